Source: an optimization exercise on an open RTL-to-GDS flow (aim: small area, a short achievable clock period and few clock cycles). Production flows keep margins and buffers that such runs may drop.
At most, simulation tests tie the RTL to the original design; equivalence was not proved.
Runs are listed by start time; runs that overlapped did not see each other's results, and the first one shown may already differ from the original design.
Some runs may be left out. An edit can pass the tests and still lose a function that they never use.
Function not checked in runs 2 to 6: the RTL went through the layout flow alone.
No activity file was given, so power comes from the tool's default toggle rates.

**flow/config.mk**
```make
export PLATFORM = sky130hd
export DESIGN_NAME = cascaded_alu
export DESIGN_NICKNAME = cascaded_alu
export VERILOG_FILES = /design/flow/design.v
export SDC_FILE = /design/flow/constraint.sdc
export NUM_CORES = 4
export LEC_CHECK = 0
export CAP_MARGIN = 20
export CORE_MARGIN = 2
export CORE_UTILIZATION = 40
export SLEW_MARGIN = 20
```
**flow/constraint.sdc**
```tcl
create_clock -name core_clock -period 7.5 [get_ports {clk}]
set_input_delay 1.5000 -clock core_clock [delete_from_list [all_inputs] [get_ports {clk}]]
set_output_delay 1.5000 -clock core_clock [all_outputs]
set_load 0.01 [all_outputs]
```
**flow/design.v**
```verilog
module cascaded_alu (A1, B1, op_sel, clk, rst, start_op, end_op, result);
    parameter DATA_WIDTH = 16;
    parameter RESULT_WIDTH = 32;
    input [DATA_WIDTH-1:0] A1;
    input [DATA_WIDTH-1:0] B1;
    input [2:0] op_sel;
    input clk;
    input rst;
    input start_op;
    output end_op;
    output [RESULT_WIDTH-1:0] result;
    wire end_op_alu1;  
    wire [RESULT_WIDTH-1:0] result_alu1;  
    alu1 #(.DATA_WIDTH(DATA_WIDTH), .RESULT_WIDTH(RESULT_WIDTH)) alu1
    (
        .A(A1),
        .B(B1),
        .op_sel(op_sel),
        .clk(clk),
        .rst(rst),
        .start_op(start_op),
        .end_op(end_op_alu1),
        .result(result_alu1)
    );
    alu2 #(.DATA_WIDTH(DATA_WIDTH), .RESULT_WIDTH(RESULT_WIDTH)) alu2
    (
        .A(result_alu1[RESULT_WIDTH-1:DATA_WIDTH]),
        .B(result_alu1[DATA_WIDTH-1:0]),
        .op_sel(op_sel),
        .clk(clk),
        .rst(rst),
        .start_op(end_op_alu1),
        .end_op(end_op),
        .result(result)
    );
endmodule
module alu1 (A, B, op_sel, clk, rst, start_op, end_op, result);
    parameter DATA_WIDTH = 16;
    parameter RESULT_WIDTH = 32;
    input [DATA_WIDTH-1:0] A;
    input [DATA_WIDTH-1:0] B;
    input [2:0] op_sel;
    input clk;
    input rst;
    input start_op;
    output end_op;
    output [RESULT_WIDTH-1:0] result;
    wire [RESULT_WIDTH-1:0] result_zero, result_single, result_mult;
    wire start_op_zero, start_op_single, start_op_mult, end_op_zero, end_op_single, end_op_mult;
    assign start_op_zero = start_op & op_sel[2];
    assign start_op_single = start_op & (op_sel != 3'b000) & ~op_sel[2];
    assign start_op_mult   = start_op & (op_sel == 3'b000);
    zero_cycle #(.DATA_WIDTH(DATA_WIDTH), .RESULT_WIDTH(RESULT_WIDTH)) pass_through
    (
        .A(A),
        .B(B),
        .op_sel(op_sel),
        .clk(clk),
        .rst(rst),
        .start_op(start_op_zero),
        .end_op(end_op_zero),
        .result(result_zero)
    );
    single_cycle1 #(.DATA_WIDTH(DATA_WIDTH), .RESULT_WIDTH(RESULT_WIDTH)) single
    (
        .A(A),
        .B(B),
        .op_sel(op_sel),
        .clk(clk),
        .rst(rst),
        .start_op(start_op_single),
        .end_op(end_op_single),
        .result(result_single)
    );
    three_cycle #(.DATA_WIDTH(DATA_WIDTH), .RESULT_WIDTH(RESULT_WIDTH)) mult
    (
        .A(A),
        .B(B),
        .clk(clk),
        .rst(rst),
        .start_op(start_op_mult),
        .end_op(end_op_mult),
        .result(result_mult)
    );
    assign result = op_sel[2] ? result_zero : (op_sel == 3'b000) ? result_mult : result_single;
    assign end_op = op_sel[2] ? end_op_zero : (op_sel == 3'b000) ? end_op_mult : end_op_single;
endmodule
module alu2 (A, B, op_sel, clk, rst, start_op, end_op, result);
    parameter DATA_WIDTH = 16;
    parameter RESULT_WIDTH = 32;
    input [DATA_WIDTH-1:0] A;
    input [DATA_WIDTH-1:0] B;
    input [2:0] op_sel;
    input clk;
    input rst;
    input start_op;
    output end_op;
    output [RESULT_WIDTH-1:0] result;
    wire [RESULT_WIDTH-1:0] result_zero, result_single;
    wire start_op_zero, start_op_single, end_op_zero, end_op_single;
    assign start_op_zero = start_op & ~op_sel[2];
    assign start_op_single = start_op & op_sel[2];
    zero_cycle #(.DATA_WIDTH(DATA_WIDTH), .RESULT_WIDTH(RESULT_WIDTH)) pass_through
    (
        .A(A),
        .B(B),
        .op_sel(op_sel),
        .clk(clk),
        .rst(rst),
        .start_op(start_op_zero),
        .end_op(end_op_zero),
        .result(result_zero)
    );
    single_cycle2 #(.DATA_WIDTH(DATA_WIDTH), .RESULT_WIDTH(RESULT_WIDTH)) single
    (
        .A(A),
        .B(B),
        .op_sel(op_sel),
        .clk(clk),
        .rst(rst),
        .start_op(start_op_single),
        .end_op(end_op_single),
        .result(result_single)
    );
    assign result = ~op_sel[2] ? result_zero : result_single;
    assign end_op = ~op_sel[2] ? end_op_zero : end_op_single;
endmodule
module zero_cycle (A, B, op_sel, clk, rst, start_op, end_op, result);
    parameter DATA_WIDTH = 16;
    parameter RESULT_WIDTH = 32;
    input [DATA_WIDTH-1:0] A;
    input [DATA_WIDTH-1:0] B;
    input [2:0] op_sel;
    input clk;
    input rst;
    input start_op;
    output logic end_op;
    output logic [RESULT_WIDTH-1:0] result;
    assign result = {A, B};
    assign end_op = start_op;  
endmodule
module single_cycle1 (A, B, op_sel, clk, rst, start_op, end_op, result);
    parameter DATA_WIDTH = 16;
    parameter RESULT_WIDTH = 32;
    input [DATA_WIDTH-1:0] A;
    input [DATA_WIDTH-1:0] B;
    input [2:0] op_sel;
    input clk;
    input rst;
    input start_op;
    output logic end_op;
    output logic [RESULT_WIDTH-1:0] result;
    always_ff @(posedge clk)
        if (rst)
            result <= '0;
        else
            case(op_sel)
                3'b001 : result <= A + B;
                3'b010 : result <= A - B;
                3'b011 : result <= A + B + 1;
            endcase
    always_ff @(posedge clk)
        if (rst)
            end_op <= '0;
        else
            end_op = (start_op == '1);
endmodule
module single_cycle2 (A, B, op_sel, clk, rst, start_op, end_op, result);
    parameter DATA_WIDTH = 16;
    parameter RESULT_WIDTH = 32;
    input [DATA_WIDTH-1:0] A;
    input [DATA_WIDTH-1:0] B;
    input [2:0] op_sel;
    input clk;
    input rst;
    input start_op;
    output logic end_op;
    output logic [RESULT_WIDTH-1:0] result;
    always_ff @(posedge clk)
        if (rst)
            result <= '0;
        else
            case(op_sel)
                3'b100 : result <= A | B;
                3'b101 : result <= A & B;
                3'b110 : result <= A ^ B;
                3'b111 : result <= {~A, ~B};
            endcase
    always_ff @(posedge clk)
        if (rst)
            end_op <= '0;
        else
            end_op = (start_op == '1);
endmodule
module three_cycle (A, B, clk, rst, start_op, end_op, result);
    parameter DATA_WIDTH = 16;
    parameter RESULT_WIDTH = 32;
    input [DATA_WIDTH-1:0] A;
    input [DATA_WIDTH-1:0] B;
    input clk;
    input rst;
    input start_op;
    output logic end_op;
    output logic [RESULT_WIDTH-1:0] result;
    typedef enum logic [1:0] {
        MUL_IDLE,
        MUL_START,
        MUL_WAIT
    } mul_state_t;
    mul_state_t mul_state;
    always_ff @(posedge clk) begin
        if (rst) begin
            mul_state <= MUL_IDLE;
            end_op <= '0;
            result <= '0;
        end else begin
            unique case (mul_state)
                MUL_IDLE: begin
                    if (start_op) begin
                        mul_state <= MUL_START;
                    end
                    end_op <= '0;
                end
                MUL_START: begin
                    mul_state <= MUL_WAIT;
                end             
                MUL_WAIT: begin
                    result <= A * B;
                    end_op <= '1;
                    mul_state <= MUL_IDLE;
                end
            endcase
        end
    end
endmodule
```
**flow/run.sh**
```bash
#!/bin/bash
# synth_recipe.tcl (not shown) runs the flow's synth.tcl, then flattens the netlist and writes it again
# the make line also repeats each setting of config.mk as NAME=value (left out here)
make -C /OpenROAD-flow-scripts/flow DESIGN_CONFIG=/design/flow/config.mk WORK_HOME=/design/flow/orfs CLKGATE_MAP_FILE= SYNTH_SCRIPT=/design/flow/synth_recipe.tcl finish
```
==> flow_metrics.tcl, run 1 <==
set metrics [dict create \
    run_status "finished clean" \
    tightest_slew_ns 1.04 \
    place_hpwl_um 43600 \
    rrSetupSlack_ns 4.93 \
    drc_errors 0 \
    antenna_left 0 \
    synth-simple-area-share_pct 15.8 \
    h-tree-depth 3 \
    async_reset_ff_share_pct 0 \
    post-route-period-util_pct 98.5 \
    synth_compound_area_share_pct 15.2 \
    peakVddDrop_v 0.000558 \
    yosys.area_share.xor_xnor_pct 3.02 \
    cts_hold_buf 0 \
    path_clk_slew_ns 0.07 \
    overflow 0 \
    drt_wl_total_um 53800 \
    end_kind "flop" \
    gp_congestion 0.922 \
    insertion_delay_ns 0.36 \
    grt.total_usage_pct 26.8 \
    regArea_um2 1760 \
    yosysUniqueCellTypes 84 \
    initial_core_util_pct 40.8 \
    final_common_cell "inv_1" \
    finalHoldViolations 0 \
    arrival_ns 7.64 \
    r2r_end "alu2.single.result[6]$_SDFFE_PP0P_" \
    yosys.area.top_type "fa_1" \
    avgSynthCellArea_um2 7.93 \
    synth_edf_count 0 \
    ys_ff_latch 88 \
    reg2reg_from "alu1.single.result[30]$_SDFFE_PP0P_" \
    grt_pass1_wl_um 82400 \
    synthAdderAreaFrac_pct 39.5 \
    dp.cells 2624 \
    synth.top_cells.by_area "fa_1 (25%), ha_1 (14%), dfxtp_1 (11%)" \
    min_path_cells 2 \
    finalSetupTns_ns 0 \
    synth_top_family_by_area "adder cells" \
    synthMuxAreaShare_pct 3.37 \
    die_width_um 200 \
    multi_input_area_um2 12100 \
    start_kind "input port" \
    syn2layout_area_growth_pct 21.5 \
    synth_nets 2346 \
    cts_tree "built" \
    insertedDiodeCount 0 \
    drv_slew 0 \
    finalSetupViolCount 0 \
    power_density_nw_per_um2 456 \
    drt_iter0_drc 1149 \
    synth_flop_cell "dfxtp_1" \
    critPathCapture "alu1.mult.result[29]$_SDFFE_PP0P_" \
    hold_path.class "reg2reg" \
    grt_max_degree 92 \
    via_per_inst 5.35 \
    critPathMaxFanout 7 \
    wl_per_cell_um 20.2 \
    rows 71 \
    cp.required_ns 7.75 \
    grt_pass1_vias 14500 \
    crit_type "in2reg" \
    crit_path_start "A1[8]" \
    drive_above_1_share_pct 14.7 \
    core_region_area_um2 37800 \
    syn_area_um2 15400 \
    period_needed_ns 7.39 \
    nets 2548 \
    leakagePower_nw 9.11 \
    synth.top_cell.area_share_pct 25.5 \
    utilization_pct 49.5 \
    dieArea_um2 40100 \
    drv_cap 0 \
    cts_made_buffers 9 \
    ys_warn_count 3 \
    layout_common_cells "inv_1 (350), nor2_1 (234), nand2_1 (202)" \
    antenna_found_initial 0 \
    slew_headroom_pct 30.4 \
    clock.fmax_ghz 0.135 \
    cts_num_sinks 88 \
    final_cells 2658 \
    dieHeight_um 200 \
    clk_path_buf_depth 2 \
    ios 71 \
    yosysSeqAreaShare_pct 11.4 \
    r2r_cells 9 \
    netlist_instances 1940 \
    io_buffers 70 \
    cts_root_buf "clkbuf_16" \
    rsz0062_at_grt "yes" \
    clock_skew_ns 0.00831 \
    fill_cells 3600 \
    firstDrtPassIters 6 \
    vias 14200 \
]
-- stage by stage --
step	setup slack [ns]	instance area [µm²]	total power, mW	hold WS, ns
6_report	0.111	18700	8.53	0.451
3_3_place_gp	-0.391	17900	7.37	0.438
5_1_grt	-0.102	18700	9.28	0.461
4_1_cts	0.0103	18300	8.00	0.452
2_1_floorplan	0.377	15400	4.32	0.427
3_5_place_dp	-0.548	17900	7.41	0.442
-- sequential cells by signal, indices dropped and copies added (netlist names) --
signal / cells
alu1.mult.result: 32
alu1.mult.mul_state: 2
alu1.single.result: 19
alu1.mult.end_op: 1
alu2.single.end_op: 1
alu1.single.end_op: 1
alu2.single.result: 32
-- critical path, stage by stage --
cell             delay [ns]
clkdlybuf4s50_1        0.50
buf_12                 0.15
clkinvlp_4             0.21
nor2_4                 0.15
fa_1                   0.39
inv_1                  0.08
fa_1                   0.43
fa_1                   0.52
inv_1                  0.06
fa_1                   0.50
fa_1                   0.50
inv_1                  0.06
fa_1                   0.47
inv_1                  0.04
ha_1                   0.33
nand3_4                0.12
nor2_4                 0.11
a31oi_4                0.12
a31oi_4                0.23
o211ai_1               0.21
a21oi_2                0.27
a31oi_1                0.14
or4_1                  0.41
o311ai_0               0.10
-- cells by family (layout without fill, tap and decap cells) --
logic type | Yosys count | in the layout
compound gates | 360 | 360
simple gates | 561 | 561
buf+inv | 466 | 673
xor+xnor | 53 | 53
fa+ha+maj | 368 | 368
flops | 88 | 88
mux | 44 | 44
-- layout make-up --
class	instances	share of cell area [%]
multi-input combinational	1386	64.5
sequential	88	9.42
tap	511	3.42
inverter	367	7.45
timing repair buffer	290	13.5
clock inverter	7	0.549
clock buffer	9	1.20
-- what timing repair did --
item / in CTS / in global routing
pin swaps: 0 / 22
buffers inserted: 2 / 16
setup endpoints to repair: 3 / 16
gates cloned: 0 / 0
resized for setup: 5 / 73
-- layer usage --
metal  wire length (µm)  part of all wire [%]  up-vias  global-route usage [%]
met5                  0                     0        -                       0
met4               2310                   4.3        0                    10.0
met3               3390                   6.3      119                    4.41
met2              25700                    48      501                    45.6
met1              22400                    42     6988                    34.1
li1                   -                     -     6621                       -
-- cell usage after synthesis (5+ instances only) --
library cell,instances
xor2_1,17
a31oi_1,9
mux2i_1,36
o22ai_1,13
buf_1,17
nand3_1,14
dfxtp_1,88
o21a_1,6
o21ai_0,41
clkinv_1,6
o311ai_0,5
inv_1,359
nand2_1,203
nand4b_1,5
a21oi_1,145
a21o_1,36
xnor2_1,36
nor2_1,241
nor4_1,5
nand3b_1,5
ha_1,172
a211oi_1,50
fa_1,196
nor2b_1,24
mux4_2,6
clkbuf_1,73
nand2b_1,14
and3_1,7
nor3_1,11
o211ai_1,6
-- power by group --
group | switching [mW] | leakage (nW) | internal [mW]
Sequential | 0.0112 | 0.717 | 0.490
Combinational | 3.88 | 8.23 | 3.64
Clock | 0.217 | 0.157 | 0.296
Total | 4.10 | 9.11 | 4.43
-- worst min path at each step --
stage                                              from  slack, ns                                  end
floorplan           alu1.single.result[12]$_SDFFE_PP0P_       0.43  alu1.single.result[12]$_SDFFE_PP0P_
global placement     alu1.single.result[4]$_SDFFE_PP0P_       0.44   alu1.single.result[4]$_SDFFE_PP0P_
detailed placement  alu1.single.result[12]$_SDFFE_PP0P_       0.44  alu1.single.result[12]$_SDFFE_PP0P_
CTS                  alu1.single.result[6]$_SDFFE_PP0P_       0.45   alu1.single.result[6]$_SDFFE_PP0P_
global route         alu1.single.result[6]$_SDFFE_PP0P_       0.46   alu1.single.result[6]$_SDFFE_PP0P_
finish              alu1.single.result[12]$_SDFFE_PP0P_       0.45  alu1.single.result[12]$_SDFFE_PP0P_
Testbench counts, summed over its fixed seeds: cycles 53,994.
==> run 2, diff against run 1 <==
==> flow/design.v (replaced) <==
module cascaded_alu (A1, B1, op_sel, clk, rst, start_op, end_op, result);
    input  [15:0] A1;
    input  [15:0] B1;
    input  [2:0]  op_sel;
    input         clk;
    input         rst;
    input         start_op;
    output        end_op;
    output [31:0] result;
    localparam W = 4;
    localparam K = 16 / W;
    reg  [K:1]  s;       
    reg  [31:0] r;       
    wire mstart = start_op & (op_sel == 3'd0);
    always @(posedge clk)
        if (rst) s <= '0;
        else     s <= {s[K-1:1], mstart};
    reg [W-1:0] dig;
    integer i;
    always @* begin
        dig = {W{start_op}} & B1[W-1:0];
        for (i = 1; i < K; i = i + 1)
            dig = dig | ({W{s[i]}} & B1[i*W +: W]);
    end
    wire [15:0]   acc = start_op ? 16'd0 : r[31:16];
    wire [15+W:0] t   = acc + A1 * dig;
    always @(posedge clk)
        r <= {t, r[15:W]};
    wire        sub  = op_sel[1] & ~op_sel[0];
    wire [16:0] sum  = {1'b0, A1} + {1'b0, B1 ^ {16{sub}}} + op_sel[1];
    wire [15:0] ahi  = {{15{sub & ~sum[16]}}, sum[16] ^ sub};
    reg [31:0] res;
    always @* begin
        case (op_sel)
            3'd0:    res = r;
            3'd1, 3'd2, 3'd3: res = {ahi, sum[15:0]};
            3'd4:    res = {16'd0, A1 | B1};
            3'd5:    res = {16'd0, A1 & B1};
            3'd6:    res = {16'd0, A1 ^ B1};
            default: res = {~A1, ~B1};
        endcase
    end
    assign result = res;
    assign end_op = (start_op & (op_sel != 3'd0)) | s[K];
endmodule
==> flow_metrics.tcl, run 2 <==
set metrics [dict create \
    cts_hold_buf 0 \
    clock.fmax_ghz 0.139 \
    finalSetupTns_ns 0 \
    nets 959 \
    yosysSeqAreaShare_pct 12.2 \
    grt_max_degree 34 \
    gp_congestion 0.915 \
    final_area_um2 6990 \
    dp.cells 977 \
    critPathBufInv 4 \
    crit_type "in2out" \
    p_comb_share_pct 58.3 \
    power_density_nw_per_um2 185 \
    avgSynthCellArea_um2 7.97 \
    core_region_area_um2 14500 \
    drt_iter0_drc 450 \
    rows 44 \
    cts_setup_buffers 0 \
    slew_headroom_pct 42.2 \
    yosysMostFrequentCell "a21oi_1" \
    synth.top_cell.area_share_pct 16.0 \
    leakagePower_nw 3.32 \
    rsz0062_at_grt "no" \
    grt.total_usage_pct 22.4 \
    synth_nets 903 \
    yosys-top-cells-count "a21oi_1 (119), inv_1 (111), ha_1 (76)" \
    synth_edf_count 0 \
    drv_cap 0 \
    finalSetupViolCount 0 \
    firstDrtPassIters 6 \
    arrival_ns 5.69 \
    final_cells 985 \
    holdWs_ns 0.351 \
    tightest_slew_ns 0.866 \
    h-tree-depth 2 \
    antenna_left 0 \
    overflow 0 \
    swShare_pct 42.3 \
    io_buffers 70 \
    drive_above_1_share_pct 5.74 \
    drt_wl_total_um 17600 \
    regMostFlops "r" \
    run_status "finished clean" \
    dpl_cell_area_um2 6840 \
    async_reset_ff_share_pct 0 \
    p_int_mw 0.746 \
    cts_tree "built" \
    pwr-share-clk_pct 16.7 \
    path_delay_family "compound AO/OA/AOI/OAI gates" \
    via_per_inst 5.66 \
    end_kind "primary output" \
    vias 5571 \
    yosysUniqueCellTypes 58 \
    crit_chain "clkdlybuf4s50_1 -> nand2b_1 -> xnor2_1 -> fa_1 -> inv_1 -> fa_1 -> a21o_1 -> a2111o_1 -> nand4_1 -> a31oi_1 -> a21o_1 -> a21oi_1 -> ha_1 -> and2_1 -> buf_4 -> a21oi_1 -> o22ai_1 -> clkdlybuf4s50_1" \
    dieHeight_um 126 \
    top_regs "r x32, s x4" \
    wl_per_cell_um 17.9 \
    ios 71 \
    insertedDiodeCount 0 \
    peakVddDrop_v 0.0000931 \
    cts_num_sinks 36 \
    drv_slew 0 \
    synth.top_cells.by_area "ha_1 (16%), fa_1 (15%), dfxtp_1 (12%)" \
    finalHoldViolations 0 \
    syn_area_um2 5930 \
    insertion_delay_ns 0.29 \
    final_common_cell "a21oi_1" \
    synth_flop_cell "dfxtp_1" \
    post-route-period-util_pct 95.8 \
    die_width_um 126 \
    cp.required_ns 6.00 \
    start_kind "input port" \
    slowest_delay_ns 0.56 \
    cts_root_buf "clkbuf_16" \
    layout_common_cells "a21oi_1 (119), inv_1 (111), ha_1 (76)" \
    largest_reg_flops 32 \
    grt_pass1_vias 5580 \
    cp_slowest_cell "clkdlybuf4s50_1" \
    netSwitchingPower_mw 0.547 \
    ys_ff_latch 36 \
    critPathMaxFanout 15 \
    p_seq_share_pct 25.0 \
    grt_pass1_wl_um 28700 \
    drc_errors 0 \
    place_hpwl_um 14200 \
    cts_made_buffers 5 \
    syn2layout_area_growth_pct 17.9 \
    dieArea_um2 15800 \
    hold_path.class "reg2reg" \
    yosys.area.top_type "ha_1" \
    period_needed_ns 7.19 \
    antenna_found_initial 0 \
    clk_path_buf_depth 2 \
    utilization_pct 48.1 \
    clock_skew_ns 0.00907 \
    netlist_instances 744 \
    ys_warn_count 1 \
    initial_core_util_pct 40.8 \
    post_cts_resized 0 \
    path_clk_slew_ns 0.05 \
]
==> run 2: cell types whose count changed in the layout (fill, tap and decap cells not counted), sizes merged, moves of 13 or more <==
cell           change
a211oi            -43
a21o              -20
a21oi             -22
buf              -204
clkdlybuf4s50     +13
dfxtp             -52
fa               -151
ha                -96
inv              -248
mux2i             -32
nand2            -166
nor2             -215
nor2b             -13
o21ai             -21
==> run 2: layer usage <==
metal	global-route usage [%]	part of all wire (%)	vias to the layer above
met5	0	0	-
met4	5.17	1.6	0
met3	3.19	6.7	23
met2	38.3	47	217
met1	30.1	44	2643
li1	-	-	2688
==> run 2: cell type report <==
type                            count  area (µm²)
Timing Repair Buffer               88         835
Sequential cell                    36         721
Tap cell                          184         230
Inverter                          112         420
Multi-Input combinational cell    557        4630
Fill cell                        1466        7540
Clock inverter                      2        10.0
Clock buffer                        6         139
==> run 2: metrics by stage <==
stage / worst slack, ns / power [mW]
finish: 0.314 / 1.29
floorplan: 0.784 / 0.826
detailed placement: 0.334 / 1.07
global route: 0.0227 / 1.40
global placement: 0.457 / 1.06
CTS: 0.303 / 1.29
==> run 2: worst register-to-register path: stages, from the launching register on <==
cell	delay, ns
dfxtp_1	0.35
a22oi_1	0.53
nand2_1	0.25
nand2_1	0.16
fa_1	0.43
fa_1	0.55
fa_1	0.56
inv_1	0.04
ha_1	0.34
o211ai_1	0.09
nor2_1	0.28
nor3_1	0.13
o311ai_0	0.67
a31oi_1	0.24
xnor2_1	0.17
==> run 2: logic make-up after synthesis <==
kind of cell	count (synthesis)	synth area share [%]
buf+inv	151	9.71
mux	10	2.95
compound gates	254	26.7
flops	36	12.2
fa+ha+maj	121	31.2
xor+xnor	41	6.06
simple gates	131	11.2
==> run 2: path summary, 6_finish.rpt <==
check / startpoint / to / slack [ns] / depth (start not counted)
max: op_sel[0] / result[27] / 0.31 / 18
min: r[5]$_DFF_P_ / r[1]$_DFF_P_ / 0.35 / 0
min reg2reg: r[5]$_DFF_P_ / r[1]$_DFF_P_ / 0.35 / 0
max reg2reg: s[2]$_SDFF_PP0_ / r[28]$_DFF_P_ / 2.61 / 14
==> run 2: power by group through the flow <==
stage	Sequential [mW]	Combinational [mW]	Clock, mW
after floorplan	0.301	0.525	0
after global placement	0.328	0.734	0
after detailed placement	0.324	0.747	0
after CTS	0.321	0.754	0.217
after global routing	0.329	0.843	0.225
final	0.324	0.753	0.216
==> run 3, diff against run 2 <==
--- a/flow/config.mk
+++ b/flow/config.mk
@@ -9,3 +9,4 @@
 export CORE_MARGIN = 2
 export CORE_UTILIZATION = 40
+export SETUP_SLACK_MARGIN = 2.0
 export SLEW_MARGIN = 20
==> flow_metrics.tcl, run 3 <==
set metrics [dict create \
    run_status "finished clean" \
    layout_common_cells "inv_1 (99), a21oi_1 (94), ha_1 (70)" \
    final_area_um2 7820 \
    drv_slew 0 \
    end_kind "primary output" \
    netlist_instances 744 \
    dpl_cell_area_um2 6990 \
    p_int_mw 0.819 \
    largest_reg_flops 32 \
    yosysSeqAreaShare_pct 12.2 \
    peakVddDrop_v 0.000134 \
    crit_path_start "op_sel[0]" \
    via_per_inst 5.77 \
    hold_path.class "reg2reg" \
    critPathMaxFanout 8 \
    syn_area_um2 5930 \
    p_comb_share_pct 60.3 \
    h-tree-depth 2 \
    total_power_mw 1.44 \
    netSwitchingPower_mw 0.623 \
    arrival_ns 4.61 \
    dieHeight_um 126 \
    top_regs "r x32, s x4" \
    tightest_slew_ns 0.766 \
    grt.total_usage_pct 24.5 \
    crit_chain "buf_6 -> nand2b_4 -> xnor2_2 -> fa_2 -> inv_2 -> fa_2 -> a21o_1 -> a2111o_1 -> nand4_1 -> a31oi_2 -> a21o_1 -> a21oi_2 -> ha_4 -> nor2b_4 -> buf_8 -> a21oi_1 -> o22ai_2 -> buf_2" \
    final_cells 1037 \
    wl_per_cell_um 19.3 \
    cp.required_ns 6.00 \
    grt_pass1_wl_um 31200 \
    reg2reg_from "s[2]$_SDFF_PP0_" \
    synth_compound_area_share_pct 26.7 \
    avgSynthCellArea_um2 7.97 \
    leakagePower_nw 3.77 \
    cts_num_sinks 36 \
    drive_above_1_share_pct 28.1 \
    finalSetupTns_ns 0 \
    yosysUniqueCellTypes 58 \
    regArea_um2 721 \
    swShare_pct 43.2 \
    dp.cells 978 \
    clock.fmax_ghz 0.164 \
    slew_headroom_pct 48.8 \
    antenna_found_initial 0 \
    yosys-top-cells-count "a21oi_1 (119), inv_1 (111), ha_1 (76)" \
    vias 5983 \
    overflow 0 \
    crit_type "in2out" \
    drv_cap 0 \
    slowest_delay_ns 0.40 \
    drt_iter0_drc 538 \
    async_reset_ff_share_pct 0 \
    antenna_left 0 \
    period_needed_ns 6.11 \
    synth_top_family_by_area "adder cells" \
    core_region_area_um2 14500 \
    cts_made_buffers 5 \
    initial_core_util_pct 40.8 \
    ys_ff_latch 36 \
    synth.top_cell.area_share_pct 16.0 \
    critPathBufInv 4 \
    pwr-share-clk_pct 17.0 \
    synth_nets 903 \
    path_clk_slew_ns 0.05 \
    finalSetupViolCount 0 \
    post-route-period-util_pct 81.5 \
    multi_input_area_um2 5160 \
    finalHoldViolations 0 \
    grt_max_degree 48 \
    synth_edf_count 0 \
    die_width_um 126 \
    place_hpwl_um 14900 \
    dieArea_um2 15800 \
    fill_cells 1368 \
    cp_slowest_cell "a2111o_1" \
    rsz0062_at_grt "yes" \
    yosys.area.top_type "ha_1" \
    start_kind "input port" \
    io_buffers 70 \
    synth_flop_cell "dfxtp_1" \
    yosysMostFrequentCell "a21oi_1" \
    synth-simple-area-share_pct 11.2 \
    regMostFlops "r" \
    ys_warn_count 1 \
    final_common_cell "inv_1" \
    syn2layout_area_growth_pct 31.9 \
    power_density_nw_per_um2 184 \
    drt_wl_total_um 20000 \
    drc_errors 0 \
    insertion_delay_ns 0.29 \
    synthAdderAreaFrac_pct 31.2 \
    insertedDiodeCount 0 \
    synth.top_cells.by_area "ha_1 (16%), fa_1 (15%), dfxtp_1 (12%)" \
    nets 1011 \
    cts_root_buf "clkbuf_16" \
    min_from "r[15]$_DFF_P_" \
    clk_path_buf_depth 2 \
    cts_tree "built" \
    gp_congestion 0.980 \
    synthMuxAreaShare_pct 2.95 \
    path_delay_family "compound AO/OA/AOI/OAI gates" \
    firstDrtPassIters 5 \
    rows 44 \
    ios 71 \
    clock_skew_ns 0.00736 \
    yosys.area_share.xor_xnor_pct 6.06 \
    p_seq_share_pct 22.7 \
    grt_pass1_vias 6018 \
]
run 3: cell counts after synthesis:
No cell type changed its count.
run 3: cell type report:
class	count	area share [%]
clock buffer	5	1.60
clock inverter	3	0.544
inverter	112	5.44
multi-input combinational	557	65.9
sequential	36	9.21
tap	184	2.94
timing repair buffer	140	14.3
run 3: path summary, 6_finish.rpt:
kind                   end  slack (ns)  cells after the start
max reg2reg  r[29]$_DFF_P_        3.12                     16
min          r[11]$_DFF_P_        0.35                      0
max             result[26]        1.39                     18
min reg2reg  r[11]$_DFF_P_        0.35                      0
run 3: through the flow:
stage / utilization [%] / hold WS [ns] / setup WS (ns)
after CTS: 51.6 / 0.351 / 1.30
final: 53.8 / 0.349 / 1.39
after detailed placement: 48.1 / 0.338 / 0.314
after global placement: 48.1 / 0.338 / 0.367
after floorplan: - / 0.324 / 1.48
after global routing: 53.8 / 0.361 / 1.30
run 3: cell families (layout without fill, tap and decap cells):
family                   Yosys count  after routing
AO/OA/AOI/OAI                    254            254
buffers and inverters            151            260
AND/OR/NAND/NOR                  131            131
adder cells (fa/ha/maj)          121            121
XOR/XNOR                          41             41
flip-flops                        36             36
multiplexers                      10             10
run 3: worst register-to-register path: cells and delay by family, from the launching register on:
kind	cells	cell delay, ns
xor+xnor	1	0.14
fa+ha+maj	4	1.77
buf+inv	3	0.38
flops	1	0.44
compound gates	6	1.33
simple gates	2	0.19
run 3: power groups by stage:
stage | Clock, mW | Combinational [mW] | Sequential [mW]
CTS | 0.250 | 0.805 | 0.324
global route | 0.256 | 0.950 | 0.334
floorplan | 0 | 0.550 | 0.301
finish | 0.246 | 0.869 | 0.327
global placement | 0 | 0.760 | 0.328
detailed placement | 0 | 0.772 | 0.327
run 3: what timing repair did:
item,in CTS,in global routing
pin swaps,42,40
endpoints found under the setup margin,43,36
hold buffers,0,0
gates resized for setup,202,81
cloned,2,0
buffers inserted,27,22
run 3: metal layers:
| metal | vias to the layer above | GRT usage [%] | routed length (µm) |
|---|---|---|---|
| li1 | 2793 | - | - |
| met1 | 2906 | 31.9 | 8480 |
| met2 | 240 | 41.8 | 9600 |
| met3 | 44 | 2.85 | 1270 |
| met4 | 0 | 9.24 | 646 |
| met5 | - | 0 | 0 |
==> run 4, diff against run 3 <==
--- a/flow/design.v
+++ b/flow/design.v
@@ -10,4 +10,28 @@
     localparam W = 4;
     localparam K = 16 / W;
+    localparam N = 16 + W;
+    function automatic [32:0] padd(input [31:0] x, input [31:0] y, input ci, input integer n);
+        reg [31:0] g, p, h;
+        reg [32:0] c;
+        integer i, l, j;
+        begin
+            h = x ^ y;
+            g = x & y;
+            p = h;
+            g[0] = g[0] | (p[0] & ci);
+            for (l = 0; (1 << l) < n; l = l + 1)
+                for (i = 0; i < n; i = i + 1)
+                    if ((i >> l) & 1) begin
+                        j = ((i >> l) << l) - 1;
+                        g[i] = g[i] | (p[i] & g[j]);
+                        p[i] = p[i] & p[j];
+                    end
+            c = {g, ci};
+            padd = 33'd0;
+            for (i = 0; i < n; i = i + 1)
+                padd[i] = h[i] ^ c[i];
+            padd[n] = c[n];
+        end
+    endfunction
     reg  [K:1]  s;       
     reg  [31:0] r;       
@@ -23,10 +47,22 @@
             dig = dig | ({W{s[i]}} & B1[i*W +: W]);
     end
-    wire [15:0]   acc = start_op ? 16'd0 : r[31:16];
-    wire [15+W:0] t   = acc + A1 * dig;
+    reg [N-1:0] cs_s, cs_c, row;
+    reg [32:0]  tsum;
+    integer j;
+    always @* begin
+        cs_s = {{W{1'b0}}, start_op ? 16'd0 : r[31:16]};
+        cs_c = {N{1'b0}};
+        for (j = 0; j < W; j = j + 1) begin
+            row  = {{W{1'b0}}, A1 & {16{dig[j]}}} << j;
+            {cs_s, cs_c} = {cs_s ^ cs_c ^ row,
+                            ((cs_s & cs_c) | (cs_s & row) | (cs_c & row)) << 1};
+        end
+        tsum = padd(cs_s, cs_c, 1'b0, N);
+    end
     always @(posedge clk)
-        r <= {t, r[15:W]};
+        r <= {tsum[N-1:0], r[15:W]};
     wire        sub  = op_sel[1] & ~op_sel[0];
-    wire [16:0] sum  = {1'b0, A1} + {1'b0, B1 ^ {16{sub}}} + op_sel[1];
+    wire [32:0] asum = padd({16'd0, A1}, {16'd0, B1 ^ {16{sub}}}, op_sel[1], 16);
+    wire [16:0] sum  = asum[16:0];
     wire [15:0] ahi  = {{15{sub & ~sum[16]}}, sum[16] ^ sub};
     reg [31:0] res;
==> flow_metrics.tcl, run 4 <==
set metrics [dict create \
    run_status "finished clean" \
    antenna_found_initial 0 \
    clock_skew_ns 0.00542 \
    p_int_mw 0.789 \
    period_needed_ns 5.84 \
    initial_core_util_pct 41.3 \
    gp_congestion 0.910 \
    final_common_cell "inv_1" \
    netlist_instances 737 \
    antenna_left 0 \
    swShare_pct 43.2 \
    insertion_delay_ns 0.30 \
    leakagePower_nw 3.59 \
    tightest_slew_ns 1.08 \
    cts_tree "built" \
    peakVddDrop_v 0.0000928 \
    layout_common_cells "inv_1 (125), ha_1 (72), a21oi_1 (70)" \
    pwr-share-clk_pct 16.6 \
    arrival_ns 4.34 \
    synth_flop_cell "dfxtp_1" \
    top_regs "r x32, s x4" \
    grt_max_degree 45 \
    via_per_inst 5.55 \
    synth_edf_count 0 \
    yosysUniqueCellTypes 50 \
    synthMuxAreaShare_pct 1.04 \
    critPathBufInv 4 \
    start_kind "input port" \
    io_buffers 70 \
    ys_ff_latch 36 \
    drv_slew 0 \
    avgSynthCellArea_um2 7.83 \
    finalSetupViolCount 0 \
    ys_warn_count 1 \
    synth-simple-area-share_pct 12.8 \
    dieHeight_um 124 \
    netSwitchingPower_mw 0.600 \
    grt_pass1_wl_um 30000 \
    cp.required_ns 6.00 \
    multi_input_area_um2 4870 \
    insertedDiodeCount 0 \
    cts_made_buffers 5 \
    grt.total_usage_pct 25.8 \
    synth.top_cell.area_share_pct 18.7 \
    power_density_nw_per_um2 185 \
    yosys-top-cells-count "inv_1 (137), a21oi_1 (91), ha_1 (80)" \
    core_region_area_um2 14000 \
    yosysSeqAreaShare_pct 12.5 \
    h-tree-depth 2 \
    place_hpwl_um 14300 \
    ios 71 \
    cp_slowest_cell "a311oi_2" \
    regArea_um2 721 \
    wl_per_cell_um 18.8 \
    syn_area_um2 5770 \
    crit_chain "buf_6 -> nand2b_4 -> buf_8 -> xnor2_1 -> ha_1 -> and2_4 -> o21a_1 -> a311oi_2 -> a21boi_2 -> o21a_1 -> nor2_4 -> ha_4 -> and2_4 -> buf_12 -> a21oi_2 -> o22ai_2 -> buf_2" \
    total_power_mw 1.39 \
    drt_wl_total_um 19100 \
    yosys.area_share.xor_xnor_pct 5.01 \
    cts_root_buf "clkbuf_16" \
    post-route-period-util_pct 77.9 \
    finalSetupTns_ns 0 \
    yosysMostFrequentCell "inv_1" \
    path_clk_slew_ns 0.06 \
    rows 43 \
    slowest_delay_ns 0.33 \
    largest_reg_flops 32 \
    overflow 0 \
    crit_type "in2out" \
    synthAdderAreaFrac_pct 36.1 \
    vias 5641 \
    rsz0062_at_grt "yes" \
    cts_num_sinks 36 \
    critPathMaxFanout 8 \
    regMostFlops "r" \
    hold_path.class "reg2reg" \
    drt_iter0_drc 496 \
    nets 1008 \
    yosys.area.top_type "fa_1" \
    drc_errors 0 \
    p_comb_share_pct 59.9 \
    p_seq_share_pct 23.5 \
    drv_cap 0 \
    async_reset_ff_share_pct 0 \
    synth_top_family_by_area "adder cells" \
    die_width_um 124 \
    fill_cells 1323 \
    end_kind "primary output" \
    grt_pass1_vias 5683 \
    synth_nets 909 \
    slew_headroom_pct 28.1 \
    clock.fmax_ghz 0.171 \
    dieArea_um2 15400 \
    finalHoldViolations 0 \
    clk_path_buf_depth 2 \
    firstDrtPassIters 5 \
    path_delay_family "compound AO/OA/AOI/OAI gates" \
    synth.top_cells.by_area "fa_1 (19%), ha_1 (17%), dfxtp_1 (12%)" \
    drive_above_1_share_pct 25.0 \
    syn2layout_area_growth_pct 29.9 \
    synth_compound_area_share_pct 21.3 \
]
-- run 4: power groups by stage --
stage          clock, mW  sequential [mW]  combinational, mW
2_1_floorplan          0            0.301              0.546
3_3_place_gp           0            0.322              0.757
3_5_place_dp           0            0.323              0.771
4_1_cts            0.232            0.323              0.801
5_1_grt            0.241            0.333              0.924
6_report           0.230            0.326              0.832
-- run 4: layout make-up --
| class | count | area share [%] |
|---|---|---|
| multi-input cells | 530 | 65.0 |
| flip-flops and latches | 36 | 9.62 |
| clock buffers | 6 | 1.85 |
| well taps | 180 | 3.01 |
| repair buffers | 125 | 13.5 |
| clock inverters | 2 | 0.134 |
| inverters | 138 | 6.96 |
-- run 4: routing by layer --
metal | vias up | GRT usage, % | routed length, µm
met4 | 0 | 8.57 | 486
met1 | 2733 | 34.0 | 8320
li1 | 2641 | - | -
met5 | - | 0 | 0
met2 | 227 | 42.8 | 8980
met3 | 40 | 4.62 | 1340
-- run 4: metrics by stage --
| stage | hold slack [ns] | worst slack, ns | util (%) | area [µm²] | instances |
|---|---|---|---|---|---|
| detailed placement | 0.348 | 0.464 | 49.1 | 6870 | 967 |
| global route | 0.362 | 1.56 | 53.6 | 7490 | 1017 |
| CTS | 0.359 | 1.68 | 52.5 | 7340 | 1007 |
| global placement | 0.352 | 0.566 | 49.1 | 6870 | 967 |
| floorplan | 0.323 | 1.63 | - | 6060 | 737 |
| finish | 0.360 | 1.66 | 53.6 | 7490 | 1017 |
-- run 4: path summary, 6_finish.rpt --
path	to	cells after the start	from	slack, ns
hold / removal	r[3]$_DFF_P_	0	r[7]$_DFF_P_	0.36
setup / recovery	result[21]	17	op_sel[0]	1.66
hold reg to reg	r[3]$_DFF_P_	0	r[7]$_DFF_P_	0.36
setup reg to reg	r[28]$_DFF_P_	21	s[1]$_SDFF_PP0_	2.72
-- run 4: timing repair --
action | CTS | global route
hold buffers | 0 | 0
setup endpoints to repair | 46 | 36
pin swaps | 36 | 24
gates resized for setup | 203 | 60
gates cloned | 1 | 0
buffers inserted | 31 | 10
-- run 4: cell families after synthesis --
family	count (synthesis)
buffers and inverters	171
AO/OA/AOI/OAI	203
XOR/XNOR	33
adder cells (fa/ha/maj)	134
multiplexers	4
AND/OR/NAND/NOR	156
flip-flops	36
==> run 5, diff against run 4 <==
--- a/flow/config.mk
+++ b/flow/config.mk
@@ -9,4 +9,4 @@
 export CORE_MARGIN = 2
 export CORE_UTILIZATION = 40
-export SETUP_SLACK_MARGIN = 2.0
+export SETUP_SLACK_MARGIN = 3.0
 export SLEW_MARGIN = 20
==> flow_metrics.tcl, run 5 <==
set metrics [dict create \
    run_status "finished clean" \
    dieArea_um2 15400 \
    cts_tree "built" \
    cp.required_ns 6.00 \
    period_needed_ns 5.87 \
    final_area_um2 8140 \
    wl_per_cell_um 19.3 \
    pwr-share-clk_pct 17.0 \
    pre_cts_ws_ns 0.473 \
    firstDrtPassIters 5 \
    drc_errors 0 \
    crit_type "in2out" \
    cts_hold_buf 0 \
    async_reset_ff_share_pct 0 \
    dp.cells 968 \
    finalSetupViolCount 0 \
    cts_num_sinks 36 \
    clock_skew_ns 0.00497 \
    rsz0062_at_grt "yes" \
    gp_congestion 0.880 \
    p_int_mw 0.884 \
    antenna_found_initial 0 \
    largest_reg_flops 32 \
    top_regs "r x32, s x4" \
    grt_pass1_vias 6011 \
    drive_above_1_share_pct 32.3 \
    drv_cap 0 \
    avgSynthCellArea_um2 7.83 \
    die_width_um 124 \
    critPathMaxFanout 7 \
    insertion_delay_ns 0.30 \
    synth_edf_count 0 \
    rrSetupSlack_ns 2.60 \
    crit_chain "buf_6 -> nand2b_4 -> buf_6 -> buf_6 -> xnor2_2 -> ha_1 -> a21o_1 -> a311oi_2 -> a21boi_2 -> o21a_1 -> nor2_4 -> ha_4 -> and2_4 -> buf_12 -> buf_16 -> a21oi_4 -> o22ai_2 -> buf_2" \
    rows 43 \
    p_seq_share_pct 21.3 \
    drt_wl_total_um 20400 \
    clock.fmax_ghz 0.170 \
    finalHoldViolations 0 \
    yosysSeqAreaShare_pct 12.5 \
    utilization_pct 58.2 \
    grt_max_degree 45 \
    finalSetupTns_ns 0 \
    grt.total_usage_pct 27.2 \
    yosysMostFrequentCell "inv_1" \
    peakVddDrop_v 0.000105 \
    ys_warn_count 1 \
    initial_core_util_pct 41.3 \
    synth_flop_cell "dfxtp_1" \
    synth.top_cell.area_share_pct 18.7 \
    p_comb_share_pct 61.7 \
    yosys-top-cells-count "inv_1 (137), a21oi_1 (91), ha_1 (80)" \
    cp_common_cell "buf_6" \
    end_kind "primary output" \
    regMostFlops "r" \
    syn2layout_area_growth_pct 41.1 \
    synth.top_cells.by_area "fa_1 (19%), ha_1 (17%), dfxtp_1 (12%)" \
    final_common_cell "inv_1" \
    ios 71 \
    total_power_mw 1.54 \
    ys_ff_latch 36 \
    dieHeight_um 124 \
    tightest_slew_ns 0.705 \
    antenna_left 0 \
    post-route-period-util_pct 78.3 \
    netSwitchingPower_mw 0.657 \
    h-tree-depth 2 \
    path_delay_family "compound AO/OA/AOI/OAI gates" \
    drv_slew 0 \
    start_kind "input port" \
    drt_iter0_drc 518 \
    place_hpwl_um 14200 \
    dpl_cell_area_um2 6940 \
    nets 1048 \
    syn_area_um2 5770 \
    netlist_instances 737 \
    power_density_nw_per_um2 189 \
    cts_made_buffers 5 \
    cts_root_buf "clkbuf_16" \
    leakagePower_nw 3.89 \
    swShare_pct 42.6 \
    slowest_delay_ns 0.32 \
    grt_pass1_wl_um 31600 \
    io_buffers 70 \
    path_clk_slew_ns 0.07 \
    arrival_ns 4.37 \
    layout_common_cells "inv_1 (120), a21oi_1 (71), ha_1 (68)" \
    fin_ws_ns 1.63 \
    cp_slowest_cell "ha_1" \
    core_region_area_um2 14000 \
    yosys.area.top_type "fa_1" \
    yosysUniqueCellTypes 50 \
    overflow 0 \
    critPathBufInv 6 \
    final_cells 1057 \
    clk_path_buf_depth 2 \
    hold_path.class "reg2reg" \
    slew_headroom_pct 53.0 \
    insertedDiodeCount 0 \
    vias 5901 \
    via_per_inst 5.58 \
    holdWs_ns 0.355 \
    synth_nets 909 \
]
[run 5: cell counts after synthesis]
No cell type changed its count.
[run 5: worst paths after layout]
kind                                 startpoint       endpoint  depth (start not counted)
worst max-delay path                  op_sel[0]     result[25]                         18
worst min-delay path               r[5]$_DFF_P_   r[1]$_DFF_P_                          0
worst max register to register  s[2]$_SDFF_PP0_  r[29]$_DFF_P_                         21
worst min register to register     r[5]$_DFF_P_   r[1]$_DFF_P_                          0
[run 5: area by class of cell]
type / count / area (µm²)
fillers: 1251 / 5850
multi-input cells: 531 / 5090
repair buffers: 164 / 1420
flip-flops and latches: 36 / 721
inverters: 138 / 522
well taps: 180 / 225
clock buffers: 5 / 125
clock inverters: 3 / 42.5
[run 5: kinds of logic after synthesis]
family | count (synthesis) | share of synthesized area (%)
mux | 4 | 1.04
xor+xnor | 33 | 5.01
simple gates | 156 | 12.8
fa+ha+maj | 134 | 36.1
compound gates | 203 | 21.3
buf+inv | 171 | 11.3
flops | 36 | 12.5
[run 5: routing by layer]
metal	share of wire [%]	wire (µm)	up-vias	track usage (%)
li1	-	-	2724	-
met1	42	8520	2893	35.6
met2	48	9720	230	43.8
met3	6.7	1360	54	4.58
met4	4.0	810	0	12.8
met5	0	0	-	0
[run 5: repair_timing]
item / CTS / global route
cloned: 2 / 0
setup endpoints to repair: 50 / 48
buffers inserted: 60 / 19
gates resized for setup: 277 / 52
pin swaps: 63 / 54
[run 5: power by group through the flow]
stage | Combinational, mW | Clock, mW | Sequential [mW]
after CTS | 0.863 | 0.264 | 0.322
after global routing | 1.06 | 0.271 | 0.332
after detailed placement | 0.787 | 0 | 0.325
after floorplan | 0.561 | 0 | 0.301
final | 0.950 | 0.262 | 0.328
after global placement | 0.773 | 0 | 0.325
==> run 6, diff against run 5 <==
--- a/flow/config.mk
+++ b/flow/config.mk
@@ -6,4 +6,5 @@
 export NUM_CORES = 4
 export LEC_CHECK = 0
+export ABC_AREA = 1
 export CAP_MARGIN = 20
 export CORE_MARGIN = 2
==> flow_metrics.tcl, run 6 <==
set metrics [dict create \
    peakVddDrop_v 0.000139 \
    cts_made_buffers 5 \
    cts_tree "built" \
    cp.required_ns 7.67 \
    rows 42 \
    path_clk_slew_ns 0.07 \
    grt.total_usage_pct 24.6 \
    finalSetupTns_ns 0 \
    insertion_delay_ns 0.30 \
    cp_slowest_cell "fa_1" \
    clk_path_buf_depth 2 \
    finalHoldViolations 0 \
    power_density_nw_per_um2 185 \
    nets 1072 \
    final_cells 1077 \
    grt_max_degree 21 \
    layout_common_cells "inv_1 (172), nand2_1 (101), nor2_1 (85)" \
    rrSetupSlack_ns 2.81 \
    critPathBufInv 8 \
    yosysUniqueCellTypes 35 \
    ys_warn_count 1 \
    syn2layout_area_growth_pct 44.2 \
    ys_ff_latch 36 \
    crit_chain "buf_8 -> inv_6 -> o22ai_4 -> a221oi_4 -> nor2_1 -> ha_1 -> inv_1 -> fa_1 -> inv_2 -> fa_1 -> inv_1 -> fa_1 -> inv_1 -> ha_2 -> inv_2 -> fa_2 -> inv_2 -> nand3_4 -> nand3_4 -> nand3_2 -> nand4_1 -> fa_2" \
    firstDrtPassIters 4 \
    slew_headroom_pct 57.3 \
    dieHeight_um 121 \
    finalSetupViolCount 0 \
    h-tree-depth 2 \
    yosys.area.top_type "fa_1" \
    tightest_slew_ns 0.639 \
    drt_iter0_drc 330 \
    cts_root_buf "clkbuf_16" \
    synth_flop_cell "dfxtp_1" \
    top_regs "r x32, s x4" \
    drt_wl_total_um 17800 \
    largest_reg_flops 32 \
    arrival_ns 5.70 \
    ios 71 \
    avgSynthCellArea_um2 7.18 \
    post-route-period-util_pct 73.8 \
    start_kind "input port" \
    core_region_area_um2 13300 \
    slowest_delay_ns 0.49 \
    drv_cap 0 \
    path_delay_family "adder cells" \
    insertedDiodeCount 0 \
    wl_per_cell_um 16.5 \
    gp_congestion 0.940 \
    cts_hold_buf 0 \
    die_width_um 121 \
    netlist_instances 768 \
    io_buffers 70 \
    synth_nets 940 \
    syn_area_um2 5520 \
    critPathMaxFanout 8 \
    synth.top_cells.by_area "fa_1 (20%), ha_1 (18%), dfxtp_1 (13%)" \
    grt_pass1_wl_um 27700 \
    drive_above_1_share_pct 32.1 \
    end_kind "flop" \
    antenna_left 0 \
    yosysMostFrequentCell "inv_1" \
    yosysSeqAreaShare_pct 13.1 \
    synth.top_cell.area_share_pct 19.6 \
    dieArea_um2 14800 \
    final_common_cell "inv_1" \
    holdWs_ns 0.356 \
    initial_core_util_pct 41.3 \
    regMostFlops "r" \
    dp.cells 1002 \
    period_needed_ns 5.54 \
    drc_errors 0 \
    leakagePower_nw 4.12 \
    clock_skew_ns 0.0111 \
    yosys-top-cells-count "inv_1 (189), nand2_1 (128), nor2_1 (94)" \
    pre_cts_ws_ns 0.557 \
    synth_edf_count 0 \
    run_status "finished clean" \
    clock.fmax_ghz 0.181 \
    hold_path.class "reg2reg" \
    total_power_mw 1.47 \
    crit_type "in2reg" \
    via_per_inst 5.02 \
    overflow 0 \
    vias 5410 \
    cts_num_sinks 36 \
    drv_slew 0 \
    async_reset_ff_share_pct 0 \
    antenna_found_initial 0 \
    grt_pass1_vias 5448 \
    fin_ws_ns 1.96 \
    place_hpwl_um 13100 \
    rsz0062_at_grt "yes" \
    fill_cells 1216 \
]
==> run 6: cell count changes after synthesis, sizes merged, moves of 7 or more <==
cell and delta:
nand2 +72, nor2b -21, xnor2 -19, xor2 +13
o21ai -15, nand3 +21, a22oi -14, a21oi -38
a21o -9, o22ai -11, inv +55, clkbuf -15
nor2 +54, o21a -7
==> run 6: per-layer routing <==
metal	share of wire (%)	track usage, %	wire length [µm]	vias up
li1	-	-	-	2611
met3	5.8	4.23	1030	18
met2	49	41.9	8790	143
met4	1.9	7.26	346	0
met1	43	32.0	7640	2638
met5	0	0	0	-
==> run 6: power by group <==
group	switching, mW	total, mW	internal [mW]
clock network	0.0946	0.251	0.157
logic	0.495	0.888	0.392
registers	0.0579	0.333	0.276
==> run 6: cell families after synthesis <==
kind of cell	Yosys count	synth area share (%)
compound gates	102	11.1
simple gates	259	19.0
xor+xnor	27	4.29
fa+ha+maj	134	37.7
flops	36	13.1
buf+inv	210	14.8
==> run 6: metrics by stage <==
| step | utilization, % | cell area, µm² |
|---|---|---|
| after floorplan | - | 5780 |
| after global placement | 49.7 | 6640 |
| after detailed placement | 49.7 | 6640 |
| after CTS | 55.1 | 7350 |
| after global routing | 59.6 | 7960 |
| final | 59.6 | 7960 |
==> run 6: layout make-up <==
cell class,instances,area [µm²],area share [%]
clock buffer,5,125,1.57
clock inverter,3,42.5,0.535
inverter,192,759,9.55
multi-input combinational,523,4870,61.2
sequential,36,721,9.06
tap,176,220,2.77
timing repair buffer,142,1220,15.3
==> run 6: worst paths after layout <==
path | to | start | cells past startpoint
worst max-delay path | r[28]$_DFF_P_ | start_op | 22
worst max register to register | r[28]$_DFF_P_ | s[1]$_SDFF_PP0_ | 21
worst min register to register | r[6]$_DFF_P_ | r[10]$_DFF_P_ | 0
worst min-delay path | r[6]$_DFF_P_ | r[10]$_DFF_P_ | 0
==> run 6: repair_timing <==
action,4_1_cts,5_1_grt
cloned,2,0
endpoints found under the hold margin,0,0
setup endpoints to repair,50,48
gates resized for setup,290,88
setup buffers,39,26
pin swaps,57,44
==> run 7, diff against run 6 <==
--- a/flow/design.v
+++ b/flow/design.v
@@ -62,20 +62,23 @@
     always @(posedge clk)
         r <= {tsum[N-1:0], r[15:W]};
-    wire        sub  = op_sel[1] & ~op_sel[0];
+    wire d0  = (op_sel == 3'd0);
+    wire dar = ~op_sel[2] & (op_sel[1] | op_sel[0]);
+    wire sub = (op_sel == 3'd2);
+    wire d4  = (op_sel == 3'd4);
+    wire d5  = (op_sel == 3'd5);
+    wire d6  = (op_sel == 3'd6);
+    wire d7  = (op_sel == 3'd7);
     wire [32:0] asum = padd({16'd0, A1}, {16'd0, B1 ^ {16{sub}}}, op_sel[1], 16);
-    wire [16:0] sum  = asum[16:0];
-    wire [15:0] ahi  = {{15{sub & ~sum[16]}}, sum[16] ^ sub};
-    reg [31:0] res;
-    always @* begin
-        case (op_sel)
-            3'd0:    res = r;
-            3'd1, 3'd2, 3'd3: res = {ahi, sum[15:0]};
-            3'd4:    res = {16'd0, A1 | B1};
-            3'd5:    res = {16'd0, A1 & B1};
-            3'd6:    res = {16'd0, A1 ^ B1};
-            default: res = {~A1, ~B1};
-        endcase
-    end
-    assign result = res;
-    assign end_op = (start_op & (op_sel != 3'd0)) | s[K];
+    wire        c16  = asum[16];
+    wire [15:0] lo = ({16{d0}}  & r[15:0])
+                   | ({16{dar}} & asum[15:0])
+                   | ({16{d4}}  & (A1 | B1))
+                   | ({16{d5}}  & (A1 & B1))
+                   | ({16{d6}}  & (A1 ^ B1))
+                   | ({16{d7}}  & ~B1);
+    wire [15:0] hi = ({16{d0}}  & r[31:16])
+                   | ({16{d7}}  & ~A1)
+                   | {{15{sub & ~c16}}, dar & (c16 ^ sub)};
+    assign result = {hi, lo};
+    assign end_op = (start_op & ~d0) | s[K];
 endmodule
--- a/flow/config.mk
+++ b/flow/config.mk
@@ -6,8 +6,7 @@
 export NUM_CORES = 4
 export LEC_CHECK = 0
-export ABC_AREA = 1
 export CAP_MARGIN = 20
 export CORE_MARGIN = 2
 export CORE_UTILIZATION = 40
-export SETUP_SLACK_MARGIN = 3.0
+export SETUP_SLACK_MARGIN = 2.0
 export SLEW_MARGIN = 20
==> flow_metrics.tcl, run 7 <==
set metrics [dict create \
    run_status "finished clean" \
    cp_slowest_cell "fa_2" \
    clk_path_buf_depth 2 \
    path_delay_family "compound AO/OA/AOI/OAI gates" \
    grt.total_usage_pct 24.4 \
    drv_slew 0 \
    ys_ff_latch 36 \
    cts_num_sinks 36 \
    tightest_slew_ns 0.700 \
    insertedDiodeCount 0 \
    pre_cts_ws_ns 0.493 \
    power_density_nw_per_um2 184 \
    syn_area_um2 5580 \
    synth_flop_cell "dfxtp_1" \
    die_width_um 122 \
    synth_nets 880 \
    synth.top_cells.by_area "fa_1 (19%), ha_1 (18%), dfxtp_1 (13%)" \
    drv_cap 0 \
    core_region_area_um2 13800 \
    firstDrtPassIters 5 \
    drive_above_1_share_pct 22.3 \
    grt_pass1_wl_um 27900 \
    slowest_delay_ns 0.35 \
    yosys-top-cells-count "inv_1 (135), ha_1 (80), a21oi_1 (78)" \
    place_hpwl_um 13400 \
    synth_edf_count 0 \
    start_kind "input port" \
    via_per_inst 5.33 \
    hold_path.class "reg2reg" \
    nets 982 \
    synth.top_cell.area_share_pct 19.4 \
    drc_errors 0 \
    rsz0062_at_grt "yes" \
    cts_root_buf "clkbuf_16" \
    crit_chain "buf_6 -> nor3_4 -> xnor2_2 -> fa_2 -> inv_2 -> fa_2 -> a211oi_2 -> buf_4 -> o21ai_4 -> a21oi_2 -> nor2b_1 -> nor2_1 -> fa_2 -> xor2_1 -> a21oi_1 -> o21ai_1 -> o21ai_1 -> buf_2" \
    insertion_delay_ns 0.29 \
    cts_made_buffers 5 \
    cp_common_cell "fa_2" \
    grt_max_degree 52 \
    min_path_cells 0 \
    post-route-period-util_pct 78.6 \
    cp.required_ns 6.00 \
    period_needed_ns 5.90 \
    peakVddDrop_v 0.000108 \
    h-tree-depth 2 \
    crit_type "in2out" \
    avgSynthCellArea_um2 7.88 \
    ios 71 \
    drt_wl_total_um 17800 \
    async_reset_ff_share_pct 0 \
    arrival_ns 4.40 \
    finalSetupTns_ns 0 \
    wl_per_cell_um 17.9 \
    yosysMostFrequentCell "inv_1" \
    fin_ws_ns 1.60 \
    finalHoldViolations 0 \
    top_regs "r x32, s x4" \
    largest_reg_flops 32 \
    critPathBufInv 4 \
    vias 5280 \
    gp_congestion 0.951 \
    clock_skew_ns 0.0114 \
    io_buffers 70 \
    leakagePower_nw 3.52 \
    cp.depth 18 \
    end_kind "primary output" \
    grt_pass1_vias 5554 \
    drt_iter0_drc 329 \
    ys_warn_count 1 \
    rows 43 \
    finalSetupViolCount 0 \
    final_common_cell "inv_1" \
    layout_common_cells "inv_1 (126), ha_1 (72), a21oi_1 (63)" \
    rrSetupSlack_ns 2.90 \
    regMostFlops "r" \
    antenna_found_initial 0 \
    syn2layout_area_growth_pct 31.0 \
    slew_headroom_pct 53.3 \
    dieHeight_um 122 \
    netlist_instances 708 \
    r2r_cells 20 \
    initial_core_util_pct 40.5 \
    dieArea_um2 14900 \
    path_clk_slew_ns 0.07 \
    critPathMaxFanout 3 \
    yosysSeqAreaShare_pct 12.9 \
    yosysUniqueCellTypes 47 \
    clock.fmax_ghz 0.170 \
    yosys.area.top_type "fa_1" \
    antenna_left 0 \
    cts_tree "built" \
    overflow 0 \
]
==> run 7: changes by cell type after synthesis, sizes merged, moves of 15 or more <==
| cell | previous run | this run |
|---|---|---|
| nand2 | 130 | 65 |
| nor2 | 96 | 36 |
| inv | 192 | 136 |
| o21ai | 12 | 44 |
| a21oi | 53 | 79 |
| nand3 | 25 | 1 |
| nor2b | 0 | 24 |
| xnor2 | 6 | 23 |
| clkbuf | 6 | 21 |
==> run 7: layout make-up <==
cell class	instances	area, µm²
fill	1324	6460
multi-input combinational	507	4650
timing repair buffer	124	1060
sequential	36	721
inverter	136	510
tap	180	225
clock buffer	5	125
clock inverter	3	18.8
==> run 7: path summary, 6_finish.rpt <==
path,endpoint,start
max,result[9],op_sel[0]
min,r[9]$_DFF_P_,r[13]$_DFF_P_
max reg2reg,r[28]$_DFF_P_,s[1]$_SDFF_PP0_
min reg2reg,r[9]$_DFF_P_,r[13]$_DFF_P_
==> run 7: stage by stage <==
| step | area, µm² | power, mW | hold slack [ns] | utilization [%] | instances |
|---|---|---|---|---|---|
| 2_1_floorplan | 5770 | 0.796 | 0.326 | - | 708 |
| 3_3_place_gp | 6610 | 1.02 | 0.342 | 48.0 | 941 |
| 3_5_place_dp | 6610 | 1.04 | 0.339 | 48.0 | 941 |
| 4_1_cts | 7010 | 1.29 | 0.353 | 50.9 | 975 |
| 5_1_grt | 7310 | 1.45 | 0.364 | 53.1 | 991 |
| 6_report | 7310 | 1.34 | 0.355 | 53.1 | 991 |
==> run 7: cell families after synthesis <==
logic type | count (synthesis) | share of synthesized area [%]
xor+xnor | 35 | 5.49
fa+ha+maj | 134 | 37.3
simple gates | 144 | 11.9
buf+inv | 165 | 11.1
flops | 36 | 12.9
mux | 5 | 0.897
compound gates | 189 | 20.3
==> run 7: report_power, final <==
group	switching, mW	total (mW)	internal, mW
Combinational	0.432	0.802	0.370
Sequential	0.0516	0.326	0.274
Clock	0.0938	0.217	0.123
==> run 7: worst register-to-register path, stage by stage, from the launching register on <==
cell and delay, ns:
dfxtp_1 0.45, a22oi_2 0.10, buf_4 0.17, buf_4 0.13, buf_6 0.12, buf_4 0.13, a21oi_1 0.12, ha_1 0.16
inv_1 0.06, fa_1 0.51, inv_1 0.06, fa_1 0.48, inv_1 0.05, fa_1 0.50, inv_1 0.05, ha_1 0.27
o211ai_1 0.12, a21oi_4 0.20, o21ai_4 0.08, o31ai_4 0.25, fa_2 0.48
==> run 7: timing repair <==
action,4_1_cts,5_1_grt
pin swaps,39,29
hold endpoints to repair,0,0
gates resized for setup,202,59
setup buffers,26,16
endpoints found under the setup margin,48,36
hold buffers,0,0
==> run 7: per-layer routing <==
| metal | vias up | GRT usage, % | routed length [µm] |
|---|---|---|---|
| met2 | 146 | 41.7 | 8870 |
| met1 | 2577 | 30.6 | 7570 |
| li1 | 2523 | - | - |
| met5 | - | 0 | 0 |
| met4 | 0 | 10.8 | 497 |
| met3 | 34 | 3.09 | 849 |
Testbench counts for the RTL of run 7, summed over its fixed seeds: cycles 35,988.
==> run 8, diff against run 7 <==
==> flow/flow/run.sh (new file) <==
#!/bin/bash
# Standard layout, unchanged; full tool output goes to standard.log.
bash standard.sh > standard.log 2>&1
==> flow/standard.sh (new file) <==
#!/bin/bash
# synth_recipe.tcl (not shown) runs the flow's synth.tcl, then flattens the netlist and writes it again
# the make line also repeats each setting of config.mk as NAME=value (left out here)
make -C /OpenROAD-flow-scripts/flow DESIGN_CONFIG=/design/flow/config.mk WORK_HOME=/design/flow/orfs CLKGATE_MAP_FILE= SYNTH_SCRIPT=/design/flow/synth_recipe.tcl "${@:-finish}"
removed: flow/run.sh
==> flow_metrics.tcl, run 8 <==
set metrics [dict create \
    run_status "finished clean" \
    cts_num_sinks 36 \
    nets 982 \
    vias 5280 \
    synth_nets 880 \
    netSwitchingPower_mw 0.577 \
    largest_reg_flops 32 \
    cts_made_buffers 5 \
    yosysSeqAreaShare_pct 12.9 \
    critPathMaxFanout 3 \
    dp.cells 941 \
    cp.required_ns 6.00 \
    swShare_pct 42.9 \
    final_common_cell "inv_1" \
    final_cells 991 \
    io_buffers 70 \
    rsz0062_at_grt "yes" \
    netlist_instances 708 \
    ys_ff_latch 36 \
    p_int_mw 0.767 \
    syn2layout_area_growth_pct 31.0 \
    synth.top_cells.by_area "fa_1 (19%), ha_1 (18%), dfxtp_1 (13%)" \
    die_width_um 122 \
    cp_common_cell "fa_2" \
    antenna_found_initial 0 \
    yosysUniqueCellTypes 47 \
    grt_max_degree 52 \
    wl_per_cell_um 17.9 \
    fill_cells 1324 \
    avgSynthCellArea_um2 7.88 \
    cp_slowest_cell "fa_2" \
    crit_chain "buf_6 -> nor3_4 -> xnor2_2 -> fa_2 -> inv_2 -> fa_2 -> a211oi_2 -> buf_4 -> o21ai_4 -> a21oi_2 -> nor2b_1 -> nor2_1 -> fa_2 -> xor2_1 -> a21oi_1 -> o21ai_1 -> o21ai_1 -> buf_2" \
    start_kind "input port" \
    slowest_delay_ns 0.35 \
    async_reset_ff_share_pct 0 \
    final_area_um2 7310 \
    drv_cap 0 \
    yosys-top-cells-count "inv_1 (135), ha_1 (80), a21oi_1 (78)" \
    insertedDiodeCount 0 \
    place_hpwl_um 13400 \
    firstDrtPassIters 5 \
    p_comb_share_pct 59.6 \
    clock_skew_ns 0.0114 \
    grt_pass1_vias 5554 \
    utilization_pct 53.1 \
    via_per_inst 5.33 \
    crit_type "in2out" \
    clk_path_buf_depth 2 \
    core_region_area_um2 13800 \
    h-tree-depth 2 \
    insertion_delay_ns 0.29 \
    regMostFlops "r" \
    r2r_cells 20 \
    drive_above_1_share_pct 22.3 \
    drc_errors 0 \
    p_seq_share_pct 24.2 \
    yosys.area.top_type "fa_1" \
    cts_hold_buf 0 \
    cts_tree "built" \
    synth.top_cell.area_share_pct 19.4 \
    finalSetupViolCount 0 \
    initial_core_util_pct 40.5 \
    drt_iter0_drc 329 \
    slew_headroom_pct 53.3 \
    regArea_um2 721 \
    synth_flop_cell "dfxtp_1" \
    dieArea_um2 14900 \
    dieHeight_um 122 \
    dpl_cell_area_um2 6610 \
    grt_pass1_wl_um 27900 \
    period_needed_ns 5.90 \
    post-route-period-util_pct 78.6 \
    power_density_nw_per_um2 184 \
    end_kind "primary output" \
    synth_edf_count 0 \
    hold_path.class "reg2reg" \
    ys_warn_count 1 \
    pre_cts_ws_ns 0.493 \
    fin_ws_ns 1.60 \
    arrival_ns 4.40 \
    finalHoldViolations 0 \
    multi_input_area_um2 4650 \
    overflow 0 \
    finalSetupTns_ns 0 \
    cts_root_buf "clkbuf_16" \
    syn_area_um2 5580 \
    grt.total_usage_pct 24.4 \
    ios 71 \
    leakagePower_nw 3.52 \
    yosysMostFrequentCell "inv_1" \
    gp_congestion 0.951 \
    pwr-share-clk_pct 16.1 \
    min_path_cells 0 \
    layout_common_cells "inv_1 (126), ha_1 (72), a21oi_1 (63)" \
    path_clk_slew_ns 0.07 \
    top_regs "r x32, s x4" \
    drv_slew 0 \
    peakVddDrop_v 0.000108 \
    antenna_left 0 \
    clock.fmax_ghz 0.170 \
    tightest_slew_ns 0.700 \
    drt_wl_total_um 17800 \
    rows 43 \
]
-- run 8: power by group through the flow --
| stage | combinational (mW) | sequential [mW] | clock, mW |
|---|---|---|---|
| after floorplan | 0.494 | 0.302 | 0 |
| after global placement | 0.697 | 0.321 | 0 |
| after detailed placement | 0.712 | 0.323 | 0 |
| after CTS | 0.752 | 0.323 | 0.217 |
| after global routing | 0.900 | 0.330 | 0.225 |
| final | 0.802 | 0.326 | 0.217 |
-- run 8: routing by layer --
metal  vias up  wire length, µm  global-route usage [%]
met1      2577             7570                    30.6
met2       146             8870                    41.7
met4         0              497                    10.8
met5         -                0                       0
met3        34              849                    3.09
li1       2523                -                       -
-- run 8: worst max-delay path: cells and delay by family --
family | cells | cell delay (ns)
xor+xnor | 2 | 0.32
fa+ha+maj | 3 | 0.78
buf+inv | 4 | 0.45
compound gates | 6 | 0.88
simple gates | 3 | 0.44
-- run 8: kinds of logic (layout without fill, tap and decap cells) --
kind of cell               Yosys count  in the layout  share of synthesized area (%)
AOI/OAI and AO/OA                  189            189                           20.3
xor gates and xnor gates            35             35                           5.49
adders and majority gates          134            134                           37.3
buffers and inverters              165            268                           11.1
DFF                                 36             36                           12.9
muxes                                5              5                          0.897
and+or+nand+nor                    144            144                           11.9
-- run 8: through the flow --
stage / hold slack [ns] / total power, mW
floorplan: 0.326 / 0.796
global placement: 0.342 / 1.02
detailed placement: 0.339 / 1.04
CTS: 0.353 / 1.29
global route: 0.364 / 1.45
finish: 0.355 / 1.34
-- run 8: final timing paths --
check | startpoint | end | slack, ns
min reg2reg | r[13]$_DFF_P_ | r[9]$_DFF_P_ | 0.36
min | r[13]$_DFF_P_ | r[9]$_DFF_P_ | 0.36
max reg2reg | s[1]$_SDFF_PP0_ | r[28]$_DFF_P_ | 2.90
max | op_sel[0] | result[9] | 1.60
-- run 8: layout make-up --
class | instances | share of cell area (%)
Multi-Input combinational cell | 507 | 63.7
Clock inverter | 3 | 0.257
Clock buffer | 5 | 1.71
Tap cell | 180 | 3.08
Sequential cell | 36 | 9.86
Timing Repair Buffer | 124 | 14.4
Inverter | 136 | 6.99
-- run 8: what timing repair did --
item,in CTS,in global routing
gates resized for setup,202,59
endpoints found under the setup margin,48,36
pin swaps,39,29
gates cloned,0,0
buffers inserted,26,16
==> run 9, diff against run 8 <==
==> flow/run.sh (new file) <==
#!/bin/bash
# synth_recipe.tcl (not shown) runs the flow's synth.tcl, then flattens the netlist and writes it again
# the make line also repeats each setting of config.mk as NAME=value (left out here)
make -C /OpenROAD-flow-scripts/flow DESIGN_CONFIG=/design/flow/config.mk WORK_HOME=/design/flow/orfs CLKGATE_MAP_FILE= SYNTH_SCRIPT=/design/flow/synth_recipe.tcl finish
--- a/flow/config.mk
+++ b/flow/config.mk
@@ -6,4 +6,5 @@
 export NUM_CORES = 4
 export LEC_CHECK = 0
+export ABC_AREA = 1
 export CAP_MARGIN = 20
 export CORE_MARGIN = 2
removed: flow/flow/run.sh
removed: flow/standard.sh
==> flow_metrics.tcl, run 9 <==
set metrics [dict create \
    run_status "finished clean" \
    ys_warn_count 1 \
    grt_pass1_vias 5435 \
    dieHeight_um 122 \
    cts_made_buffers 5 \
    largest_reg_flops 32 \
    fin_ws_ns 2.05 \
    rsz0062_at_grt "yes" \
    initial_core_util_pct 40.5 \
    gr-usage-met1_pct 31.7 \
    clock.fmax_ghz 0.183 \
    grt_pass1_wl_um 27900 \
    firstDrtPassIters 7 \
    cts_tree "built" \
    rows 43 \
    gp_congestion 0.896 \
    wl_per_cell_um 16.8 \
    tightest_slew_ns 0.861 \
    finalSetupViolCount 0 \
    leakagePower_nw 3.94 \
    netSwitchingPower_mw 0.609 \
    insertedDiodeCount 0 \
    antenna_left 0 \
    io_buffers 70 \
    overflow 0 \
    start_kind "input port" \
    swShare_pct 44.0 \
    p_int_mw 0.775 \
    core_region_area_um2 13700 \
    cts_num_sinks 36 \
    yosysUniqueCellTypes 42 \
    fill_cells 1315 \
    drc_errors 0 \
    synth_flop_cell "dfxtp_1" \
    arrival_ns 5.62 \
    die_width_um 122 \
    final_common_cell "inv_1" \
    place_hpwl_um 12900 \
    antenna_found_initial 0 \
    regMostFlops "r" \
    p_seq_share_pct 22.4 \
    final_cells 1038 \
    slew_headroom_pct 42.6 \
    period_needed_ns 5.45 \
    p_comb_share_pct 61.1 \
    yosysSeqAreaShare_pct 13.0 \
    synth.top_cell.area_share_pct 19.4 \
    cp.required_ns 7.66 \
    end_kind "flop" \
    insertion_delay_ns 0.29 \
    min_from "r[5]$_DFF_P_" \
    layout_common_cells "inv_1 (173), nand2_1 (111), nor2_1 (72), ha_1 (72), fa_1 (47)" \
    grt_max_degree 29 \
    synth_nets 926 \
    yosysMostFrequentCell "inv_1" \
    via_per_inst 5.05 \
    drt_iter0_drc 331 \
    drv_slew 0 \
    drt_wl_total_um 17400 \
    crit_path_start "B1[0]" \
    ios 71 \
    syn_area_um2 5560 \
    ys_ff_latch 36 \
    clk_path_buf_depth 2 \
    synth_edf_count 0 \
    netlist_instances 754 \
    pwr-share-clk_pct 16.5 \
    avgSynthCellArea_um2 7.37 \
    cts_root_buf "clkbuf_16" \
    path_clk_slew_ns 0.06 \
    h-tree-depth 2 \
    grt_use_met3_pct 3.56 \
    dp.cells 993 \
    crit_type "in2reg" \
    synth.top_cells.by_area "fa_1 (19%), ha_1 (18%), inv_1 (13%)" \
    finalSetupTns_ns 0 \
    power_density_nw_per_um2 189 \
    finalHoldViolations 0 \
    hold_path.class "reg2reg" \
    utilization_pct 53.3 \
    grt.total_usage_pct 24.5 \
    cts_hold_buf 0 \
    pre_cts_ws_ns 0.514 \
    yosys-top-cells-count "inv_1 (197), nand2_1 (128), ha_1 (80)" \
    yosys.area.top_type "fa_1" \
    clock_skew_ns 0.00636 \
    top_usage_layer "met2" \
    total_power_mw 1.38 \
    async_reset_ff_share_pct 0 \
    peakVddDrop_v 0.000115 \
    dieArea_um2 14900 \
    top_regs "r x32, s x4" \
    post-route-period-util_pct 72.7 \
    vias 5237 \
    critPathMaxFanout 4 \
    nets 1030 \
    drv_cap 0 \
    reg2reg_from "s[1]$_SDFF_PP0_" \
    grt_use_met2_pct 41.0 \
    syn2layout_area_growth_pct 31.4 \
    drive_above_1_share_pct 21.7 \
]
==> run 9: changes by cell type after synthesis, sizes merged, moves of 8 or more <==
cell	delta
inv	+68
nand2	+67
a21oi	-58
nor2	+45
o21ai	-31
nand3	+25
nor2b	-24
clkbuf	-19
xnor2	-19
o221ai	+16
xor2	+10
a211oi	-8
a22oi	-8
o22ai	+8
==> run 9: cell families after synthesis <==
family / Yosys count / share of synthesized area [%]
and+or+nand+nor: 252 / 18.8
AOI/OAI and AO/OA: 87 / 11.2
buffers and inverters: 219 / 15.5
DFF: 36 / 13.0
xor gates and xnor gates: 26 / 4.10
adders and majority gates: 134 / 37.4
==> run 9: worst max-delay path, stage by stage <==
cell,delay (ns)
buf_6,0.11
inv_4,0.07
o22ai_4,0.08
a221oi_4,0.23
buf_6,0.16
buf_6,0.10
buf_12,0.10
nor2_2,0.03
ha_1,0.28
inv_1,0.07
fa_1,0.44
fa_1,0.41
fa_1,0.47
inv_1,0.08
ha_2,0.17
inv_2,0.03
fa_2,0.34
nand3b_1,0.18
nand2_2,0.12
nand3_2,0.10
nand3_4,0.11
fa_2,0.41
==> run 9: cell type report <==
type                            count  area (µm²)  share of cell area (%)
Multi-Input combinational cell    499        4370                    59.8
Timing Repair Buffer              112        1040                    14.3
Inverter                          204         791                    10.8
Sequential cell                    36         721                    9.86
Tap cell                          180         225                    3.08
Clock buffer                        7         153                    2.09
==> run 9: power groups by stage <==
stage | clock network [mW] | registers (mW) | logic [mW]
6_report | 0.229 | 0.310 | 0.845
5_1_grt | 0.240 | 0.316 | 0.954
2_1_floorplan | 0 | 0.297 | 0.500
3_3_place_gp | 0 | 0.312 | 0.720
4_1_cts | 0.233 | 0.309 | 0.774
3_5_place_dp | 0 | 0.314 | 0.735
==> run 9: path summary, 6_finish.rpt <==
check	endpoint	slack, ns	cells past startpoint
worst max-delay path	r[28]$_DFF_P_	2.05	22
worst min-delay path	r[1]$_DFF_P_	0.35	0
worst max register to register	r[28]$_DFF_P_	2.88	21
worst min register to register	r[1]$_DFF_P_	0.35	0
==> run 9: what timing repair did <==
action,4_1_cts,5_1_grt
endpoints found under the hold margin,0,0
pin swaps,26,38
endpoints found under the setup margin,47,38
resized for setup,203,69
cloned,2,0
buffers inserted,21,15
==> run 9: metal layers <==
layer | share of wire [%] | vias up
li1 | - | 2523
met1 | 43 | 2494
met2 | 49 | 177
met3 | 4.6 | 43
met4 | 3.6 | 0
met5 | 0 | -
==> run 9: metrics by stage <==
stage | cell area (µm²) | hold slack [ns]
after CTS | 6970 | 0.353
after detailed placement | 6480 | 0.342
after global routing | 7310 | 0.362
after floorplan | 5630 | 0.331
after global placement | 6480 | 0.338
final | 7310 | 0.354

afterwards: timing with drivers on the ports:
The results above use ideal ports. As a check the final layouts listed here were re-extracted and re-timed, cells and wires unchanged. Step 1 assumes that a clkbuf_16 drives the clock port and a buf_2 every other input. Step 2 adds t to the input delays and takes it off the output delays; t is the mean of the earliest and latest rising clock arrival at the registers after step 1. Input paths then give back, and output paths get back, about the clock's delay inside the block. a / b / c = ideal / step 1 / step 2; a / b = the first two.
| run | shift t [ns] | slack for setup (ns) | hold WS [ns] | slew at the worst register clock pin (ns) |
|---|---|---|---|---|
| run 1 | 0.399 | 0.111 / 0.135 / -0.264 | 0.451 / 0.451 / 0.451 | 0.07 / 0.07 |
| run 2 | 0.329 | 0.314 / 0.290 / 0.290 | 0.351 / 0.351 / 0.351 | 0.06 / 0.06 |
| run 3 | 0.325 | 1.389 / 1.357 / 1.357 | 0.349 / 0.349 / 0.349 | 0.06 / 0.06 |
| run 4 | 0.339 | 1.660 / 1.628 / 1.604 | 0.360 / 0.360 / 0.360 | 0.06 / 0.06 |
| run 5 | 0.342 | 1.630 / 1.594 / 1.407 | 0.355 / 0.355 / 0.355 | 0.07 / 0.07 |
| run 6 | 0.329 | 1.964 / 1.918 / 1.634 | 0.356 / 0.356 / 0.356 | 0.07 / 0.07 |
| run 7 | 0.326 | 1.605 / 1.569 / 1.569 | 0.355 / 0.355 / 0.355 | 0.07 / 0.07 |
| run 8 | 0.326 | 1.605 / 1.569 / 1.569 | 0.355 / 0.355 / 0.355 | 0.07 / 0.07 |
| run 9 | 0.328 | 2.046 / 2.003 / 1.731 | 0.354 / 0.354 / 0.354 | 0.06 / 0.06 |
With both steps, setup timing fails in run 1, where it was met with ideal ports. For run 1, which loses most, drivers alone change the setup slack by +0.024 ns; drivers and shift together by -0.375 ns.
